Context: an optimization exercise on an open-source flow, tuned for small area. The choices shown serve that exercise and are no tape-out recipe. At most, simulation tests tie the RTL to the original design; equivalence was not proved. Runs are listed by start time; runs that overlapped did not see each other's results, and the first one shown may already differ from the original design. Some runs may be left out. An edit can pass the tests and still lose a function that they never use. No functional check of the RTL was part of runs 1 and 12.

<file path="design/flow/design.v">
module poly_unit(clk, resetn, go, data_in, data_result, hex0, hex1);
    input clk;
    input resetn;
    input go;
    input [7:0] data_in;
    output [7:0] data_result;
    output [6:0] hex0, hex1;
    part2 u0(
        .clk(clk),
        .resetn(resetn),
        .go(go),
        .data_in(data_in),
        .data_result(data_result)
    );
    hex_decoder H0(
        .hex_digit(data_result[3:0]), 
        .segments(hex0)
        );
    hex_decoder H1(
        .hex_digit(data_result[7:4]), 
        .segments(hex1)
        );
endmodule
module part2(
    input clk,
    input resetn,
    input go,
    input [7:0] data_in,
    output [7:0] data_result
    );
    wire ld_a, ld_b, ld_c, ld_x, ld_r;
    wire ld_alu_out;
    wire [1:0]  alu_select_a, alu_select_b;
    wire alu_op;
    control C0(
        .clk(clk),
        .resetn(resetn),
        .go(go),
        .ld_alu_out(ld_alu_out), 
        .ld_x(ld_x),
        .ld_a(ld_a),
        .ld_b(ld_b),
        .ld_c(ld_c), 
        .ld_r(ld_r), 
        .alu_select_a(alu_select_a),
        .alu_select_b(alu_select_b),
        .alu_op(alu_op)
    );
    datapath D0(
        .clk(clk),
        .resetn(resetn),
        .ld_alu_out(ld_alu_out), 
        .ld_x(ld_x),
        .ld_a(ld_a),
        .ld_b(ld_b),
        .ld_c(ld_c), 
        .ld_r(ld_r), 
        .alu_select_a(alu_select_a),
        .alu_select_b(alu_select_b),
        .alu_op(alu_op),
        .data_in(data_in),
        .data_result(data_result)
    );
 endmodule        
module control(
    input clk,
    input resetn,
    input go,
    output reg  ld_a, ld_b, ld_c, ld_x, ld_r,
    output reg  ld_alu_out,
    output reg [1:0]  alu_select_a, alu_select_b,
    output reg alu_op
    );
    reg [3:0] current_state, next_state; 
    localparam  S_LOAD_A        = 4'd0,
                S_LOAD_A_WAIT   = 4'd1,
                S_LOAD_B        = 4'd2,
                S_LOAD_B_WAIT   = 4'd3,
                S_LOAD_C        = 4'd4,
                S_LOAD_C_WAIT   = 4'd5,
                S_LOAD_X        = 4'd6,
                S_LOAD_X_WAIT   = 4'd7,
                S_CYCLE_0       = 4'd8,
                S_CYCLE_1       = 4'd9,
                S_CYCLE_2       = 4'd10,
					 S_CYCLE_3       = 4'd11,
					 S_CYCLE_4       = 4'd12;
    always @(*)
    begin: state_table 
            case (current_state)
                S_LOAD_A: next_state = go ? S_LOAD_A_WAIT : S_LOAD_A;  
                S_LOAD_A_WAIT: next_state = go ? S_LOAD_A_WAIT : S_LOAD_B;  
                S_LOAD_B: next_state = go ? S_LOAD_B_WAIT : S_LOAD_B;  
                S_LOAD_B_WAIT: next_state = go ? S_LOAD_B_WAIT : S_LOAD_C;  
                S_LOAD_C: next_state = go ? S_LOAD_C_WAIT : S_LOAD_C;  
                S_LOAD_C_WAIT: next_state = go ? S_LOAD_C_WAIT : S_LOAD_X;  
                S_LOAD_X: next_state = go ? S_LOAD_X_WAIT : S_LOAD_X;  
                S_LOAD_X_WAIT: next_state = go ? S_LOAD_X_WAIT : S_CYCLE_0;  
                S_CYCLE_0: next_state = S_CYCLE_1;
					 S_CYCLE_1: next_state = S_CYCLE_2;
					 S_CYCLE_2: next_state = S_CYCLE_3;
					 S_CYCLE_3: next_state = S_CYCLE_4;
                S_CYCLE_4: next_state = S_LOAD_A;  
            default:     next_state = S_LOAD_A;
        endcase
    end  
    always @(*)
    begin: enable_signals
        ld_alu_out = 1'b0;
        ld_a = 1'b0;
        ld_b = 1'b0;
        ld_c = 1'b0;
        ld_x = 1'b0;
        ld_r = 1'b0;
        alu_select_a = 2'b00;
        alu_select_b = 2'b00;
        alu_op       = 1'b0;
        case (current_state)
            S_LOAD_A: begin
                ld_a = 1'b1;
                end
            S_LOAD_B: begin
                ld_b = 1'b1;
                end
            S_LOAD_C: begin
                ld_c = 1'b1;
                end
            S_LOAD_X: begin
                ld_x = 1'b1;
                end
            S_CYCLE_0: begin  
                ld_alu_out = 1'b1; ld_a = 1'b1;  
                alu_select_a = 2'b00;  
                alu_select_b = 2'b11;  
                alu_op = 1'b1;  
            end
				S_CYCLE_1: begin  
					 ld_alu_out = 1'b1; ld_b = 1'b1;
					 alu_select_a = 2'b01;
					 alu_select_b = 2'b11;
					 alu_op = 1'b1;
			   end
				S_CYCLE_2: begin  
					 ld_alu_out = 1'b1; ld_a =  1'b1;
					 alu_select_a = 2'b00;
					 alu_select_b = 2'b11;
					 alu_op = 1'b1;
				end
				S_CYCLE_3: begin  
					 ld_alu_out = 1'b1; ld_a = 1'b1;
					 alu_select_a = 2'b00;
					 alu_select_b = 2'b01;
					 alu_op = 1'b0;
				end
            S_CYCLE_4: begin
                ld_r = 1'b1;  
                alu_select_a = 2'b00;  
                alu_select_b = 2'b10;  
                alu_op = 1'b0;  
            end
        endcase
    end  
    always@(posedge clk)
    begin: state_FFs
        if(!resetn)
            current_state <= S_LOAD_A;
        else
            current_state <= next_state;
    end  
endmodule
module datapath(
    input clk,
    input resetn,
    input [7:0] data_in,
    input ld_alu_out, 
    input ld_x, ld_a, ld_b, ld_c,
    input ld_r,
    input alu_op, 
    input [1:0] alu_select_a, alu_select_b,
    output reg [7:0] data_result
    );
    reg [7:0] a, b, c, x;
    reg [7:0] alu_out;
    reg [7:0] alu_a, alu_b;
    always @ (posedge clk) begin
        if (!resetn) begin
            a <= 8'd0; 
            b <= 8'd0; 
            c <= 8'd0; 
            x <= 8'd0; 
        end
        else begin
            if (ld_a)
                a <= ld_alu_out ? alu_out : data_in;  
            if (ld_b)
                b <= ld_alu_out ? alu_out : data_in;  
            if (ld_x)
                x <= data_in;
            if (ld_c)
                c <= data_in;
        end
    end
    always @ (posedge clk) begin
        if (!resetn) begin
            data_result <= 8'd0; 
        end
        else 
            if(ld_r)
                data_result <= alu_out;
    end
    always @(*)
    begin
        case (alu_select_a)
            2'd0:
                alu_a = a;
            2'd1:
                alu_a = b;
            2'd2:
                alu_a = c;
            2'd3:
                alu_a = x;
            default: alu_a = 8'd0;
        endcase
        case (alu_select_b)
            2'd0:
                alu_b = a;
            2'd1:
                alu_b = b;
            2'd2:
                alu_b = c;
            2'd3:
                alu_b = x;
            default: alu_b = 8'd0;
        endcase
    end
    always @(*)
    begin : ALU
        case (alu_op)
            0: begin
                   alu_out = alu_a + alu_b;  
               end
            1: begin
                   alu_out = alu_a * alu_b;  
               end
            default: alu_out = 8'd0;
        endcase
    end
endmodule
module hex_decoder(hex_digit, segments);
    input [3:0] hex_digit;
    output reg [6:0] segments;
    always @(*)
        case (hex_digit)
            4'h0: segments = 7'b100_0000;
            4'h1: segments = 7'b111_1001;
            4'h2: segments = 7'b010_0100;
            4'h3: segments = 7'b011_0000;
            4'h4: segments = 7'b001_1001;
            4'h5: segments = 7'b001_0010;
            4'h6: segments = 7'b000_0010;
            4'h7: segments = 7'b111_1000;
            4'h8: segments = 7'b000_0000;
            4'h9: segments = 7'b001_1000;
            4'hA: segments = 7'b000_1000;
            4'hB: segments = 7'b000_0011;
            4'hC: segments = 7'b100_0110;
            4'hD: segments = 7'b010_0001;
            4'hE: segments = 7'b000_0110;
            4'hF: segments = 7'b000_1110;   
            default: segments = 7'h7f;
        endcase
endmodule
</file>
<file path="design/flow/run.sh">
#!/bin/bash
# synth_recipe.tcl (not shown) runs the flow's synth.tcl, then flattens the netlist and writes it again
# the make line also repeats each setting of config.mk as NAME=value (left out here)
make -C /OpenROAD-flow-scripts/flow DESIGN_CONFIG=/design/flow/config.mk WORK_HOME=/design/flow/orfs CLKGATE_MAP_FILE= SYNTH_SCRIPT=/design/flow/synth_recipe.tcl finish
</file>
<file path="design/flow/config.mk">
export PLATFORM = sky130hd
export DESIGN_NAME = poly_unit
export DESIGN_NICKNAME = poly_unit
export VERILOG_FILES = /design/flow/design.v
export SDC_FILE = /design/flow/constraint.sdc
export NUM_CORES = 4
export LEC_CHECK = 0
export CAP_MARGIN = 20
export CORE_MARGIN = 2
export CORE_UTILIZATION = 40
export SLEW_MARGIN = 20
</file>
<file path="design/flow/constraint.sdc">
create_clock -name core_clock -period 6.0 [get_ports {clk}]
set_input_delay 1.2000 -clock core_clock [delete_from_list [all_inputs] [get_ports {clk}]]
set_output_delay 1.2000 -clock core_clock [all_outputs]
set_load 0.01 [all_outputs]
</file>
==> results of run 1 <==
-- state kept, by name, summed over array words and instances, names as in the netlist --
signal,count
u0.D0.data_result,8
u0.C0.ld_b,1
u0.C0.ld_c,1
u0.D0.alu_select_a,1
u0.C0.ld_x,1
u0.D0.c,8
u0.D0.alu_op,1
u0.D0.b,8
u0.D0.a,8
u0.D0.x,8
u0.D0.alu_select_b,2
u0.C0.current_state,4
u0.C0.ld_a,1
hex1,7
hex0,7
u0.C0.ld_r,1
-- cell usage after synthesis, types with 5 or more instances --
master | number | area share [%]
dfxtp_1 | 67 | 31
nor2_1 | 64 | 5.5
inv_1 | 53 | 4.6
mux2i_1 | 41 | 9.4
ha_1 | 33 | 9.5
nand2_1 | 33 | 2.8
a21oi_1 | 30 | 3.4
clkbuf_1 | 16 | 1.4
fa_1 | 13 | 6.0
xnor2_1 | 12 | 2.4
and2_1 | 11 | 1.6
nor3_1 | 10 | 1.1
o21ai_0 | 8 | 0.92
o22ai_1 | 8 | 1.1
mux4_2 | 7 | 3.6
nand3_1 | 7 | 0.80
or3_1 | 7 | 1.0
mux2_1 | 5 | 1.3
nand2b_1 | 5 | 0.72
-- cell usage in the layout, fill, tap and decap left out, types with 3 or more instances in the layout --
cell type,Yosys,routed
a211o_1,3,3
a21o_1,4,4
a21oi_1,30,30
a31oi_1,4,4
and2_1,11,11
buf_4,0,7
clkbuf_8,0,9
clkdlybuf4s50_1,0,32
dfxtp_1,67,67
fa_1,13,13
ha_1,33,33
inv_1,53,53
inv_2,4,4
mux2_1,5,5
mux2i_1,41,41
mux4_2,7,7
nand2_1,33,33
nand2b_1,5,5
nand3_1,7,7
nor2_1,64,64
nor2b_1,4,4
nor3_1,10,10
o21ai_0,8,8
o21ai_1,4,4
o22ai_1,8,8
or3_1,7,7
xnor2_1,12,12
xor2_1,4,4
-- layer usage --
layer / GRT usage [%] / up-vias / share of wire [%]
met3: 3.32 / 15 / 3.7
met4: 6.32 / 0 / 2.1
met2: 29.0 / 68 / 46
met1: 23.9 / 1649 / 48
met5: 0 / - / 0
li1: - / 1711 / -
-- metrics by stage --
step	hold slack, ns	setup WS (ns)	util [%]
2_1_floorplan	0.446	0.837	-
6_report	0.481	0.444	46.7
5_1_grt	0.516	0.174	46.7
3_5_place_dp	0.472	0.428	44.6
3_3_place_gp	0.460	0.577	44.6
4_1_cts	0.483	0.431	46.7
-- cell type report --
cell class / instances / area, um2 / area share [%]
inverters: 59 / 221 / 4.42
repair buffers: 39 / 373 / 7.43
clock inverters: 7 / 100 / 2.00
flip-flops and latches: 67 / 1340 / 26.7
well taps: 140 / 175 / 3.49
clock buffers: 9 / 124 / 2.47
multi-input cells: 345 / 2680 / 53.5
-- how the worst max path moves through the flow --
stage | slack, ns | endpoint | from
after floorplan | 0.84 | hex1[0] | u0.D0.alu_select_b[0]
after global placement | 0.58 | hex1[6] | u0.D0.alu_select_b[0]
after detailed placement | 0.43 | hex1[6] | u0.D0.alu_select_b[0]
after CTS | 0.43 | hex1[5] | u0.D0.alu_select_b[0]
after global routing | 0.17 | hex1[5] | u0.D0.alu_select_b[0]
final | 0.44 | hex1[6] | u0.D0.alu_select_b[0]
-- cell families after synthesis --
family                   synth area share (%)
AND/OR/NAND/NOR                          15.3
buffers and inverters                    7.83
AO/OA/AOI/OAI                            11.6
flip-flops                               30.7
multiplexers                             14.9
adder cells (fa/ha/maj)                  15.4
XOR/XNOR                                 4.24
-- worst register-to-register path: cells and delay by family, from the launching register on --
family	cells	cell delay, ns
mux	2	0.76
simple gates	2	0.26
flops	1	0.54
buf+inv	4	0.64
fa+ha+maj	5	2.01
xor+xnor	2	0.66
compound gates	3	0.59
==> results by group, run 1 <==
Status
  – Outcome: finished clean

Global route
  – Largest net degree at the start of global routing: 43
  – Global-route wire length before repair: 16.4 mm
  – Vias in the first global route: 3,383
  – Initial antenna violation count: 0
  – Total GRT Usage: 17.9%
  – Grt ovf: 0

Drt
  – Via density: 5.17
  – Via count: 3,443
  – Drc violations: 0
  – Routed len/inst: 14.5 um
  – WL final: 9.64 mm
  – DRT iter0 DRCs: 228
  – DRT Pass-1 Iters: 4
  – Post-DRT Antenna Nets: 0

Critical path
  – CP top delay family: adder cells
  – Worst-path fanout max: 19
  – Worst Setup Path Type: flip-flop to flip-flop
  – Startpoint Class: flip-flop
  – Reg2reg path depth: 18
  – Critical R2R Capture: hex1[6]
  – Crit path cell chain: buf_4 -> mux4_2 -> and2_1 -> ha_1 -> ha_1 -> fa_1 -> inv_1 -> fa_1 -> inv_1 -> ha_1 -> a21oi_1 -> xnor3_1 -> xnor3_1 -> nand2_2 -> a31oi_4 -> buf_4 -> mux2i_1 -> o22ai_1
  – Slowest stage delay, CP: 0.56 ns
  – Register-to-register setup slack: 0.44 ns
  – Crit path DAT: 5.79 ns
  – FF-to-FF Start: u0.D0.alu_select_b[0]
  – Slowest CP cell: mux4_2
  – WP buf/inv: 4
  – CP required: 6.23 ns
  – Crit end category: flip-flop
  – Critical Path Most Common Cell: ha_1
  – Critical Path Stages: 18

Synthesis
  – Synth Register Bits: 67
  – Synth Cell Area: 0.00436 mm2
  – FFs w/ async S/R, synth: 0%
  – Cell count after synthesis: 494
  – EDFF count, synth: 0
  – Syn_nets: 551
  – Syn Area/Cell: 8.83 um2
  – Post-synth cell types: 50
  – Yosys warns: 3
  – Register area share after synthesis: 30.7%
  – Main synth FF type: dfxtp_1

Die
  – FP Rows: 38
  – Core box area: 0.0107 mm2
  – Initial Util: 40.6%
  – I/O pins: 33
  – Die width: 108 um
  – DIE AREA: 0.0118 mm2
  – Die Y: 108 um

Min path
  – Worst min-delay path endpoint: u0.D0.a[7]
  – Min-delay src: u0.D0.a[7]
  – HP Class: flip-flop to flip-flop
  – Hold depth: 2

STA
  – Slew at the pin with the worst max-slew slack: 0.625 ns
  – Final period utilization: 92.6%
  – Min cycle time layout: 5.56 ns
  – Slew Limit Fails: 0
  – Skew final: 0.0128 ns
  – Max frequency: 0.180 GHz
  – Setup-failing EPs final: 0
  – Fin Setup TNS: 0 ns
  – Slew HR: 58.3%
  – RSZ-0062 raised after global routing: false
  – Endpoints failing hold: 0

Cells and area
  – Final instance area: 0.00502 mm2
  – Post-layout nets: 578
  – # diodes: 0
  – P&R area growth vs syn: 14.9%
  – Final std cells w/o fill: 666
  – Filler instances: 1,089
  – Layout cells sized above 1: 7.79%

CTS
  – CTS H-tree depth: 3
  – Sink Count: 67
  – TritonCTS clock tree: done
  – Buffer count from post-CTS setup fixing: 0
  – CTS clk-pin slew, worst paths: 0.08 ns
  – Clock Path Buffers: 2
  – Root buf cell: clkbuf_8
  – Cts bufs inserted: 9
  – Latest clock arrival within the worst-skew pair: 0.35 ns
  – CTS resizes: 0
  – Hold_buf cts: 0

Placement
  – DP Area: 0.00479 mm2
  – Port Buffer Count: 32
  – Detailed Place HPWL: 7.62 mm
  – Number of instances in the placed design: 650
  – Final Wtd Congestion: 0.872

Flow run
  – Number of max-cap violations: 0
Power of run 1 is not shown: the default activity estimate is doubtful for this run.
==> run 2: changes to the inputs <==
==> design/flow/design.v (replaced) <==
module poly_unit(clk, resetn, go, data_in, data_result, hex0, hex1);
    input clk;
    input resetn;
    input go;
    input [7:0] data_in;
    output reg [7:0] data_result;
    output [6:0] hex0, hex1;
    reg [3:0] st;
    reg [7:0] a, r2, r3, x;
    wire [7:0] y;
    wire ld_a    = st == 4'd0;
    wire ld_b    = st == 4'd2;
    wire ld_c    = st == 4'd4;
    wire ld_x    = ~st[3] & ~st[0];        
    wire cyc     = st[3];
    wire cyc0    = st == 4'd8;
    wire cyc4    = st[3] & st[2];
    wire adv     = cyc | (st[0] ^ go);
    always @(posedge clk) begin
        if (!resetn)
            st <= 4'd0;
        else if (cyc4)
            st <= 4'd0;
        else if (adv)
            st <= st + 4'd1;
    end
    always @(posedge clk) begin
        if (ld_a)
            a <= data_in;
        else if (cyc0)
            a <= y;
        if (ld_b | (ld_c & go))
            r3 <= data_in;
        if ((ld_c & go) | cyc)
            r2 <= r3;
        if (ld_x)
            x <= data_in;
    end
    always @(posedge clk) begin
        if (!resetn)
            data_result <= 8'd0;
        else if (cyc4)
            data_result <= y;
    end
    mac8 u_mac(.m(a), .q(x), .k(r2), .y(y));
    hex7 h0(.h(data_result[3:0]), .s(hex0));
    hex7 h1(.h(data_result[7:4]), .s(hex1));
endmodule
module hex7(input [3:0] h, output [6:0] s);
    wire [15:0] t0 = 16'h2812, t1 = 16'hd860, t2 = 16'hd004, t3 = 16'h8692,
                t4 = 16'h02ba, t5 = 16'h208e, t6 = 16'h1083;
    assign s = {t6[h], t5[h], t4[h], t3[h], t2[h], t1[h], t0[h]};
endmodule
module mac8(input [7:0] m, input [7:0] q, input [7:0] k, output [7:0] y);
    wire p1, p2, p3, p4, p5, p6, p7, p8, p9, p10, p11, p12, p13, p14, p15, p16, p17, p18, p19, p20, p21, p22, p23, p24, p25, p26, p27, p28, p29, p30, p31, p32, p33, p34, p35, p36, s37, c38, s39, c40, s41, c42, s43, c44, s45, c46, s47, c48, s49, c50, s51, c52, s53, c54, s55, c56, s57, c58, s59, c60, s61, c62, s63, c64, s65, c66, s67, c68, s69, c70, s71, c72, s73, c74, s75, c76, s77, c78, s79, c80, s81, c82, s83, c84, s85, c86, s87, c88, s89, c90, s91, c92, x93, x94, x95, x96, x97, x98, x99, x100, x101, x102, x103, x104, x105, x106, x107;
    assign p1 = m[0] & q[0];
    assign p2 = m[1] & q[0];
    assign p3 = m[2] & q[0];
    assign p4 = m[3] & q[0];
    assign p5 = m[4] & q[0];
    assign p6 = m[5] & q[0];
    assign p7 = m[6] & q[0];
    assign p8 = m[7] & q[0];
    assign p9 = m[0] & q[1];
    assign p10 = m[1] & q[1];
    assign p11 = m[2] & q[1];
    assign p12 = m[3] & q[1];
    assign p13 = m[4] & q[1];
    assign p14 = m[5] & q[1];
    assign p15 = m[6] & q[1];
    assign p16 = m[0] & q[2];
    assign p17 = m[1] & q[2];
    assign p18 = m[2] & q[2];
    assign p19 = m[3] & q[2];
    assign p20 = m[4] & q[2];
    assign p21 = m[5] & q[2];
    assign p22 = m[0] & q[3];
    assign p23 = m[1] & q[3];
    assign p24 = m[2] & q[3];
    assign p25 = m[3] & q[3];
    assign p26 = m[4] & q[3];
    assign p27 = m[0] & q[4];
    assign p28 = m[1] & q[4];
    assign p29 = m[2] & q[4];
    assign p30 = m[3] & q[4];
    assign p31 = m[0] & q[5];
    assign p32 = m[1] & q[5];
    assign p33 = m[2] & q[5];
    assign p34 = m[0] & q[6];
    assign p35 = m[1] & q[6];
    assign p36 = m[0] & q[7];
    assign s37 = k[0] ^ p1;
    assign c38 = k[0] & p1;
    assign s39 = k[1] ^ p2 ^ p9;
    assign c40 = (k[1] & p2) | (p9 & (k[1] ^ p2));
    assign s41 = c38 ^ s39;
    assign c42 = c38 & s39;
    assign s43 = k[2] ^ p10 ^ p16;
    assign c44 = (k[2] & p10) | (p16 & (k[2] ^ p10));
    assign s45 = p3 ^ c40 ^ s43;
    assign c46 = (p3 & c40) | (s43 & (p3 ^ c40));
    assign s47 = c42 ^ s45;
    assign c48 = c42 & s45;
    assign s49 = k[3] ^ p11 ^ p17;
    assign c50 = (k[3] & p11) | (p17 & (k[3] ^ p11));
    assign s51 = p22 ^ p4 ^ c44;
    assign c52 = (p22 & p4) | (c44 & (p22 ^ p4));
    assign s53 = s49 ^ c46 ^ s51;
    assign c54 = (s49 & c46) | (s51 & (s49 ^ c46));
    assign s55 = c48 ^ s53;
    assign c56 = c48 & s53;
    assign s57 = k[4] ^ p12 ^ p18;
    assign c58 = (k[4] & p12) | (p18 & (k[4] ^ p12));
    assign s59 = p23 ^ p27 ^ p5;
    assign c60 = (p23 & p27) | (p5 & (p23 ^ p27));
    assign s61 = c50 ^ s57 ^ s59;
    assign c62 = (c50 & s57) | (s59 & (c50 ^ s57));
    assign s63 = c52 ^ s61 ^ c54;
    assign c64 = (c52 & s61) | (c54 & (c52 ^ s61));
    assign s65 = c56 ^ s63;
    assign c66 = c56 & s63;
    assign s67 = k[5] ^ p13 ^ p19;
    assign c68 = (k[5] & p13) | (p19 & (k[5] ^ p13));
    assign s69 = p24 ^ p28 ^ p31;
    assign c70 = (p24 & p28) | (p31 & (p24 ^ p28));
    assign s71 = p6 ^ c58 ^ c60;
    assign c72 = (p6 & c58) | (c60 & (p6 ^ c58));
    assign s73 = s67 ^ s69 ^ c62;
    assign c74 = (s67 & s69) | (c62 & (s67 ^ s69));
    assign s75 = s71 ^ s73 ^ c64;
    assign c76 = (s71 & s73) | (c64 & (s71 ^ s73));
    assign s77 = c66 ^ s75;
    assign c78 = c66 & s75;
    assign s79 = k[6] ^ p14 ^ p20;
    assign c80 = (k[6] & p14) | (p20 & (k[6] ^ p14));
    assign s81 = p25 ^ p29 ^ p32;
    assign c82 = (p25 & p29) | (p32 & (p25 ^ p29));
    assign s83 = p34 ^ p7 ^ c68;
    assign c84 = (p34 & p7) | (c68 & (p34 ^ p7));
    assign s85 = c70 ^ s79 ^ s81;
    assign c86 = (c70 & s79) | (s81 & (c70 ^ s79));
    assign s87 = c72 ^ s83 ^ s85;
    assign c88 = (c72 & s83) | (s85 & (c72 ^ s83));
    assign s89 = c74 ^ s87 ^ c76;
    assign c90 = (c74 & s87) | (c76 & (c74 ^ s87));
    assign s91 = c78 ^ s89;
    assign c92 = c78 & s89;
    assign x93 = k[7] ^ p15;
    assign x94 = p21 ^ p26;
    assign x95 = p30 ^ p33;
    assign x96 = p35 ^ p36;
    assign x97 = p8 ^ x93;
    assign x98 = x94 ^ x95;
    assign x99 = x96 ^ c80;
    assign x100 = c82 ^ x97;
    assign x101 = x98 ^ x100;
    assign x102 = x99 ^ c84;
    assign x103 = c86 ^ x101;
    assign x104 = x102 ^ x103;
    assign x105 = c88 ^ x104;
    assign x106 = x105 ^ c90;
    assign x107 = c92 ^ x106;
    assign y = {x107, s91, s77, s65, s55, s47, s41, s37};
endmodule
==> run 2 against run 1 <==
  * First-iteration DRC count fell by 55%
  * Core utilization up 1.8 points
  * Critical path type unchanged
  * Register-to-register slack gained 1.1 ns
  * Still clean on timing, DRC and antenna
  * Critical endpoint is now a[7]
==> results by group, run 2 <==
Critical path
  – Worst-path fanout max: 8 (-11)
  – Crit path DAT: 4.63 ns (-1.16 ns)
  – Worst Setup Path Type: flip-flop to flip-flop
  – Startpoint Class: flip-flop
  – Crit end category: flip-flop
  – CP required: 6.15 ns (-0.08 ns)

STA
  – Slew Limit Fails: 0 (unchanged)
  – Slew at the pin with the worst max-slew slack: 1.08 ns (+0.458 ns)
  – Setup-failing EPs final: 0 (unchanged)
  – Fin Setup TNS: 0 ns (unchanged)
  – Slew HR: 27.8% (-30 points)
  – Skew final: 0.0120 ns (-0.000869 ns)
  – RSZ-0062 raised after global routing: false
  – Final period utilization: 74.8% (-18 points)
  – Max frequency: 0.223 GHz (+24%)
  – Endpoints failing hold: 0 (unchanged)
  – Min cycle time layout: 4.49 ns (-1.07 ns)

Cells and area
  – Storage element area: 0.00120 mm2 (-10%)
  – Multi-input logic area: 0.00163 mm2 (-39%)
  – Layout cells sized above 1: 6.09% (-1.7 points)
  – Most frequent cells in the layout: nand2_1, edfxtp_1, clkdlybuf4s50_1
  – Filler instances: 702 (-36%)
  – Post-layout nets: 363 (-37%)
  – P&R area growth vs syn: 17.8%
  – Commonest non-fill, non-tap cell in the layout: nand2_1
  – # diodes: 0 (unchanged)

Drt
  – Drc violations: 0 (unchanged)
  – Routed len/inst: 14.4 um (-0.49%)
  – DRT iter0 DRCs: 102 (-55%)
  – WL final: 5.92 mm (-39%)
  – DRT Pass-1 Iters: 4 (unchanged)
  – Via count: 1,986 (-42%)
  – Post-DRT Antenna Nets: 0 (unchanged)
  – Via density: 4.83 (-6.5%)

Placement
  – Detailed Place HPWL: 4.52 mm (-41%)
  – Port Buffer Count: 32 (unchanged)
  – Final Wtd Congestion: 0.798 (-8.5%)

Synthesis
  – Top cells by count, synth: nand2_1, edfxtp_1, inv_1, fa_1, ha_1
  – Syn_nets: 334 (-39%)
  – Synth Cell Area: 0.00297 mm2 (-32%)
  – Synth area leaders: edfxtp_1, fa_1, ha_1, dfxtp_1, nand2_1
  – Syn Area/Cell: 10.5 um2 (+19%)
  – Synth Area in XOR/XNOR: 5.14% (+0.89 points)
  – Mux cell area share after synthesis: 4.67% (-10 points)
  – Yosys warns: 1 (-2)
  – Post-synth cell types: 32 (-36%)
  – Cell count after synthesis: 282 (-43%)
  – Synth Register Bits: 44 (-34%)
  – Post-synth top area cell: edfxtp_1
  – Compound-Gate Fraction of Synth Area: 7.83% (-3.8 points)
  – Register area share after synthesis: 40.4% (+9.7 points)
  – Adder-cell share of the synthesized area: 22.6% (+7.1 points)
  – EDFF count, synth: 32 (+32)
  – Post-synth top area share: 32.3% (+1.6 points)
  – Count leader, synth: nand2_1
  – FFs w/ async S/R, synth: 0% (unchanged)
  – Main synth FF type: edfxtp_1
  – Largest family of logic cells by synthesized area: adder cells
  – Simple-gate portion of the synthesized area: 14.7% (-0.63 points)

Global route
  – Vias in the first global route: 1,970 (-42%)
  – Total GRT Usage: 15.6% (-2.3 points)
  – Initial antenna violation count: 0 (unchanged)
  – Global-route wire length before repair: 10.0 mm (-39%)
  – Largest net degree at the start of global routing: 20 (-53%)
  – Grt ovf: 0 (unchanged)

Die
  – Initial Util: 41.2% (+0.57 points)
  – FP Rows: 31 (-18%)
  – Die width: 90.2 um (-17%)
  – Core box area: 0.00721 mm2 (-33%)
  – Die Y: 90.2 um (-17%)
  – I/O pins: 33 (unchanged)
  – DIE AREA: 0.00813 mm2 (-31%)

CTS
  – Latest clock arrival within the worst-skew pair: 0.30 ns (-0.05 ns)
  – CTS resizes: 0 (unchanged)
  – TritonCTS clock tree: done
  – Root buf cell: clkbuf_8
  – Cts bufs inserted: 5 (-4)
  – Clock Path Buffers: 2 (unchanged)
  – Hold_buf cts: 0 (unchanged)
  – CTS clk-pin slew, worst paths: 0.08 ns (about the same)
  – Buffer count from post-CTS setup fixing: 0 (unchanged)
  – Sink Count: 44 (-34%)
  – CTS H-tree depth: 2 (-1)

Status
  – Outcome: finished clean

Flow run
  – Number of max-cap violations: 0 (unchanged)

Min path
  – HP Class: flip-flop to flip-flop
==> run 2: worst paths after layout <==
path | endpoint | cells past startpoint | start | slack (ns)
setup / recovery | a[7] | 14 | x[0] | 1.51
setup reg to reg | a[7] | 14 | x[0] | 1.51
hold / removal | r2[7] | 0 | r3[7] | 0.42
hold reg to reg | r2[7] | 0 | r3[7] | 0.42
==> run 2: worst max-delay path, cell delays in order (launching register included) <==
cell,delay [ns]
edfxtp_1,0.52
nand2_1,0.12
fa_1,0.43
fa_1,0.43
fa_1,0.42
fa_1,0.39
fa_1,0.40
fa_1,0.51
inv_1,0.05
ha_1,0.18
xor2_1,0.17
xnor2_1,0.19
xnor2_1,0.14
xnor3_1,0.25
mux2i_1,0.14
==> run 2: kinds of logic (layout without fill, tap and decap cells) <==
logic type,Yosys count,count (layout)
AOI/OAI and AO/OA,39,39
DFF,44,44
buffers and inverters,37,67
and+or+nand+nor,93,93
adders and majority gates,41,41
xor gates and xnor gates,15,15
muxes,13,13
==> run 2: final cells by class <==
cell class	instances	area share (%)
multi-input combinational	201	46.6
timing repair buffer	32	9.15
tap	99	3.54
inverter	27	2.90
sequential	44	34.3
clock buffer	8	3.50
==> run 2: layer usage <==
metal / global-route usage, % / up-vias / part of all wire [%]
met5: 0 / - / 0
met4: 3.72 / 0 / 0.93
met3: 3.86 / 7 / 4.1
met2: 24.7 / 41 / 48
met1: 21.8 / 959 / 47
li1: - / 979 / -
==> run 2: through the flow <==
step	area [um2]	hold slack (ns)	util, %	std cells	worst slack [ns]
3_5_place_dp	3380	0.406	46.8	403	1.55
5_1_grt	3500	0.435	48.5	411	1.29
6_report	3500	0.424	48.5	411	1.51
2_1_floorplan	2970	0.400	-	282	1.79
4_1_cts	3500	0.425	48.5	411	1.51
3_3_place_gp	3380	0.401	46.8	403	1.65
Power of run 2 is not shown: the default activity estimate is doubtful for this run.
==> run 3: changes to the inputs <==
--- a/design/flow/design.v
+++ b/design/flow/design.v
@@ -8,12 +8,10 @@
     reg [3:0] st;
-    reg [7:0] a, r2, r3, x;
+    reg [7:0] a, r2, r3, q;
     wire [7:0] y;
-    wire ld_a    = st == 4'd0;
-    wire ld_b    = st == 4'd2;
-    wire ld_c    = st == 4'd4;
-    wire ld_x    = ~st[3] & ~st[0];        
-    wire cyc     = st[3];
-    wire cyc0    = st == 4'd8;
-    wire cyc4    = st[3] & st[2];
-    wire adv     = cyc | (st[0] ^ go);
+    wire cyc  = st[3];
+    wire cyc0 = st == 4'd8;
+    wire cyc4 = st[3] & st[2];
+    wire sh   = ~st[3] & ~st[0] & go;      
+    wire ldx  = st[2] & st[1];             
+    wire adv  = cyc | (st[0] ^ go);
     always @(posedge clk) begin
@@ -27,12 +25,10 @@
     always @(posedge clk) begin
-        if (ld_a)
-            a <= data_in;
-        else if (cyc0)
-            a <= y;
-        if (ld_b | (ld_c & go))
-            r3 <= data_in;
-        if ((ld_c & go) | cyc)
+        if (sh) begin
+            q  <= data_in;
+            r3 <= q;
+        end
+        if (sh | cyc)
             r2 <= r3;
-        if (ld_x)
-            x <= data_in;
+        if (sh | cyc0)
+            a <= (ldx | cyc) ? y : 8'd0;
     end
@@ -44,3 +40,3 @@
     end
-    mac8 u_mac(.m(a), .q(x), .k(r2), .y(y));
+    mac8 u_mac(.m(a), .q(q), .k(r2), .y(y));
     hex7 h0(.h(data_result[3:0]), .s(hex0));
==> design/flow/flow/run.sh (new file) <==
#!/bin/bash
# The standard layout (standard.sh) with these changes to how it is made:
#  - synthesis is the standard flow's own script (synth_recipe.tcl) with two changes:
#    Yosys's synth also skips its quick ABC pass (-noabc, besides -nofsm
#    -noshare), and the final ABC technology mapping runs
#    flow/abc_area.script, an area-oriented script. Registers are mapped
#    before ABC, so they are the standard synthesis's.
#  - the port buffers are sky130_fd_sc_hd__buf_1;
#  - the clock tree uses clkbuf_4 in clusters of at most 8 sinks, with no
#    dummy loads.
# Each tool's output goes to a log of its own in this folder.
set -euo pipefail
work=$(pwd)
{
  echo 'proc synth {args} { yosys synth -nofsm -noshare -noabc {*}$args }'
  cat <<TCL
proc abc {args} {
  set i [lsearch -exact \$args -script]
  if { \$i >= 0 } {
    set args [lreplace \$args \$i [expr {\$i + 1}] -script $work/flow/abc_area.script]
  }
  yosys abc {*}\$args
}
TCL
  # synth_recipe.tcl without its first line, the proc synth replaced above
  head -1 "$work/synth_recipe.tcl" | grep -q '^proc synth ' || { echo "unexpected synth_recipe.tcl" >&2; exit 1; }
  tail -n +2 "$work/synth_recipe.tcl"
} > "$work/area_synth.tcl"
args=("SYNTH_SCRIPT=$work/area_synth.tcl"
      "BUFFER_PORTS_ARGS=-buffer_cell sky130_fd_sc_hd__buf_1"
      "CTS_ARGS=-sink_clustering_enable -repair_clock_nets -dont_use_dummy_load -sink_clustering_size 8 -buf_list sky130_fd_sc_hd__clkbuf_4")
bash standard.sh "${args[@]}" synth > synth.log 2>&1
bash standard.sh "${args[@]}" finish > layout.log 2>&1
==> design/flow/flow/abc_area.script (new file) <==
strash
dch -f
map -a
mfs2
strash
dch -f
map -a
topo
==> design/flow/standard.sh (new file) <==
#!/bin/bash
# synth_recipe.tcl (not shown) runs the flow's synth.tcl, then flattens the netlist and writes it again
# the make line also repeats each setting of config.mk as NAME=value (left out here)
make -C /OpenROAD-flow-scripts/flow DESIGN_CONFIG=/design/flow/config.mk WORK_HOME=/design/flow/orfs CLKGATE_MAP_FILE= SYNTH_SCRIPT=/design/flow/synth_recipe.tcl "${@:-finish}"
--- a/design/flow/config.mk
+++ b/design/flow/config.mk
@@ -9,3 +9,3 @@
 export CORE_MARGIN = 2
-export CORE_UTILIZATION = 40
+export CORE_UTILIZATION = 60
 export SLEW_MARGIN = 20
removed: design/flow/run.sh
==> run 3 against run 2 <==
  * Non-clock buffer count increased by 2
  * Still clean
  * Clock skew increased by 0.0021 ns
  * Register-to-register slack got worse by 0.26 ns
  * Flip-flop and latch count unchanged
==> results by group, run 3 <==
CTS
  – Latest clock arrival within the worst-skew pair: 0.35 ns (+0.05 ns)
  – CTS clk-pin slew, worst paths: 0.12 ns (+0.04 ns)
  – CTS H-tree depth: 2 (unchanged)
  – TritonCTS clock tree: done
  – Hold_buf cts: 0 (unchanged)
  – Buffer count from post-CTS setup fixing: 0 (unchanged)
  – CTS resizes: 0 (unchanged)
  – Sink Count: 44 (unchanged)
  – Root buf cell: clkbuf_4
  – Cts bufs inserted: 5 (unchanged)
  – Clock Path Buffers: 2 (unchanged)

Critical path
  – Worst Setup Path Type: flip-flop to flip-flop
  – FF-to-FF Start: a[0]
  – Setup crit start: a[0]
  – CP required: 6.08 ns (-0.07 ns)
  – Worst-path fanout max: 7 (-1)
  – Crit path DAT: 4.83 ns (+0.20 ns)
  – Crit end category: flip-flop
  – Startpoint Class: flip-flop

Placement
  – Number of instances in the placed design: 327 (-19%)
  – Final Wtd Congestion: 0.932 (+17%)
  – Pre-CTS worst setup slack: 1.27 ns (-0.280 ns)
  – Detailed Place HPWL: 3.93 mm (-13%)
  – Port Buffer Count: 32 (unchanged)

Synthesis
  – Post-synth top area cell: edfxtp_1
  – Main synth FF type: edfxtp_1
  – Cell count after synthesis: 243 (-14%)
  – FFs w/ async S/R, synth: 0% (unchanged)
  – Count leader, synth: nor2_1
  – Syn_nets: 284 (-15%)
  – Register area share after synthesis: 47.3% (+6.8 points)
  – EDFF count, synth: 32 (unchanged)
  – Synth Cell Area: 0.00254 mm2 (-14%)
  – Synth Register Bits: 44 (unchanged)
  – Syn Area/Cell: 10.5 um2 (-0.76%)
  – Synth area leaders: edfxtp_1, fa_1, dfxtp_1, nor2_1, clkinv_1
  – Yosys warns: 1 (unchanged)
  – Top cells by count, synth: nor2_1, clkinv_1, edfxtp_1, nand2_1, fa_1
  – Post-synth top area share: 37.8% (+5.5 points)
  – Post-synth cell types: 23 (-28%)

Drt
  – Post-DRT Antenna Nets: 0 (unchanged)
  – Drc violations: 0 (unchanged)
  – WL final: 4.82 mm (-19%)
  – DRT Pass-1 Iters: 4 (unchanged)
  – Via density: 5.49 (+14%)
  – Routed len/inst: 14.5 um (+0.83%)
  – Via count: 1,824 (-8.2%)
  – DRT iter0 DRCs: 126 (+24%)

Min path
  – Min-delay src: r3[6]
  – HP Class: flip-flop to flip-flop

STA
  – Max frequency: 0.211 GHz (-5.5%)
  – Final worst slack: 1.25 ns (-0.260 ns)
  – Slew HR: 52.8% (+25 points)
  – Skew final: 0.0141 ns (+0.00213 ns)
  – Min cycle time layout: 4.75 ns (+0.261 ns)
  – Slew Limit Fails: 0 (unchanged)
  – Final period utilization: 79.1% (+4.3 points)
  – Setup-failing EPs final: 0 (unchanged)
  – Slew at the pin with the worst max-slew slack: 0.701 ns (-0.382 ns)
  – Endpoints failing hold: 0 (unchanged)
  – Fin Setup TNS: 0 ns (unchanged)
  – RSZ-0062 raised after global routing: false

Die
  – Die width: 69.1 um (-23%)
  – Initial Util: 63.1% (+22 points)
  – DIE AREA: 0.00477 mm2 (-41%)
  – I/O pins: 33 (unchanged)
  – FP Rows: 23 (-26%)
  – Die Y: 69.1 um (-23%)
  – Core box area: 0.00403 mm2 (-44%)

Cells and area
  – # diodes: 0 (unchanged)
  – Most frequent cells in the layout: nor2_1, clkinv_1, edfxtp_1, buf_1, nand2_1
  – Post-layout nets: 325 (-10%)
  – P&R area growth vs syn: 9.26%
  – Layout cells sized above 1: 3.19% (-2.9 points)
  – Final std cells w/o fill: 332 (-19%)
  – Commonest non-fill, non-tap cell in the layout: nor2_1

Global route
  – Initial antenna violation count: 0 (unchanged)
  – Largest net degree at the start of global routing: 17 (-15%)
  – Grt ovf: 0 (unchanged)
  – Vias in the first global route: 1,781 (-9.6%)
  – Total GRT Usage: 21.8% (+6.1 points)
  – Global-route wire length before repair: 8.11 mm (-19%)

Flow run
  – Number of max-cap violations: 0 (unchanged)

Status
  – Outcome: finished clean
==> run 3: cell types whose count changed in the layout (fill, tap and decap cells not counted), moves of 15 or more <==
cell,delta
and2_1,-15
inv_1,-27
clkinv_1,+36
nand2_1,-25
clkdlybuf4s50_1,-32
buf_1,+32
nor2_1,+37
==> run 3: critical path, stage by stage, from the launching register on <==
cell and delay [ns]:
edfxtp_1 0.38, clkinv_1 0.20, nor2_1 0.21, fa_1 0.46, fa_1 0.46, fa_1 0.42, fa_1 0.42, fa_1 0.39
fa_1 0.47, ha_1 0.22, xor2_1 0.18, xor2_1 0.19, xor2_1 0.18, xor2_1 0.22, nor2_1 0.06
==> run 3: cell type report <==
class | count | area, um2
Fill cell | 336 | 1250
Multi-Input combinational cell | 163 | 1200
Sequential cell | 44 | 1200
Timing Repair Buffer | 34 | 135
Inverter | 36 | 135
Tap cell | 50 | 62.6
Clock buffer | 5 | 37.5
==> run 3: path summary, 6_finish.rpt <==
kind              slack (ns)    end  cells after the start
setup / recovery        1.25   a[7]                     14
hold reg to reg         0.44  r2[6]                      0
hold / removal          0.44  r2[6]                      0
setup reg to reg        1.25   a[7]                     14
==> run 3: cells by family after synthesis <==
family | Yosys count | share of synthesized area, %
fa+ha+maj | 30 | 21.0
compound gates | 29 | 7.19
flops | 44 | 47.3
simple gates | 89 | 14.1
buf+inv | 36 | 5.32
xor+xnor | 15 | 5.17
==> run 3: metal layers <==
layer	vias up	share of wire [%]	track usage [%]
met5	-	0	0
li1	888	-	-
met4	0	1.0	6.10
met2	64	46	32.8
met3	7	6.2	6.29
met1	865	47	31.0
==> run 3: metrics by stage <==
stage | hold slack (ns) | instance area (um2) | utilization [%]
floorplan | 0.400 | 2540 | -
global placement | 0.401 | 2740 | 68.0
detailed placement | 0.405 | 2740 | 68.0
CTS | 0.438 | 2780 | 68.9
global route | 0.446 | 2780 | 68.9
finish | 0.436 | 2780 | 68.9
Power of run 3 is not shown: the default activity estimate is doubtful for this run.
==> run 4: changes to the inputs <==
--- a/design/flow/design.v
+++ b/design/flow/design.v
@@ -11,3 +11,3 @@
     wire cyc  = st[3];
-    wire cyc0 = st == 4'd8;
+    wire cyc3 = st[3] & st[1] & st[0];    
     wire cyc4 = st[3] & st[2];
@@ -29,5 +29,5 @@
         end
-        if (sh | cyc)
+        if (sh | cyc3)
             r2 <= r3;
-        if (sh | cyc0)
+        if (sh | cyc3)
             a <= (ldx | cyc) ? y : 8'd0;
--- a/design/flow/flow/run.sh
+++ b/design/flow/flow/run.sh
@@ -4,5 +4,6 @@
 #    Yosys's synth also skips its quick ABC pass (-noabc, besides -nofsm
-#    -noshare), and the final ABC technology mapping runs
-#    flow/abc_area.script, an area-oriented script. Registers are mapped
-#    before ABC, so they are the standard synthesis's.
+#    -noshare), extract_fa extracts only full adders (-fa), and the final
+#    ABC technology mapping runs flow/abc_area.script, an area-oriented
+#    script. Registers are mapped before ABC, so they are the standard
+#    synthesis's.
 #  - the port buffers are sky130_fd_sc_hd__buf_1;
@@ -16,2 +17,3 @@
   cat <<TCL
+proc extract_fa {args} { yosys extract_fa -fa {*}\$args }
 proc abc {args} {
@@ -30,3 +32,3 @@
       "BUFFER_PORTS_ARGS=-buffer_cell sky130_fd_sc_hd__buf_1"
-      "CTS_ARGS=-sink_clustering_enable -repair_clock_nets -dont_use_dummy_load -sink_clustering_size 8 -buf_list sky130_fd_sc_hd__clkbuf_4")
+      "CTS_ARGS=-sink_clustering_enable -repair_clock_nets -dont_use_dummy_load -sink_clustering_size 50 -buf_list sky130_fd_sc_hd__clkbuf_8")
 bash standard.sh "${args[@]}" synth > synth.log 2>&1
==> design/flow/flow/abc_area.script (replaced) <==
strash
dc2
dch -f
map -a
mfs2
strash
dc2
dch -f
amap
==> run 4 against run 3 <==
  * Synthesized cell count up 4.9%
  * Routed wire length down 4.6%
  * Fmax up 0.56%
  * Clock skew down 0.0069 ns
  * Largest cell class is now flip-flops and latches
  * Critical path type unchanged
  * Still clean on timing, DRC and antenna
==> results by group, run 4 <==
Drt
  – Routed len/inst: 13.4 um (-7.9%)
  – DRT Pass-1 Iters: 4 (unchanged)
  – Drc violations: 0 (unchanged)
  – Post-DRT Antenna Nets: 0 (unchanged)
  – Via density: 5.37 (-2.2%)
  – DRT iter0 DRCs: 97 (-23%)
  – WL final: 4.60 mm (-4.6%)
  – Via count: 1,848 (+1.3%)

CTS
  – Latest clock arrival within the worst-skew pair: 0.29 ns (-0.06 ns)
  – TritonCTS clock tree: done
  – Clock Path Buffers: 2 (unchanged)
  – Hold_buf cts: 0 (unchanged)
  – CTS clk-pin slew, worst paths: 0.07 ns (-0.05 ns)
  – CTS H-tree depth: 2 (unchanged)
  – Sink Count: 44 (unchanged)
  – Cts bufs inserted: 5 (unchanged)
  – Root buf cell: clkbuf_8
  – Buffer count from post-CTS setup fixing: 0 (unchanged)
  – CTS resizes: 0 (unchanged)

Synthesis
  – Largest family of logic cells by synthesized area: adder cells
  – Main synth FF type: edfxtp_1
  – Cell count after synthesis: 255 (+4.9%)
  – Post-synth top area share: 38.8% (+0.99 points)
  – Mux cell area share after synthesis: 0% (unchanged)
  – Syn_nets: 287 (+1.1%)
  – Syn Area/Cell: 9.71 um2 (-7.1%)
  – Yosys warns: 1 (unchanged)
  – Post-synth top area cell: edfxtp_1
  – Synth Cell Area: 0.00248 mm2 (-2.6%)
  – FFs w/ async S/R, synth: 0% (unchanged)
  – Simple-gate portion of the synthesized area: 16.3% (+2.2 points)
  – Synth Register Bits: 44 (unchanged)
  – Compound-Gate Fraction of Synth Area: 12.9% (+5.7 points)
  – Synth Area in XOR/XNOR: 0% (-5.2 points)
  – Adder-cell share of the synthesized area: 17.0% (-4.0 points)
  – Top cells by count, synth: nor2_1, clkinv_1, edfxtp_1, fa_1, a21oi_1
  – Post-synth cell types: 21 (-8.7%)
  – Synth area leaders: edfxtp_1, fa_1, nor2_1, dfxtp_1, clkinv_1
  – Register area share after synthesis: 48.5% (+1.2 points)
  – EDFF count, synth: 32 (unchanged)
  – Count leader, synth: nor2_1

STA
  – RSZ-0062 raised after global routing: false
  – Fin Setup TNS: 0 ns (unchanged)
  – Final period utilization: 78.7% (-0.44 points)
  – Slew HR: 47.4% (-5.4 points)
  – Max frequency: 0.212 GHz (+0.56%)
  – Endpoints failing hold: 0 (unchanged)
  – Min cycle time layout: 4.72 ns (-0.0266 ns)
  – Skew final: 0.00719 ns (-0.00691 ns)
  – Slew Limit Fails: 0 (unchanged)
  – Setup-failing EPs final: 0 (unchanged)
  – Slew at the pin with the worst max-slew slack: 0.789 ns (+0.0889 ns)

Die
  – FP Rows: 23 (unchanged)
  – Die Y: 68.2 um (-1.2%)
  – DIE AREA: 0.00466 mm2 (-2.4%)
  – I/O pins: 33 (unchanged)
  – Die width: 68.2 um (-1.2%)
  – Initial Util: 61.9% (-1.2 points)
  – Core box area: 0.00400 mm2 (-0.71%)

Critical path
  – Crit path DAT: 4.73 ns (-0.10 ns)
  – Crit path cell chain: clkinv_1 -> nor2_1 -> fa_1 -> fa_1 -> fa_1 -> fa_1 -> fa_1 -> fa_1 -> a21oi_1 -> nor2_1 -> a21oi_1 -> nor2_1 -> a21oi_1 -> nor2_1 -> a21oi_1 -> nor2_1 -> a21oi_1 -> nor2_1
  – WP buf/inv: 1 (unchanged)
  – Crit end category: flip-flop
  – Worst-path fanout max: 7 (unchanged)
  – CP top delay family: adder cells
  – Worst Setup Path Type: flip-flop to flip-flop
  – CP required: 6.01 ns (-0.07 ns)
  – Slowest CP cell: fa_1
  – Startpoint Class: flip-flop
  – Slowest stage delay, CP: 0.47 ns (about the same)

Cells and area
  – Post-layout nets: 328 (+0.92%)
  – P&R area growth vs syn: 10.8%
  – Layout cells sized above 1: 2.38% (-0.81 points)
  – Final instance area: 0.00274 mm2 (-1.2%)
  – Most frequent cells in the layout: nor2_1, clkinv_1, edfxtp_1, buf_1, fa_1
  – Fin util: 68.6% (-0.35 points)
  – Final std cells w/o fill: 344 (+3.6%)
  – # diodes: 0 (unchanged)
  – Commonest non-fill, non-tap cell in the layout: nor2_1

Global route
  – Initial antenna violation count: 0 (unchanged)
  – Vias in the first global route: 1,635 (-8.2%)
  – Global-route wire length before repair: 7.44 mm (-8.3%)
  – Grt ovf: 0 (unchanged)
  – Largest net degree at the start of global routing: 17 (unchanged)
  – Total GRT Usage: 22.1% (+0.30 points)

Status
  – Outcome: finished clean

Flow run
  – Number of max-cap violations: 0 (unchanged)

Placement
  – Number of instances in the placed design: 339 (+3.7%)
  – Port Buffer Count: 32 (unchanged)
  – DP Area: 0.00267 mm2 (-2.4%)
  – Detailed Place HPWL: 3.57 mm (-9.1%)
  – Final Wtd Congestion: 0.880 (-5.6%)

Min path
  – HP Class: flip-flop to flip-flop
## run 4: cell count changes in the layout (fill, tap and decap cells not counted), sizes merged, moves of 3 or more
cell and delta:
nor3 +3, a21oi +9, o21ai +8, xnor2 -5, nand2 -11, nand3 -11
xor2 -10, ha -9, nor2 +32, o32ai +4
## run 4: final cells by class
class | count | area [um2]
Clock buffer | 5 | 68.8
Multi-Input combinational cell | 176 | 1140
Sequential cell | 44 | 1200
Fill cell | 312 | 1260
Inverter | 35 | 131
Timing Repair Buffer | 34 | 135
Tap cell | 50 | 62.6
## run 4: cells by family (layout without fill, tap and decap cells)
logic type	after synthesis	in the layout
adder cells (fa/ha/maj)	21	21
AO/OA/AOI/OAI	52	52
AND/OR/NAND/NOR	103	103
buffers and inverters	35	74
flip-flops	44	44
## run 4: through the flow
step / setup slack (ns) / hold WS, ns
detailed placement: 1.32 / 0.406
global route: 0.879 / 0.431
finish: 1.28 / 0.421
CTS: 1.30 / 0.416
global placement: 1.46 / 0.401
floorplan: 1.61 / 0.400
## run 4: per-layer routing
metal  wire (um)  global-route usage [%]  up-vias
li1            -                       -      943
met4          29                    6.00        0
met5           0                       0        -
met1        2230                    31.6      864
met2        2160                    34.1       39
met3         184                    4.93        2
## run 4: worst paths after layout
check / start / end / slack (ns) / cells past startpoint
min reg2reg: r3[2] / r2[2] / 0.42 / 0
max reg2reg: q[2] / a[7] / 1.28 / 18
min: r3[2] / r2[2] / 0.42 / 0
max: q[2] / a[7] / 1.28 / 18
## run 4: worst register-to-register path: cells and delay by family (launching register included)
family                     cells  cell delay, ns
adders and majority gates      6            2.57
and+or+nand+nor                6            0.52
DFF                            1            0.36
AOI/OAI and AO/OA              5            0.79
buffers and inverters          1            0.20
Power of run 4 is not shown: the default activity estimate is doubtful for this run.
==> run 5: changes to the inputs <==
--- a/design/flow/flow/run.sh
+++ b/design/flow/flow/run.sh
@@ -32,3 +32,3 @@
       "BUFFER_PORTS_ARGS=-buffer_cell sky130_fd_sc_hd__buf_1"
-      "CTS_ARGS=-sink_clustering_enable -repair_clock_nets -dont_use_dummy_load -sink_clustering_size 50 -buf_list sky130_fd_sc_hd__clkbuf_8")
+      "CTS_ARGS=-sink_clustering_enable -repair_clock_nets -dont_use_dummy_load -sink_clustering_size 8 -buf_list sky130_fd_sc_hd__clkbuf_4")
 bash standard.sh "${args[@]}" synth > synth.log 2>&1
==> run 5 against run 4 <==
  * Routed wire length down 0.11%
  * Final cell count did not move
  * Clock skew increased by 0.0076 ns
  * Non-clock buffer count stayed put
  * Cell area is 1.1% lower
  * Via count rose by 0.54%
  * Sequential share of layout area up 0.51 points
  * Critical path depth is the same
  * Worst hold slack better by 0.0037 ns
  * Critical path type unchanged
  * Largest cell class unchanged
  * Highest routed layer unchanged
==> results by group, run 5 <==
Status
  – Outcome: finished clean

STA
  – Slew Limit Fails: 0 (unchanged)
  – Max frequency: 0.212 GHz (+0.21%)
  – RSZ-0062 raised after global routing: false
  – Slew HR: 47.6% (+0.24 points)
  – Final period utilization: 78.5% (-0.16 points)
  – Setup-failing EPs final: 0 (unchanged)
  – Fin Setup TNS: 0 ns (unchanged)
  – Slew at the pin with the worst max-slew slack: 0.786 ns (-0.00362 ns)
  – Min cycle time layout: 4.71 ns (-0.00980 ns)
  – Skew final: 0.0148 ns (+0.00763 ns)
  – Endpoints failing hold: 0 (unchanged)

Die
  – Die Y: 68.2 um (unchanged)
  – Core box area: 0.00400 mm2 (unchanged)
  – Die width: 68.2 um (unchanged)
  – Initial Util: 61.9% (unchanged)
  – I/O pins: 33 (unchanged)
  – FP Rows: 23 (unchanged)
  – DIE AREA: 0.00466 mm2 (unchanged)

CTS
  – Sink Count: 44 (unchanged)
  – Latest clock arrival within the worst-skew pair: 0.35 ns (+0.06 ns)
  – Hold_buf cts: 0 (unchanged)
  – Clock Path Buffers: 2 (unchanged)
  – TritonCTS clock tree: done
  – CTS H-tree depth: 2 (unchanged)
  – Root buf cell: clkbuf_4
  – CTS resizes: 0 (unchanged)
  – Cts bufs inserted: 5 (unchanged)
  – Buffer count from post-CTS setup fixing: 0 (unchanged)
  – CTS clk-pin slew, worst paths: 0.12 ns (+0.05 ns)

Synthesis
  – Post-synth top area cell: edfxtp_1
  – Synth Area in XOR/XNOR: 0% (unchanged)
  – Top cells by count, synth: nor2_1, clkinv_1, edfxtp_1, fa_1, a21oi_1
  – Compound-Gate Fraction of Synth Area: 12.9% (unchanged)
  – Cell count after synthesis: 255 (unchanged)
  – Mux cell area share after synthesis: 0% (unchanged)
  – Synth Register Bits: 44 (unchanged)
  – Syn_nets: 287 (unchanged)
  – EDFF count, synth: 32 (unchanged)
  – Largest family of logic cells by synthesized area: adder cells
  – Synth area leaders: edfxtp_1, fa_1, nor2_1, dfxtp_1, clkinv_1
  – FFs w/ async S/R, synth: 0% (unchanged)
  – Main synth FF type: edfxtp_1
  – Count leader, synth: nor2_1
  – Simple-gate portion of the synthesized area: 16.3% (unchanged)
  – Post-synth top area share: 38.8% (unchanged)
  – Register area share after synthesis: 48.5% (unchanged)
  – Adder-cell share of the synthesized area: 17.0% (unchanged)
  – Yosys warns: 1 (unchanged)
  – Syn Area/Cell: 9.71 um2 (unchanged)
  – Post-synth cell types: 21 (unchanged)
  – Synth Cell Area: 0.00248 mm2 (unchanged)

Critical path
  – WP buf/inv: 1 (unchanged)
  – CP top delay family: adder cells
  – Slowest stage delay, CP: 0.47 ns (about the same)
  – Crit path cell chain: clkinv_1 -> nor2_1 -> fa_1 -> fa_1 -> fa_1 -> fa_1 -> fa_1 -> fa_1 -> a21oi_1 -> nor2_1 -> a21oi_1 -> nor2_1 -> a21oi_1 -> nor2_1 -> a21oi_1 -> nor2_1 -> a21oi_1 -> nor2_1
  – Worst-path fanout max: 7 (unchanged)
  – Setup crit start: a[0]
  – Worst Setup Path Type: flip-flop to flip-flop
  – Slowest CP cell: fa_1
  – Crit end category: flip-flop
  – Startpoint Class: flip-flop
  – Crit path DAT: 4.79 ns (+0.06 ns)
  – FF-to-FF Start: a[0]
  – CP required: 6.08 ns (+0.07 ns)

Cells and area
  – Commonest non-fill, non-tap cell in the layout: nor2_1
  – Most frequent cells in the layout: nor2_1, clkinv_1, edfxtp_1, buf_1, fa_1
  – P&R area growth vs syn: 9.50%
  – Post-layout nets: 328 (unchanged)
  – Layout cells sized above 1: 2.38% (unchanged)
  – # diodes: 0 (unchanged)

Min path
  – Min-delay src: r3[0]
  – HP Class: flip-flop to flip-flop

Global route
  – Vias in the first global route: 1,652 (+1.0%)
  – Initial antenna violation count: 0 (unchanged)
  – Total GRT Usage: 22.0% (-0.11 points)
  – Grt ovf: 0 (unchanged)
  – Global-route wire length before repair: 7.45 mm (about the same)
  – Largest net degree at the start of global routing: 17 (unchanged)

Drt
  – WL final: 4.60 mm (-0.11%)
  – Drc violations: 0 (unchanged)
  – DRT iter0 DRCs: 82 (-15%)
  – Post-DRT Antenna Nets: 0 (unchanged)
  – Routed len/inst: 13.4 um (-0.11%)
  – DRT Pass-1 Iters: 4 (unchanged)
  – Via density: 5.40 (+0.54%)
  – Via count: 1,858 (+0.54%)

Placement
  – Final Wtd Congestion: 0.880 (unchanged)
  – Port Buffer Count: 32 (unchanged)
  – Detailed Place HPWL: 3.57 mm (unchanged)

Flow run
  – Number of max-cap violations: 0 (unchanged)
## run 5: cell counts after synthesis
No cell type changed its count.
## run 5: logic make-up (layout without fill, tap and decap cells)
family | Yosys count | in the layout
DFF | 44 | 44
AOI/OAI and AO/OA | 52 | 52
adders and majority gates | 21 | 21
buffers and inverters | 35 | 74
and+or+nand+nor | 103 | 103
## run 5: worst paths after layout
path | end | slack (ns) | depth (start not counted)
setup / recovery | a[7] | 1.29 | 18
hold / removal | r2[0] | 0.43 | 0
setup reg to reg | a[7] | 1.29 | 18
hold reg to reg | r2[0] | 0.43 | 0
## run 5: metrics by stage
stage,instance area [um2],std cells,worst slack [ns],utilization (%),hold slack [ns]
after detailed placement,2670,339,1.32,66.8,0.406
after global placement,2670,339,1.46,66.8,0.401
after CTS,2710,344,1.28,67.8,0.416
final,2710,344,1.29,67.8,0.425
after floorplan,2480,255,1.61,-,0.400
after global routing,2710,344,0.866,67.8,0.434
## run 5: per-layer routing
layer	up-vias	share of wire [%]	global-route usage (%)
met4	0	1.6	8.00
met3	8	2.7	3.62
li1	947	-	-
met2	33	46	33.9
met1	870	50	31.5
met5	-	0	0
## run 5: area by class of cell
type	count	area (um2)
inverter	35	131
multi-input combinational	176	1140
tap	50	62.6
fill	318	1290
timing repair buffer	34	135
clock buffer	5	37.5
sequential	44	1200
Power of run 5 is not shown: the default activity estimate is doubtful for this run.
==> run 6: changes to the inputs <==
--- a/design/flow/design.v
+++ b/design/flow/design.v
@@ -8,9 +8,7 @@
     reg [3:0] st;
-    reg [7:0] a, r2, r3, q;
+    reg [7:0] a, r2, r3;
     wire [7:0] y;
     wire cyc  = st[3];
-    wire cyc3 = st[3] & st[1] & st[0];    
     wire cyc4 = st[3] & st[2];
     wire sh   = ~st[3] & ~st[0] & go;      
-    wire ldx  = st[2] & st[1];             
     wire adv  = cyc | (st[0] ^ go);
@@ -26,9 +24,6 @@
         if (sh) begin
-            q  <= data_in;
-            r3 <= q;
+            r3 <= data_in;
+            r2 <= r3;
+            a  <= st[2] ? y : 8'd0;        
         end
-        if (sh | cyc3)
-            r2 <= r3;
-        if (sh | cyc3)
-            a <= (ldx | cyc) ? y : 8'd0;
     end
@@ -40,3 +35,3 @@
     end
-    mac8 u_mac(.m(a), .q(q), .k(r2), .y(y));
+    mac8 u_mac(.m(a), .q(cyc ? r3 : data_in), .k(r2), .y(y));
     hex7 h0(.h(data_result[3:0]), .s(hex0));
==> run 6 against run 5 <==
  * Largest cell class is now multi-input combinational cells
  * Global-route usage grew 1.8 points
  * Synthesized cell count shrank 5.1%
  * Cell area shrank 7.6%
  * Still clean
  * Critical endpoint unchanged
  * Via count grew 1.3%
  * Critical path depth grew 1
==> results by group, run 6 <==
Global route
  – Global-route wire length before repair: 7.58 mm (+1.9%)
  – Grt ovf: 0 (unchanged)
  – Initial antenna violation count: 0 (unchanged)
  – Vias in the first global route: 1,674 (+1.3%)
  – Largest net degree at the start of global routing: 25 (+8)
  – Total GRT Usage: 23.8% (+1.8 points)

Cells and area
  – Multi-input logic area: 0.00121 mm2 (+5.6%)
  – # diodes: 0 (unchanged)
  – P&R area growth vs syn: 11.3%
  – Fin util: 69.0% (+1.2 points)
  – Layout cells sized above 1: 3.53% (+1.2 points)
  – Post-layout nets: 317 (-3.4%)
  – Filler instances: 324 (+1.9%)
  – Storage element area: 961 um2 (-20%)
  – Most frequent cells in the layout: nor2_1, buf_1, clkinv_1, edfxtp_1, fa_1
  – Final instance area: 0.00251 mm2 (-7.6%)
  – Commonest non-fill, non-tap cell in the layout: nor2_1

CTS
  – Sink Count: 36 (-18%)
  – CTS H-tree depth: 2 (unchanged)
  – CTS clk-pin slew, worst paths: 0.10 ns (-0.02 ns)
  – CTS resizes: 0 (unchanged)
  – Cts bufs inserted: 5 (unchanged)
  – TritonCTS clock tree: done
  – Root buf cell: clkbuf_4
  – Clock Path Buffers: 2 (unchanged)
  – Hold_buf cts: 0 (unchanged)
  – Latest clock arrival within the worst-skew pair: 0.33 ns (-0.02 ns)
  – Buffer count from post-CTS setup fixing: 0 (unchanged)

Min path
  – Hold depth: 0 (unchanged)
  – HP Class: flip-flop to flip-flop

STA
  – Slew Limit Fails: 0 (unchanged)
  – Fin Setup TNS: 0 ns (unchanged)
  – Final period utilization: 88.6% (+10 points)
  – Slew HR: 56.0% (+8.4 points)
  – RSZ-0062 raised after global routing: false
  – Min cycle time layout: 5.32 ns (+0.609 ns)
  – Endpoints failing hold: 0 (unchanged)
  – Slew at the pin with the worst max-slew slack: 0.658 ns (-0.128 ns)
  – Max frequency: 0.188 GHz (-11%)
  – Skew final: 0.00888 ns (-0.00595 ns)
  – Setup-failing EPs final: 0 (unchanged)

Critical path
  – Critical Path Stages: 19 (+1)
  – CP required: 6.09 ns (about the same)
  – Slowest CP cell: dfxtp_1
  – Crit path DAT: 5.41 ns (+0.62 ns)
  – Critical Path Most Common Cell: fa_1
  – Crit path cell chain: clkinv_1 -> o22ai_1 -> nor2_1 -> fa_1 -> fa_1 -> fa_1 -> fa_1 -> fa_1 -> fa_1 -> a21oi_1 -> nor2_1 -> a21oi_1 -> nor2_1 -> a21oi_1 -> nor2_1 -> a21oi_1 -> nand2_1 -> o21ai_0 -> nor2_1
  – Reg2reg path depth: 19 (+1)
  – WP buf/inv: 1 (unchanged)
  – Crit end category: flip-flop
  – CP top delay family: adder cells
  – Slowest stage delay, CP: 0.57 ns (+0.10 ns)
  – Startpoint Class: flip-flop
  – Worst-path fanout max: 11 (+4)
  – Worst Setup Path Type: flip-flop to flip-flop

Drt
  – Via density: 5.69 (+5.3%)
  – Post-DRT Antenna Nets: 0 (unchanged)
  – Routed len/inst: 13.8 um (+3.2%)
  – WL final: 4.56 mm (-0.70%)
  – DRT iter0 DRCs: 115 (+40%)
  – Via count: 1,882 (+1.3%)
  – DRT Pass-1 Iters: 4 (unchanged)
  – Drc violations: 0 (unchanged)

Synthesis
  – Register area share after synthesis: 42.7% (-5.8 points)
  – Synth Cell Area: 0.00225 mm2 (-9.1%)
  – Post-synth cell types: 24 (+14%)
  – Synth area leaders: edfxtp_1, fa_1, nor2_1, dfxtp_1, o22ai_1
  – Yosys warns: 1 (unchanged)
  – Syn Area/Cell: 9.30 um2 (-4.2%)
  – FFs w/ async S/R, synth: 0% (unchanged)
  – Main synth FF type: edfxtp_1
  – Cell count after synthesis: 242 (-5.1%)
  – Post-synth top area share: 32.0% (-6.8 points)
  – Synth Register Bits: 36 (-18%)
  – Count leader, synth: nor2_1
  – Top cells by count, synth: nor2_1, clkinv_1, edfxtp_1, fa_1
  – Post-synth top area cell: edfxtp_1
  – Syn_nets: 274 (-4.5%)
  – EDFF count, synth: 24 (-25%)

Die
  – Initial Util: 61.9% (about the same)
  – Die Y: 65.3 um (-4.4%)
  – Core box area: 0.00363 mm2 (-9.2%)
  – Die width: 65.3 um (-4.4%)
  – FP Rows: 22 (-4.3%)
  – I/O pins: 33 (unchanged)
  – DIE AREA: 0.00426 mm2 (-8.6%)

Placement
  – Final Wtd Congestion: 0.910 (+3.4%)
  – DP Area: 0.00246 mm2 (-7.9%)
  – Detailed Place HPWL: 3.56 mm (-0.46%)
  – Port Buffer Count: 32 (unchanged)

Flow run
  – Number of max-cap violations: 0 (unchanged)

Status
  – Outcome: finished clean
==> run 6: cell types whose count changed after synthesis, moves of 2 or more <==
cell / change
nor3_1: -2
a21oi_1: -3
clkinv_1: -11
o211a_1: +2
nor2_1: -5
edfxtp_1: -8
a211oi_1: +3
o22ai_1: +7
o21ai_0: +3
o32ai_1: -3
==> run 6: layout make-up <==
cell class	count	area share [%]
Clock buffer	5	1.50
Inverter	24	3.59
Multi-Input combinational cell	182	48.2
Sequential cell	36	38.3
Tap cell	48	2.40
Timing Repair Buffer	36	5.99
==> run 6: per-layer routing <==
metal / wire, um / vias to the layer above / global-route usage [%]
met5: 0 / - / 0
met4: 40 / 0 / 7.03
met3: 278 / 4 / 4.62
met2: 2110 / 76 / 37.1
met1: 2140 / 870 / 34.0
li1: - / 932 / -
==> run 6: path summary, 6_finish.rpt <==
path	startpoint	endpoint	slack, ns
max	st[3]	a[7]	0.68
min	r3[0]	r2[0]	0.46
max reg2reg	st[3]	a[7]	0.68
min reg2reg	r3[0]	r2[0]	0.46
==> run 6: worst reg2reg max path: cells and delay by family (launching register included) <==
| family | cells | cell delay (ns) |
|---|---|---|
| DFF | 1 | 0.57 |
| adders and majority gates | 6 | 2.65 |
| buffers and inverters | 1 | 0.38 |
| AOI/OAI and AO/OA | 6 | 1.09 |
| and+or+nand+nor | 6 | 0.41 |
==> run 6: logic make-up after synthesis <==
| group | synth area share, % |
|---|---|
| AND/OR/NAND/NOR | 17.8 |
| AO/OA/AOI/OAI | 16.4 |
| flip-flops | 42.7 |
| buffers and inverters | 4.00 |
| adder cells (fa/ha/maj) | 18.7 |
| XOR/XNOR | 0.389 |
==> run 6: per-stage QoR <==
step | hold WS [ns] | worst slack, ns | cells
2_1_floorplan | 0.427 | 0.599 | 242
3_3_place_gp | 0.431 | 0.479 | 326
3_5_place_dp | 0.438 | 0.416 | 326
4_1_cts | 0.463 | 0.681 | 331
5_1_grt | 0.475 | 0.229 | 331
6_report | 0.462 | 0.682 | 331
Power of run 6 is not shown: the default activity estimate is doubtful for this run.
==> run 7: changes to the inputs <==
--- a/design/flow/flow/run.sh
+++ b/design/flow/flow/run.sh
@@ -32,3 +32,3 @@
       "BUFFER_PORTS_ARGS=-buffer_cell sky130_fd_sc_hd__buf_1"
-      "CTS_ARGS=-sink_clustering_enable -repair_clock_nets -dont_use_dummy_load -sink_clustering_size 8 -buf_list sky130_fd_sc_hd__clkbuf_4")
+      "CTS_ARGS=-sink_clustering_enable -repair_clock_nets -dont_use_dummy_load -sink_clustering_size 12 -buf_list sky130_fd_sc_hd__clkbuf_4")
 bash standard.sh "${args[@]}" synth > synth.log 2>&1
--- a/design/flow/config.mk
+++ b/design/flow/config.mk
@@ -7,5 +7,6 @@
 export LEC_CHECK = 0
-export CAP_MARGIN = 20
+export CAP_MARGIN = 0
 export CORE_MARGIN = 2
 export CORE_UTILIZATION = 60
-export SLEW_MARGIN = 20
+export GPL_TIMING_DRIVEN = 0
+export SLEW_MARGIN = 0
==> run 7 against run 6 <==
  * Sequential share of layout area about the same
  * Via count down 0.96%
  * Clock skew up 0.0046 ns
  * Worst hold slack worse by 0.015 ns
  * Routed wire length up 2.1%
  * Die area unchanged
  * Register-to-register slack worse by 0.06 ns
  * Fmax down 3.9%
  * Core utilization up 0.10 points
  * Synthesized cell count unchanged
  * Setup slack worse by 0.22 ns
==> results by group, run 7 <==
Status
  – Outcome: finished clean

Cells and area
  – Multi-input logic area: 0.00122 mm2 (+1.1%)
  – Layout cells sized above 1: 4.29% (+0.75 points)
  – Post-layout nets: 314 (-0.95%)
  – Fin util: 69.1% (+0.10 points)
  – Most frequent cells in the layout: nor2_1, buf_1, edfxtp_1
  – Filler instances: 311 (-4.0%)
  – Final instance area: 0.00251 mm2 (+0.15%)
  – P&R area growth vs syn: 11.5%
  – Commonest non-fill, non-tap cell in the layout: nor2_1
  – Storage element area: 962 um2 (+0.13%)
  – # diodes: 0 (unchanged)

STA
  – Max frequency: 0.181 GHz (-3.9%)
  – Slew HR: 44.9% (-11 points)
  – Skew final: 0.0135 ns (+0.00457 ns)
  – Slew Limit Fails: 0 (unchanged)
  – RSZ-0062 raised after global routing: false
  – Setup-failing EPs final: 0 (unchanged)
  – Slew at the pin with the worst max-slew slack: 0.821 ns (+0.163 ns)
  – Endpoints failing hold: 0 (unchanged)
  – Min cycle time layout: 5.53 ns (+0.215 ns)
  – Final period utilization: 92.2% (+3.6 points)
  – Final worst slack: 0.466 ns (-0.215 ns)

Synthesis
  – Syn_nets: 274 (unchanged)
  – Simple-gate portion of the synthesized area: 17.8% (unchanged)
  – Post-synth top area cell: edfxtp_1
  – EDFF count, synth: 24 (unchanged)
  – Yosys warns: 1 (unchanged)
  – Synth area leaders: edfxtp_1, fa_1, nor2_1, dfxtp_1, o22ai_1
  – Compound-Gate Fraction of Synth Area: 16.4% (unchanged)
  – Synth Cell Area: 0.00225 mm2 (unchanged)
  – Count leader, synth: nor2_1
  – Synth Area in XOR/XNOR: 0.389% (unchanged)
  – Largest family of logic cells by synthesized area: adder cells
  – Register area share after synthesis: 42.7% (unchanged)
  – Cell count after synthesis: 242 (unchanged)
  – Post-synth cell types: 24 (unchanged)
  – FFs w/ async S/R, synth: 0% (unchanged)
  – Adder-cell share of the synthesized area: 18.7% (unchanged)
  – Post-synth top area share: 32.0% (unchanged)
  – Synth Register Bits: 36 (unchanged)
  – Top cells by count, synth: nor2_1, clkinv_1, edfxtp_1, fa_1
  – Mux cell area share after synthesis: 0% (unchanged)
  – Syn Area/Cell: 9.30 um2 (unchanged)
  – Main synth FF type: edfxtp_1

CTS
  – Root buf cell: clkbuf_4
  – Latest clock arrival within the worst-skew pair: 0.33 ns (about the same)
  – CTS H-tree depth: 2 (unchanged)
  – Sink Count: 36 (unchanged)
  – Clock Path Buffers: 2 (unchanged)
  – TritonCTS clock tree: done
  – CTS clk-pin slew, worst paths: 0.10 ns (about the same)
  – Hold_buf cts: 0 (unchanged)
  – Cts bufs inserted: 5 (unchanged)
  – Buffer count from post-CTS setup fixing: 0 (unchanged)

Drt
  – Post-DRT Antenna Nets: 0 (unchanged)
  – Routed len/inst: 14.2 um (+3.0%)
  – DRT Pass-1 Iters: 5 (+1)
  – WL final: 4.66 mm (+2.1%)
  – DRT iter0 DRCs: 119 (+3.5%)
  – Via density: 5.68 (about the same)
  – Via count: 1,864 (-0.96%)
  – Drc violations: 0 (unchanged)

Critical path
  – Worst Setup Path Type: input pin to flip-flop
  – Worst-path fanout max: 7 (-4)
  – Crit end category: flip-flop
  – Crit path DAT: 5.62 ns (+0.21 ns)
  – CP required: 6.08 ns (about the same)
  – Startpoint Class: input pin

Min path
  – HP Class: flip-flop to flip-flop

Placement
  – Pre-CTS worst setup slack: -0.0886 ns (-0.504 ns)
  – Port Buffer Count: 32 (unchanged)
  – Detailed Place HPWL: 3.64 mm (+2.4%)
  – Final Wtd Congestion: 0.907 (-0.32%)
  – DP Area: 0.00245 mm2 (-0.61%)

Global route
  – Vias in the first global route: 1,790 (+6.9%)
  – Global-route wire length before repair: 8.22 mm (+8.4%)
  – Initial antenna violation count: 0 (unchanged)
  – Total GRT Usage: 25.6% (+1.8 points)
  – Grt ovf: 0 (unchanged)
  – Largest net degree at the start of global routing: 16 (-36%)

Die
  – Initial Util: 61.9% (unchanged)
  – I/O pins: 33 (unchanged)
  – FP Rows: 22 (unchanged)
  – Die Y: 65.3 um (unchanged)
  – Die width: 65.3 um (unchanged)
  – DIE AREA: 0.00426 mm2 (unchanged)
  – Core box area: 0.00363 mm2 (unchanged)

Flow run
  – Number of max-cap violations: 0 (unchanged)
## run 7: final cells by class
cell class	count	area share, %
tap	48	2.39
timing repair buffer	33	5.38
sequential	36	38.3
multi-input combinational	182	48.7
inverter	24	3.74
clock buffer	5	1.50
## run 7: cells by family after synthesis
family / count (synthesis)
simple gates: 100
compound gates: 60
flops: 36
buf+inv: 24
fa+ha+maj: 21
xor+xnor: 1
## run 7: per-layer routing
layer  part of all wire [%]  track usage (%)
met1                     46             35.6
met2                     46             40.3
met3                    6.6             5.65
met4                    1.9             8.07
met5                      0                0
## run 7: stage by stage
stage	hold WS [ns]	cells	setup TNS, ns
after floorplan	0.427	242	0
after global placement	0.431	322	0
after detailed placement	0.435	323	-0.134
after CTS	0.454	328	0
after global routing	0.475	328	0
final	0.447	328	0
## run 7: critical path, stage by stage
cell and delay (ns):
buf_1 0.10, o22ai_2 0.36, nor2_1 0.11, fa_1 0.42, fa_1 0.52, fa_1 0.48, fa_1 0.43, fa_1 0.40
fa_1 0.43, a21oi_1 0.20, nor2_1 0.05, a21oi_1 0.16, nor2_1 0.07, a21oi_1 0.17, a21oi_1 0.11, o21ai_0 0.34
nor2_1 0.07
## run 7: worst paths after layout
check	start	end	slack [ns]	cells after the start
setup / recovery	data_in[1]	a[7]	0.47	17
hold / removal	r3[5]	r2[5]	0.45	0
setup reg to reg	st[3]	a[7]	0.62	17
hold reg to reg	r3[5]	r2[5]	0.45	0
## run 7: timing repair
item                                   in CTS  in global routing
setup endpoints to repair                   0                  2
resized for setup                           0                  5
endpoints found under the hold margin       0                  0
Power of run 7 is not shown: the default activity estimate is doubtful for this run.
==> run 8: changes to the inputs <==
--- a/design/flow/design.v
+++ b/design/flow/design.v
@@ -40,5 +40,26 @@
 module hex7(input [3:0] h, output [6:0] s);
-    wire [15:0] t0 = 16'h2812, t1 = 16'hd860, t2 = 16'hd004, t3 = 16'h8692,
-                t4 = 16'h02ba, t5 = 16'h208e, t6 = 16'h1083;
-    assign s = {t6[h], t5[h], t4[h], t3[h], t2[h], t1[h], t0[h]};
+    wire _00_, _01_, _02_, _03_, _04_, _05_, _06_, _07_, _08_, _09_, _10_, _11_, _12_, _13_, _14_, _15_, _16_, _17_, _18_, _19_, _20_, _21_, _22_, _23_, _24_, _25_, _26_, _27_, _28_, _29_, _30_, _31_, _32_, _33_, _34_, _35_, _36_, _37_, _38_;
+    assign _00_ = (~h[2]);
+    assign _01_ = (~h[3]);
+    assign _02_ = (~h[1]&~h[0]);
+    assign _03_ = (~h[1]) | (~h[0]);
+    assign _04_ = (~_00_) | (~_03_);
+    assign _05_ = (~_02_&~_04_);
+    assign _06_ = (~_00_&~h[1]);
+    assign _07_ = (~_01_&~_06_);
+    assign _08_ = (~_01_&~_07_) | (~_06_&~_07_);
+    assign s[5] = (h[0]&_08_) | (_05_&_08_);
+    assign _09_ = (~_01_&~_05_);
+    assign _10_ = (~h[0]&~_06_);
+    assign _11_ = (~h[0]&~_10_) | (~_04_&~_10_);
+    assign _12_ = (~h[3]&~_11_);
+    assign s[3] = (~_09_&~_12_) | (~_00_&~_03_);
+    assign _13_ = (~_02_&~s[3]);
+    assign _14_ = (~_01_&~s[5]);
+    assign s[2] = (_05_&_12_) | (h[2]&_14_);
+    assign _15_ = (~_13_&~s[2]);
+    assign s[1] = (~s[5]&~_15_);
+    assign s[4] = (~_09_&~_10_);
+    assign s[6] = (~_13_&_08_);
+    assign s[0] = (~_03_&~h[2]&~_12_) | (~_03_&~_14_&~_12_) | (~_14_&~h[2]&~_12_) | (~_14_&~_14_&~_12_);
 endmodule
--- a/design/flow/flow/run.sh
+++ b/design/flow/flow/run.sh
@@ -32,3 +32,3 @@
       "BUFFER_PORTS_ARGS=-buffer_cell sky130_fd_sc_hd__buf_1"
-      "CTS_ARGS=-sink_clustering_enable -repair_clock_nets -dont_use_dummy_load -sink_clustering_size 12 -buf_list sky130_fd_sc_hd__clkbuf_4")
+      "CTS_ARGS=-sink_clustering_enable -repair_clock_nets -dont_use_dummy_load -sink_clustering_size 8 -buf_list sky130_fd_sc_hd__clkbuf_4")
 bash standard.sh "${args[@]}" synth > synth.log 2>&1
==> design/flow/flow/abc_area.script (replaced) <==
strash
dch -f
map -a
mfs2
strash
dch -f
map -a
mfs2
strash
dch -f
amap
--- a/design/flow/config.mk
+++ b/design/flow/config.mk
@@ -7,6 +7,6 @@
 export LEC_CHECK = 0
-export CAP_MARGIN = 0
+export CAP_MARGIN = 20
 export CORE_MARGIN = 2
-export CORE_UTILIZATION = 60
-export GPL_TIMING_DRIVEN = 0
-export SLEW_MARGIN = 0
+export CORE_UTILIZATION = 75
+export PLACE_DENSITY = 0.8
+export SLEW_MARGIN = 20
==> run 8 against run 7 <==
  * First-iteration DRC count is 42% higher
  * Via count is 3.9% higher
  * Synthesized cell count is 0.83% lower
  * Still clean
  * Flip-flop and latch count is the same
  * Synthesized area down 1.9%
  * Final cell count fell by 4.6%
  * Highest routed layer unchanged
  * Routed wire length rose by 10%
==> results by group, run 8 <==
Status
  – Outcome: finished clean

STA
  – RSZ-0062 raised after global routing: false
  – Fin Setup TNS: 0 ns (unchanged)
  – Final period utilization: 87.0% (-5.2 points)
  – Min cycle time layout: 5.22 ns (-0.312 ns)
  – Max frequency: 0.191 GHz (+6.0%)
  – Skew final: 0.0118 ns (-0.00167 ns)
  – Slew HR: 48.8% (+3.9 points)
  – Setup-failing EPs final: 0 (unchanged)
  – Slew at the pin with the worst max-slew slack: 0.759 ns (-0.0617 ns)
  – Slew Limit Fails: 0 (unchanged)
  – Endpoints failing hold: 0 (unchanged)

CTS
  – Buffer count from post-CTS setup fixing: 0 (unchanged)
  – Root buf cell: clkbuf_4
  – CTS clk-pin slew, worst paths: 0.10 ns (about the same)
  – TritonCTS clock tree: done
  – Cts bufs inserted: 5 (unchanged)
  – Sink Count: 36 (unchanged)
  – Clock Path Buffers: 2 (unchanged)
  – CTS H-tree depth: 2 (unchanged)
  – Hold_buf cts: 0 (unchanged)
  – CTS resizes: 0 (unchanged)
  – Latest clock arrival within the worst-skew pair: 0.35 ns (+0.02 ns)

Synthesis
  – Yosys warns: 1 (unchanged)
  – Cell count after synthesis: 240 (-0.83%)
  – Post-synth cell types: 19 (-21%)
  – Main synth FF type: edfxtp_1
  – Count leader, synth: nor2_1
  – Synth Area in XOR/XNOR: 0.397% (+0.0075 points)
  – FFs w/ async S/R, synth: 0% (unchanged)
  – Adder-cell share of the synthesized area: 19.0% (+0.36 points)
  – EDFF count, synth: 24 (unchanged)
  – Top cells by count, synth: nor2_1, clkinv_1, edfxtp_1, a21oi_1, fa_1
  – Simple-gate portion of the synthesized area: 16.7% (-1.2 points)
  – Post-synth top area cell: edfxtp_1
  – Compound-Gate Fraction of Synth Area: 15.6% (-0.76 points)
  – Largest family of logic cells by synthesized area: adder cells
  – Register area share after synthesis: 43.5% (+0.82 points)
  – Syn Area/Cell: 9.20 um2 (-1.1%)
  – Mux cell area share after synthesis: 0% (unchanged)
  – Synth area leaders: edfxtp_1, fa_1, nor2_1, dfxtp_1, a21oi_1
  – Post-synth top area share: 32.6% (+0.62 points)
  – Synth Cell Area: 0.00221 mm2 (-1.9%)
  – Syn_nets: 272 (-0.73%)
  – Synth Register Bits: 36 (unchanged)

Critical path
  – Crit path DAT: 5.33 ns (-0.29 ns)
  – Worst-path fanout max: 7 (unchanged)
  – Startpoint Class: input pin
  – CP required: 6.10 ns (+0.02 ns)
  – Reg2reg path depth: 14 (-3)
  – Crit path cell chain: buf_1 -> o22ai_1 -> nor2_1 -> fa_1 -> fa_1 -> fa_1 -> fa_1 -> fa_1 -> fa_1 -> nand2_1 -> nor2_1 -> a21oi_1 -> o21ai_0 -> nor2_1
  – Critical Path Most Common Cell: fa_1
  – Slowest CP cell: fa_1
  – Slowest stage delay, CP: 0.58 ns (+0.06 ns)
  – Crit end category: flip-flop
  – Worst Setup Path Type: input pin to flip-flop

Placement
  – Final Wtd Congestion: 0.927 (+2.2%)
  – Detailed Place HPWL: 3.74 mm (+2.7%)
  – Number of instances in the placed design: 308 (-4.6%)
  – Port Buffer Count: 32 (unchanged)

Drt
  – Post-DRT Antenna Nets: 0 (unchanged)
  – WL final: 5.12 mm (+10%)
  – Drc violations: 0 (unchanged)
  – DRT iter0 DRCs: 169 (+42%)
  – DRT Pass-1 Iters: 6 (+1)
  – Via density: 6.19 (+8.8%)
  – Routed len/inst: 16.4 um (+15%)
  – Via count: 1,936 (+3.9%)

Global route
  – Largest net degree at the start of global routing: 25 (+9)
  – Global-route wire length before repair: 8.14 mm (-1.0%)
  – Initial antenna violation count: 0 (unchanged)
  – Total GRT Usage: 33.1% (+7.6 points)
  – Grt ovf: 0 (unchanged)
  – Vias in the first global route: 1,807 (+0.95%)

Cells and area
  – Post-layout nets: 316 (+0.64%)
  – # diodes: 0 (unchanged)
  – Most frequent cells in the layout: nor2_1, buf_1, clkinv_1
  – Multi-input logic area: 0.00115 mm2 (-6.0%)
  – Storage element area: 961 um2 (-0.13%)
  – Commonest non-fill, non-tap cell in the layout: nor2_1
  – Filler instances: 155 (-50%)
  – Final std cells w/o fill: 313 (-4.6%)
  – Layout cells sized above 1: 3.90% (-0.39 points)
  – P&R area growth vs syn: 10.8%

Die
  – FP Rows: 19 (-14%)
  – I/O pins: 33 (unchanged)
  – Initial Util: 79.4% (+17 points)
  – Die width: 58.3 um (-11%)
  – DIE AREA: 0.00339 mm2 (-20%)
  – Die Y: 58.3 um (-11%)
  – Core box area: 0.00278 mm2 (-23%)

Min path
  – Hold depth: 0 (unchanged)
  – HP Class: flip-flop to flip-flop

Flow run
  – Number of max-cap violations: 0 (unchanged)
## run 8: changes by cell type after synthesis, moves of 2 or more
cell      change
a21oi_1       +9
a31o_1        -3
clkinv_1      +4
nor2_1        -2
nor4_1        -2
o211a_1       -2
o211ai_1      +3
o21a_1        -2
o21ai_0       -3
o31ai_1       -3
## run 8: logic make-up after synthesis
| family | count (synthesis) |
|---|---|
| flip-flops | 36 |
| adder cells (fa/ha/maj) | 21 |
| AO/OA/AOI/OAI | 60 |
| buffers and inverters | 28 |
| XOR/XNOR | 1 |
| AND/OR/NAND/NOR | 94 |
## run 8: path summary, 6_finish.rpt
path / startpoint / slack [ns] / to
worst min register to register: r3[5] / 0.46 / r2[5]
worst max-delay path: data_in[1] / 0.78 / a[7]
worst max register to register: st[3] / 1.16 / a[7]
worst min-delay path: r3[5] / 0.46 / r2[5]
## run 8: final cells by class
| cell class | instances | area share (%) |
|---|---|---|
| tap | 31 | 1.58 |
| sequential | 36 | 39.3 |
| clock buffer | 5 | 1.53 |
| multi-input combinational | 176 | 46.9 |
| timing repair buffer | 37 | 6.44 |
| inverter | 28 | 4.29 |
## run 8: stage by stage
step	utilization, %	hold WS (ns)	setup WS (ns)	area [um2]
final	88.0	0.461	0.778	2450
after global placement	86.6	0.432	0.785	2410
after global routing	88.0	0.465	0.639	2450
after floorplan	-	0.427	1.01	2210
after detailed placement	86.6	0.436	0.506	2410
after CTS	88.0	0.457	0.882	2450
## run 8: per-layer routing
layer  part of all wire, %  wire (um)  vias to the layer above  global-route usage (%)
li1                      -          -                      903                       -
met3                    11        576                       21                    10.7
met1                    37       1910                      874                    42.9
met2                    49       2500                      138                    53.3
met4                   2.6        132                        0                    11.0
met5                     0          0                        -                       0
## run 8: critical path, delay by kind of cell
kind	cells	cell delay, ns
fa+ha+maj	6	2.84
compound gates	3	0.79
simple gates	4	0.40
buf+inv	1	0.08
Power of run 8 is not shown: the default activity estimate is doubtful for this run.
==> run 9: changes to the inputs <==
--- a/design/flow/config.mk
+++ b/design/flow/config.mk
@@ -9,4 +9,3 @@
 export CORE_MARGIN = 2
-export CORE_UTILIZATION = 75
-export PLACE_DENSITY = 0.8
+export CORE_UTILIZATION = 60
 export SLEW_MARGIN = 20
==> run 9 against run 8 <==
  * Register-to-register slack better by 0.14 ns
  * Non-clock buffer count stayed put
  * Routed wire length fell by 7.2%
  * Cell area up 0.87%
  * Die area up 23%
  * Setup slack better by 0.22 ns
  * Core utilization fell by 20 points
  * Via count fell by 4.3%
  * First-iteration DRC count decreased by 36%
  * Sequential share of layout area shrank 0.34 points
  * Critical path type unchanged
  * Largest cell class unchanged
  * Highest routed layer unchanged
==> results by group, run 9 <==
Die
  – Die Y: 64.7 um (+11%)
  – Initial Util: 61.2% (-18 points)
  – DIE AREA: 0.00418 mm2 (+23%)
  – FP Rows: 22 (+3)
  – Core box area: 0.00361 mm2 (+30%)
  – Die width: 64.7 um (+11%)
  – I/O pins: 33 (unchanged)

Cells and area
  – P&R area growth vs syn: 11.8%
  – Post-layout nets: 316 (unchanged)
  – Filler instances: 312 (+100%)
  – Layout cells sized above 1: 3.90% (unchanged)
  – # diodes: 0 (unchanged)
  – Most frequent cells in the layout: nor2_1, buf_1, clkinv_1
  – Storage element area: 961 um2 (unchanged)
  – Commonest non-fill, non-tap cell in the layout: nor2_1
  – Multi-input logic area: 0.00115 mm2 (unchanged)

Drt
  – Via count: 1,853 (-4.3%)
  – DRT iter0 DRCs: 108 (-36%)
  – Via density: 5.62 (-9.2%)
  – DRT Pass-1 Iters: 5 (-1)
  – WL final: 4.75 mm (-7.2%)
  – Drc violations: 0 (unchanged)
  – Post-DRT Antenna Nets: 0 (unchanged)
  – Routed len/inst: 14.4 um (-12%)

CTS
  – Root buf cell: clkbuf_4
  – Cts bufs inserted: 5 (unchanged)
  – TritonCTS clock tree: done
  – CTS clk-pin slew, worst paths: 0.11 ns (about the same)
  – Sink Count: 36 (unchanged)
  – Clock Path Buffers: 2 (unchanged)
  – Buffer count from post-CTS setup fixing: 0 (unchanged)
  – Latest clock arrival within the worst-skew pair: 0.34 ns (about the same)
  – Hold_buf cts: 0 (unchanged)
  – CTS resizes: 0 (unchanged)
  – CTS H-tree depth: 2 (unchanged)

Status
  – Outcome: finished clean

Synthesis
  – Main synth FF type: edfxtp_1
  – Post-synth top area share: 32.6% (unchanged)
  – Cell count after synthesis: 240 (unchanged)
  – Syn_nets: 272 (unchanged)
  – Synth Cell Area: 0.00221 mm2 (unchanged)
  – Syn Area/Cell: 9.20 um2 (unchanged)
  – Post-synth top area cell: edfxtp_1
  – Count leader, synth: nor2_1
  – Top cells by count, synth: nor2_1, clkinv_1, edfxtp_1, a21oi_1, fa_1
  – Yosys warns: 1 (unchanged)
  – Register area share after synthesis: 43.5% (unchanged)
  – Synth Register Bits: 36 (unchanged)
  – Synth area leaders: edfxtp_1, fa_1, nor2_1, dfxtp_1, a21oi_1
  – Post-synth cell types: 19 (unchanged)
  – FFs w/ async S/R, synth: 0% (unchanged)
  – EDFF count, synth: 24 (unchanged)

Critical path
  – Worst Setup Path Type: input pin to flip-flop
  – CP required: 6.08 ns (-0.02 ns)
  – Startpoint Class: input pin
  – Worst-path fanout max: 7 (unchanged)
  – Crit end category: flip-flop
  – Crit path DAT: 5.09 ns (-0.24 ns)

Global route
  – Grt ovf: 0 (unchanged)
  – Vias in the first global route: 1,636 (-9.5%)
  – Largest net degree at the start of global routing: 25 (unchanged)
  – Total GRT Usage: 24.3% (-8.8 points)
  – Initial antenna violation count: 0 (unchanged)
  – Global-route wire length before repair: 7.56 mm (-7.1%)

Placement
  – Port Buffer Count: 32 (unchanged)
  – Detailed Place HPWL: 3.71 mm (-0.86%)
  – Final Wtd Congestion: 0.874 (-5.7%)

STA
  – Skew final: 0.0242 ns (+0.0124 ns)
  – Setup-failing EPs final: 0 (unchanged)
  – Final period utilization: 83.4% (-3.6 points)
  – Endpoints failing hold: 0 (unchanged)
  – Fin Setup TNS: 0 ns (unchanged)
  – Max frequency: 0.200 GHz (+4.4%)
  – Min cycle time layout: 5.00 ns (-0.219 ns)
  – RSZ-0062 raised after global routing: false
  – Slew HR: 61.6% (+13 points)
  – Slew Limit Fails: 0 (unchanged)
  – Slew at the pin with the worst max-slew slack: 0.576 ns (-0.184 ns)

Min path
  – HP Class: flip-flop to flip-flop

Flow run
  – Number of max-cap violations: 0 (unchanged)
==> run 9: cell counts after synthesis <==
No cell type changed its count.
==> run 9: cell families after synthesis <==
family	Yosys count	share of synthesized area (%)
adder cells (fa/ha/maj)	21	19.0
flip-flops	36	43.5
buffers and inverters	28	4.76
AO/OA/AOI/OAI	60	15.6
AND/OR/NAND/NOR	94	16.7
XOR/XNOR	1	0.397
==> run 9: path summary, 6_finish.rpt <==
kind              startpoint  endpoint  slack [ns]  cells past startpoint
hold / removal         r3[0]     r2[0]        0.44                      0
setup reg to reg       st[3]      a[7]        1.30                     15
setup / recovery  data_in[1]      a[7]         1.0                     14
hold reg to reg        r3[0]     r2[0]        0.44                      0
==> run 9: critical path: stages <==
cell and delay, ns:
buf_1 0.08, o22ai_1 0.45, nor2_1 0.11, fa_1 0.42, fa_1 0.52, fa_1 0.45
fa_1 0.41, fa_1 0.39, fa_1 0.53, nand2_1 0.08, nor2_1 0.09, a21oi_1 0.05
o21ai_0 0.22, nor2_1 0.08
==> run 9: per-stage QoR <==
step	setup WS [ns]	cells	instance area, um2	hold slack (ns)	utilization [%]
finish	0.997	330	2470	0.439	68.5
global route	0.840	330	2470	0.461	68.5
CTS	1.01	330	2470	0.439	68.5
detailed placement	0.656	325	2430	0.441	67.4
global placement	0.771	325	2430	0.432	67.4
floorplan	1.01	240	2210	0.427	-
==> run 9: metal layers <==
metal	vias to the layer above	wire length (um)	track usage, %
met5	-	0	0
met4	0	43	5.59
met3	6	280	5.73
met2	64	2270	37.5
met1	869	2160	35.5
li1	914	-	-
==> run 9: cell type report <==
class	instances	share of cell area [%]
inverter	28	4.26
clock buffer	5	1.52
sequential	36	38.9
tap	48	2.43
multi-input combinational	176	46.5
timing repair buffer	37	6.39
Power of run 9 is not shown: the default activity estimate is doubtful for this run.
==> run 10: changes to the inputs <==
--- a/design/flow/flow/run.sh
+++ b/design/flow/flow/run.sh
@@ -6,3 +6,4 @@
 #    ABC technology mapping runs flow/abc_area.script, an area-oriented
-#    script. Registers are mapped before ABC, so they are the standard
+#    script, without the weak _0 cells and clkinv_1, which have same-area
+#    twins. Registers are mapped before ABC, so they are the standard
 #    synthesis's.
@@ -23,2 +24,7 @@
   }
+  # weak cells with a same-area _1 (or inv_1) twin: leave them out so that the
+  # placer need not buffer their nets
+  foreach c {o21ai_0 a21boi_0 and2_0 o311ai_0 or2_0 clkinv_1} {
+    lappend args -dont_use sky130_fd_sc_hd__\$c
+  }
   yosys abc {*}\$args
==> run 10 against run 9 <==
  * Largest cell class unchanged
  * Critical path depth did not move
  * Critical path type unchanged
  * Non-clock buffer count fell by 2
  * Cell area fell by 0.61%
  * Synthesized area did not move
  * Setup slack improved by 0.0073 ns
  * Synthesized cell count fell by 0.83%
==> results by group, run 10 <==
Synthesis
  – Simple-gate portion of the synthesized area: 16.0% (-0.68 points)
  – Post-synth cell types: 20 (+1)
  – Top cells by count, synth: nor2_1, inv_1, edfxtp_1, fa_1, a21oi_1
  – Compound-Gate Fraction of Synth Area: 16.3% (+0.68 points)
  – Syn_nets: 270 (-0.74%)
  – Synth Register Bits: 36 (unchanged)
  – FFs w/ async S/R, synth: 0% (unchanged)
  – Synth Area in XOR/XNOR: 0.397% (unchanged)
  – Synth area leaders: edfxtp_1, fa_1, nor2_1, dfxtp_1, inv_1
  – Post-synth top area share: 32.6% (unchanged)
  – Cell count after synthesis: 238 (-0.83%)
  – Adder-cell share of the synthesized area: 19.0% (unchanged)
  – EDFF count, synth: 24 (unchanged)
  – Yosys warns: 1 (unchanged)
  – Syn Area/Cell: 9.28 um2 (+0.84%)
  – Main synth FF type: edfxtp_1
  – Count leader, synth: nor2_1
  – Register area share after synthesis: 43.5% (unchanged)
  – Largest family of logic cells by synthesized area: adder cells
  – Mux cell area share after synthesis: 0% (unchanged)
  – Post-synth top area cell: edfxtp_1
  – Synth Cell Area: 0.00221 mm2 (unchanged)

Critical path
  – Crit path DAT: 5.11 ns (+0.02 ns)
  – Crit end category: flip-flop
  – Worst Setup Path Type: input pin to flip-flop
  – Startpoint Class: input pin
  – Worst-path fanout max: 7 (unchanged)
  – CP required: 6.11 ns (+0.03 ns)
  – Register-to-register setup slack: 1.38 ns (+0.08 ns)

Drt
  – Post-DRT Antenna Nets: 0 (unchanged)
  – Routed len/inst: 13.7 um (-5.0%)
  – DRT iter0 DRCs: 119 (+10%)
  – DRT Pass-1 Iters: 4 (-1)
  – Via count: 1,825 (-1.5%)
  – Drc violations: 0 (unchanged)
  – WL final: 4.46 mm (-6.1%)
  – Via density: 5.60 (-0.30%)

CTS
  – Buffer count from post-CTS setup fixing: 0 (unchanged)
  – CTS H-tree depth: 2 (unchanged)
  – CTS clk-pin slew, worst paths: 0.12 ns (about the same)
  – Latest clock arrival within the worst-skew pair: 0.35 ns (about the same)
  – TritonCTS clock tree: done
  – Root buf cell: clkbuf_4
  – Sink Count: 36 (unchanged)
  – Hold_buf cts: 0 (unchanged)
  – Clock Path Buffers: 2 (unchanged)
  – CTS resizes: 0 (unchanged)
  – Cts bufs inserted: 5 (unchanged)

Global route
  – Largest net degree at the start of global routing: 25 (unchanged)
  – Initial antenna violation count: 0 (unchanged)
  – Vias in the first global route: 1,651 (+0.92%)
  – Grt ovf: 0 (unchanged)
  – Total GRT Usage: 24.3% (about the same)
  – Global-route wire length before repair: 7.58 mm (+0.37%)

STA
  – Slew Limit Fails: 0 (unchanged)
  – Slew HR: 40.0% (-22 points)
  – Final period utilization: 83.3% (-0.12 points)
  – Setup-failing EPs final: 0 (unchanged)
  – Fin Setup TNS: 0 ns (unchanged)
  – Skew final: 0.0368 ns (+0.0126 ns)
  – RSZ-0062 raised after global routing: false
  – Min cycle time layout: 5.00 ns (-0.00728 ns)
  – Max frequency: 0.200 GHz (+0.15%)
  – Slew at the pin with the worst max-slew slack: 0.894 ns (+0.318 ns)
  – Endpoints failing hold: 0 (unchanged)

Cells and area
  – Commonest non-fill, non-tap cell in the layout: nor2_1
  – Filler instances: 335 (+7.4%)
  – Storage element area: 961 um2 (unchanged)
  – Most frequent cells in the layout: nor2_1, buf_1, inv_1
  – Post-layout nets: 312 (-1.3%)
  – # diodes: 0 (unchanged)
  – P&R area growth vs syn: 11.1%
  – Multi-input logic area: 0.00115 mm2 (unchanged)
  – Layout cells sized above 1: 3.24% (-0.66 points)

Min path
  – HP Class: flip-flop to flip-flop

Die
  – Die width: 64.7 um (unchanged)
  – DIE AREA: 0.00418 mm2 (unchanged)
  – Initial Util: 61.2% (unchanged)
  – I/O pins: 33 (unchanged)
  – Core box area: 0.00361 mm2 (unchanged)
  – FP Rows: 22 (unchanged)
  – Die Y: 64.7 um (unchanged)

Flow run
  – Number of max-cap violations: 0 (unchanged)

Placement
  – Final Wtd Congestion: 0.929 (+6.3%)
  – Port Buffer Count: 32 (unchanged)
  – Detailed Place HPWL: 3.47 mm (-6.4%)

Status
  – Outcome: finished clean
-- run 10: critical path: stages --
cell     delay, ns
buf_1         0.09
o22ai_1       0.44
nor2_1        0.12
fa_1          0.44
fa_1          0.52
fa_1          0.45
fa_1          0.42
fa_1          0.39
fa_1          0.54
nand2_1       0.08
xor2_1        0.18
nand2_1       0.07
o21ai_1       0.11
nor2_1        0.05
-- run 10: final cells by class --
type	count	area share [%]
inverters	28	4.28
multi-input cells	174	46.8
well taps	48	2.45
repair buffers	35	5.81
clock buffers	5	1.53
flip-flops and latches	36	39.2
-- run 10: stage by stage --
stage	cells	hold WS [ns]	util (%)	area [um2]	setup slack [ns]
2_1_floorplan	238	0.427	-	2210	0.963
3_3_place_gp	321	0.437	67.0	2420	0.748
3_5_place_dp	321	0.434	67.0	2420	0.614
4_1_cts	326	0.452	68.0	2450	1.00
5_1_grt	326	0.456	68.0	2450	0.735
6_report	326	0.452	68.0	2450	1.00
-- run 10: per-layer routing --
metal | global-route usage (%) | part of all wire (%) | vias to the layer above
met5 | 0 | 0 | -
met1 | 35.4 | 48 | 871
li1 | - | - | 903
met4 | 6.38 | 0.81 | 0
met3 | 6.08 | 4.8 | 4
met2 | 37.0 | 47 | 47
-- run 10: final timing paths --
path	startpoint	endpoint	cells after the start
max	data_in[2]	a[7]	14
max reg2reg	st[3]	a[7]	14
min	r3[0]	r2[0]	0
min reg2reg	r3[0]	r2[0]	0
-- run 10: logic make-up after synthesis --
group,count (synthesis)
and+or+nand+nor,90
adders and majority gates,21
xor gates and xnor gates,1
DFF,36
buffers and inverters,28
AOI/OAI and AO/OA,62
Power of run 10 is not shown: the default activity estimate is doubtful for this run.
==> run 11: changes to the inputs <==
--- a/design/flow/config.mk
+++ b/design/flow/config.mk
@@ -10,2 +10,3 @@
 export CORE_UTILIZATION = 60
+export GPL_TIMING_DRIVEN = 0
 export SLEW_MARGIN = 20
==> run 11 against run 10 <==
  * Critical path depth did not move
  * Clock skew is 0.0076 ns lower
  * Synthesized cell count did not move
  * Routed wire length down 0.22%
  * Highest routed layer unchanged
  * Setup slack worse by 0.33 ns
  * Die area is the same
==> results by group, run 11 <==
Drt
  – WL final: 4.45 mm (-0.22%)
  – DRT iter0 DRCs: 140 (+18%)
  – Routed len/inst: 13.7 um (about the same)
  – Post-DRT Antenna Nets: 0 (unchanged)
  – Via density: 5.50 (-1.7%)
  – Via count: 1,788 (-2.0%)
  – DRT Pass-1 Iters: 4 (unchanged)
  – Drc violations: 0 (unchanged)

Cells and area
  – Storage element area: 961 um2 (unchanged)
  – Commonest non-fill, non-tap cell in the layout: nor2_1
  – # diodes: 0 (unchanged)
  – Filler instances: 312 (-6.9%)
  – Final std cells w/o fill: 325 (-0.31%)
  – Fin util: 67.8% (-0.21 points)
  – Multi-input logic area: 0.00115 mm2 (unchanged)
  – Most frequent cells in the layout: nor2_1, buf_1, inv_1
  – P&R area growth vs syn: 10.8%
  – Layout cells sized above 1: 2.89% (-0.35 points)
  – Post-layout nets: 311 (-0.32%)

Synthesis
  – Post-synth top area cell: edfxtp_1
  – FFs w/ async S/R, synth: 0% (unchanged)
  – Syn Area/Cell: 9.28 um2 (unchanged)
  – Post-synth top area share: 32.6% (unchanged)
  – Count leader, synth: nor2_1
  – Register area share after synthesis: 43.5% (unchanged)
  – Cell count after synthesis: 238 (unchanged)
  – Main synth FF type: edfxtp_1
  – Top cells by count, synth: nor2_1, inv_1, edfxtp_1, fa_1, a21oi_1
  – Syn_nets: 270 (unchanged)
  – EDFF count, synth: 24 (unchanged)
  – Synth Register Bits: 36 (unchanged)
  – Synth Cell Area: 0.00221 mm2 (unchanged)
  – Synth area leaders: edfxtp_1, fa_1, nor2_1, dfxtp_1, inv_1
  – Yosys warns: 1 (unchanged)
  – Post-synth cell types: 20 (unchanged)

CTS
  – Buffer count from post-CTS setup fixing: 0 (unchanged)
  – Latest clock arrival within the worst-skew pair: 0.34 ns (about the same)
  – Hold_buf cts: 0 (unchanged)
  – Cts bufs inserted: 5 (unchanged)
  – CTS clk-pin slew, worst paths: 0.10 ns (-0.02 ns)
  – Sink Count: 36 (unchanged)
  – CTS resizes: 0 (unchanged)
  – Clock Path Buffers: 2 (unchanged)
  – TritonCTS clock tree: done
  – Root buf cell: clkbuf_4
  – CTS H-tree depth: 2 (unchanged)

STA
  – Fin Setup TNS: 0 ns (unchanged)
  – Max frequency: 0.188 GHz (-6.2%)
  – Slew HR: 44.5% (+4.5 points)
  – Final period utilization: 88.8% (+5.5 points)
  – Endpoints failing hold: 0 (unchanged)
  – Final worst slack: 0.673 ns (-0.331 ns)
  – Slew at the pin with the worst max-slew slack: 0.826 ns (-0.0673 ns)
  – Skew final: 0.0292 ns (-0.00760 ns)
  – Slew Limit Fails: 0 (unchanged)
  – Min cycle time layout: 5.33 ns (+0.331 ns)
  – Setup-failing EPs final: 0 (unchanged)
  – RSZ-0062 raised after global routing: false

Placement
  – Final Wtd Congestion: 0.841 (-9.4%)
  – Port Buffer Count: 32 (unchanged)
  – Number of instances in the placed design: 320 (-0.31%)
  – Detailed Place HPWL: 3.51 mm (+1.2%)
  – Pre-CTS worst setup slack: 0.502 ns (-0.112 ns)

Status
  – Outcome: finished clean

Critical path
  – Worst-path fanout max: 13 (+6)
  – CP required: 6.10 ns (about the same)
  – Crit end category: flip-flop
  – Crit path cell chain: inv_1 -> o22ai_1 -> nor2_1 -> fa_1 -> fa_1 -> fa_1 -> fa_1 -> fa_1 -> fa_1 -> nand2_1 -> xor2_1 -> nand2_1 -> o21ai_1 -> nor2_1
  – Slowest stage delay, CP: 0.68 ns (+0.14 ns)
  – Crit path DAT: 5.43 ns (+0.32 ns)
  – Slowest CP cell: dfxtp_1
  – Worst Setup Path Type: flip-flop to flip-flop
  – Startpoint Class: flip-flop
  – Critical Path Most Common Cell: fa_1

Flow run
  – Number of max-cap violations: 0 (unchanged)

Die
  – Die Y: 64.7 um (unchanged)
  – DIE AREA: 0.00418 mm2 (unchanged)
  – FP Rows: 22 (unchanged)
  – Initial Util: 61.2% (unchanged)
  – Core box area: 0.00361 mm2 (unchanged)
  – Die width: 64.7 um (unchanged)
  – I/O pins: 33 (unchanged)

Global route
  – Vias in the first global route: 1,559 (-5.6%)
  – Total GRT Usage: 23.0% (-1.4 points)
  – Global-route wire length before repair: 7.14 mm (-5.8%)
  – Initial antenna violation count: 0 (unchanged)
  – Grt ovf: 0 (unchanged)
  – Largest net degree at the start of global routing: 14 (-44%)

Min path
  – HP Class: flip-flop to flip-flop
run 11: cell counts after synthesis:
Identical to the previous run, type by type.
run 11: area by class of cell:
class	instances	area share, %
Sequential cell	36	39.3
Timing Repair Buffer	34	5.52
Inverter	28	4.30
Clock buffer	5	1.53
Tap cell	48	2.46
Multi-Input combinational cell	174	46.9
run 11: per-layer routing:
layer | wire, um | vias up | global-route usage (%)
met5 | 0 | - | 0
met4 | 42 | 0 | 6.12
met3 | 262 | 6 | 5.90
met2 | 2050 | 47 | 34.6
met1 | 2090 | 834 | 33.4
li1 | - | 901 | -
run 11: stage by stage:
step                      hold WS [ns]  cell area, um2
after floorplan                  0.427            2210
after global placement           0.429            2390
after detailed placement         0.436            2410
after CTS                        0.463            2450
after global routing             0.469            2450
final                            0.458            2450
run 11: path summary, 6_finish.rpt:
path	startpoint	to	slack [ns]	cells past startpoint
max reg2reg	st[3]	a[7]	0.67	14
min	r3[6]	r2[6]	0.46	0
min reg2reg	r3[6]	r2[6]	0.46	0
max	st[3]	a[7]	0.67	14
run 11: worst max-delay path: cells and delay by family (launching register included):
family / cells / cell delay, ns
DFF: 1 / 0.68
AOI/OAI and AO/OA: 2 / 0.70
xor gates and xnor gates: 1 / 0.20
buffers and inverters: 1 / 0.35
and+or+nand+nor: 4 / 0.36
adders and majority gates: 6 / 2.79
run 11: cells by family (layout without fill, tap and decap cells):
| logic type | Yosys count | count (layout) | share of synthesized area [%] |
|---|---|---|---|
| AOI/OAI and AO/OA | 62 | 62 | 16.3 |
| xor gates and xnor gates | 1 | 1 | 0.397 |
| adders and majority gates | 21 | 21 | 19.0 |
| buffers and inverters | 28 | 67 | 4.76 |
| DFF | 36 | 36 | 43.5 |
| and+or+nand+nor | 90 | 90 | 16.0 |
Power of run 11 is not shown: the default activity estimate is doubtful for this run.
==> run 12: changes to the inputs <==
--- a/design/flow/design.v
+++ b/design/flow/design.v
@@ -14,2 +14,5 @@
     wire adv  = cyc | (st[0] ^ go);
+    wire ldc  = sh & st[2] & ~st[1];       
+    wire ldx  = sh & st[2] & st[1];        
+    wire upd  = ldc | ldx | cyc4;          
     always @(posedge clk) begin
@@ -26,5 +29,7 @@
             r2 <= r3;
-            a  <= st[2] ? y : 8'd0;        
         end
+        a <= y;
     end
+    wire [7:0] m = ({8{ldx}} & data_in) | ({8{cyc4}} & r3) | {7'd0, ~upd};
+    wire [7:0] k = {8{upd}} & r2;
     always @(posedge clk) begin
@@ -35,3 +40,3 @@
     end
-    mac8 u_mac(.m(a), .q(cyc ? r3 : data_in), .k(r2), .y(y));
+    mac8 u_mac(.m(a), .q(m), .k(k), .y(y));
     hex7 h0(.h(data_result[3:0]), .s(hex0));
--- a/design/flow/config.mk
+++ b/design/flow/config.mk
@@ -10,3 +10,2 @@
 export CORE_UTILIZATION = 60
-export GPL_TIMING_DRIVEN = 0
 export SLEW_MARGIN = 20
==> run 12 against run 11 <==
  * Still clean
  * Final cell count is 6.5% higher
  * Critical path depth grew 8
  * Cell area is 2.8% higher
  * Non-clock buffer count up 5
  * Worst hold slack is essentially flat
  * Clock skew is 0.012 ns lower
  * Routed wire length up 9.4%
  * Setup slack worse by 0.30 ns
  * Core utilization increased by 1.9 points
  * Fmax is 5.3% lower
  * Critical path type is now input pin to flip-flop
  * Critical endpoint is now data_result[7]
==> results by group, run 12 <==
Critical path
  – Slowest stage delay, CP: 0.46 ns (-0.22 ns)
  – CP required: 6.20 ns (+0.10 ns)
  – Slowest CP cell: fa_1
  – Critical Path Most Common Cell: fa_1
  – Worst-path fanout max: 8 (-5)
  – FF-to-FF Start: st[3]
  – WP buf/inv: 2 (+1)
  – Startpoint Class: input pin
  – Crit path cell chain: buf_1 -> inv_1 -> or2_1 -> nor2_4 -> and3_4 -> a22oi_2 -> nor2_1 -> fa_1 -> fa_1 -> fa_1 -> fa_1 -> fa_1 -> fa_2 -> a21oi_2 -> nor2_1 -> a21oi_1 -> nor2_1 -> a21oi_1 -> xor2_1 -> nor2_1 -> a21oi_1 -> o22ai_1
  – CP top delay family: adder cells
  – Worst Setup Path Type: input pin to flip-flop
  – Crit end category: flip-flop
  – Crit path DAT: 5.83 ns (+0.40 ns)
  – Setup crit start: go

Drt
  – DRT iter0 DRCs: 99 (-29%)
  – Drc violations: 0 (unchanged)
  – DRT Pass-1 Iters: 4 (unchanged)
  – Routed len/inst: 14.1 um (+2.7%)
  – Post-DRT Antenna Nets: 0 (unchanged)
  – Via count: 1,844 (+3.1%)
  – Via density: 5.33 (-3.1%)
  – WL final: 4.87 mm (+9.4%)

STA
  – Endpoints failing hold: 0 (unchanged)
  – Min cycle time layout: 5.63 ns (+0.301 ns)
  – Skew final: 0.0170 ns (-0.0122 ns)
  – Setup-failing EPs final: 0 (unchanged)
  – Final period utilization: 93.8% (+5.0 points)
  – Max frequency: 0.178 GHz (-5.3%)
  – Slew at the pin with the worst max-slew slack: 0.524 ns (-0.302 ns)
  – RSZ-0062 raised after global routing: false
  – Fin Setup TNS: 0 ns (unchanged)
  – Slew Limit Fails: 0 (unchanged)
  – Slew HR: 65.0% (+21 points)
  – Worst hold slack: 0.458 ns (-0.000106 ns)

Synthesis
  – Main synth FF type: dfxtp_1
  – Synth Register Bits: 36 (unchanged)
  – Yosys warns: 1 (unchanged)
  – Syn Area/Cell: 8.70 um2 (-6.2%)
  – Top cells by count, synth: nor2_1, inv_1, fa_1, dfxtp_1
  – Post-synth cell types: 22 (+10%)
  – Count leader, synth: nor2_1
  – FFs w/ async S/R, synth: 0% (unchanged)
  – Register area share after synthesis: 39.9% (-3.6 points)
  – Synth area leaders: edfxtp_1, fa_1, dfxtp_1, nor2_1, inv_1
  – Post-synth top area cell: edfxtp_1
  – Synth Cell Area: 0.00221 mm2 (about the same)
  – EDFF count, synth: 16 (-33%)
  – Post-synth top area share: 21.7% (-11 points)
  – Cell count after synthesis: 254 (+6.7%)
  – Syn_nets: 286 (+5.9%)

Die
  – DIE AREA: 0.00418 mm2 (about the same)
  – Core box area: 0.00361 mm2 (unchanged)
  – Die width: 64.7 um (about the same)
  – Die Y: 64.7 um (about the same)
  – FP Rows: 22 (unchanged)
  – Initial Util: 61.3% (about the same)
  – I/O pins: 33 (unchanged)

Cells and area
  – Filler instances: 302 (-3.2%)
  – Layout cells sized above 1: 6.38% (+3.5 points)
  – Final instance area: 0.00251 mm2 (+2.8%)
  – # diodes: 0 (unchanged)
  – P&R area growth vs syn: 13.8%
  – Most frequent cells in the layout: nor2_1, inv_1, buf_1
  – Final std cells w/o fill: 346 (+6.5%)
  – Post-layout nets: 332 (+6.8%)
  – Commonest non-fill, non-tap cell in the layout: nor2_1

Min path
  – Min-delay src: r3[5]
  – HP Class: flip-flop to flip-flop

CTS
  – Sink Count: 36 (unchanged)
  – Latest clock arrival within the worst-skew pair: 0.35 ns (about the same)
  – CTS H-tree depth: 2 (unchanged)
  – Clock Path Buffers: 2 (unchanged)
  – Cts bufs inserted: 5 (unchanged)
  – Buffer count from post-CTS setup fixing: 0 (unchanged)
  – CTS clk-pin slew, worst paths: 0.10 ns (about the same)
  – Hold_buf cts: 0 (unchanged)
  – Root buf cell: clkbuf_4
  – CTS resizes: 0 (unchanged)
  – TritonCTS clock tree: done

Placement
  – Final Wtd Congestion: 0.857 (+1.9%)
  – DP Area: 0.00248 mm2 (+2.9%)
  – Detailed Place HPWL: 3.91 mm (+11%)
  – Port Buffer Count: 32 (unchanged)
  – Number of instances in the placed design: 341 (+6.6%)

Global route
  – Vias in the first global route: 1,806 (+16%)
  – Total GRT Usage: 26.7% (+3.7 points)
  – Grt ovf: 0 (unchanged)
  – Initial antenna violation count: 0 (unchanged)
  – Largest net degree at the start of global routing: 17 (+3)
  – Global-route wire length before repair: 8.20 mm (+15%)

Flow run
  – Number of max-cap violations: 0 (unchanged)

Status
  – Outcome: finished clean
run 12: cell count changes after synthesis, moves of 6 or more:
cell,before,now
a22oi_1,0,7
nand2_1,13,19
dfxtp_1,12,20
nor2b_1,2,9
inv_1,28,35
edfxtp_1,24,16
o22ai_1,16,9
run 12: logic make-up (layout without fill, tap and decap cells):
| group | after synthesis | in the layout | synth area share (%) |
|---|---|---|---|
| xor gates and xnor gates | 2 | 2 | 0.793 |
| AOI/OAI and AO/OA | 57 | 57 | 15.2 |
| DFF | 36 | 36 | 39.9 |
| and+or+nand+nor | 103 | 103 | 19.1 |
| buffers and inverters | 35 | 79 | 5.95 |
| adders and majority gates | 21 | 21 | 19.0 |
run 12: final timing paths:
check	cells past startpoint	slack (ns)	endpoint
worst max register to register	23	0.73	data_result[7]
worst min register to register	0	0.46	r2[5]
worst min-delay path	0	0.46	r2[5]
worst max-delay path	22	0.37	data_result[7]
run 12: through the flow:
stage                     util, %  setup WS, ns
after floorplan                 -        0.0150
after global placement       68.7         0.129
after detailed placement     68.7        0.0479
after CTS                    69.7         0.408
after global routing         69.7         0.120
final                        69.7         0.372
run 12: per-layer routing:
layer / track usage, % / up-vias / wire, um
met5: 0 / - / 0
met4: 8.51 / 0 / 94
met3: 6.08 / 11 / 265
met2: 44.7 / 49 / 2410
met1: 34.5 / 856 / 2100
li1: - / 928 / -
run 12: final cells by class:
class | instances | area, um2 | share of cell area (%)
Clock buffer | 5 | 37.5 | 1.49
Multi-Input combinational cell | 183 | 1230 | 49.0
Sequential cell | 36 | 881 | 35.0
Tap cell | 48 | 60.1 | 2.39
Timing Repair Buffer | 39 | 173 | 6.87
Inverter | 35 | 131 | 5.22
Power of run 12 is not shown: the default activity estimate is doubtful for this run.
==> run 13: changes to the inputs <==
--- a/design/flow/design.v
+++ b/design/flow/design.v
@@ -14,5 +14,2 @@
     wire adv  = cyc | (st[0] ^ go);
-    wire ldc  = sh & st[2] & ~st[1];       
-    wire ldx  = sh & st[2] & st[1];        
-    wire upd  = ldc | ldx | cyc4;          
     always @(posedge clk) begin
@@ -29,7 +26,5 @@
             r2 <= r3;
+            a  <= st[2] ? y : 8'd0;        
         end
-        a <= y;
     end
-    wire [7:0] m = ({8{ldx}} & data_in) | ({8{cyc4}} & r3) | {7'd0, ~upd};
-    wire [7:0] k = {8{upd}} & r2;
     always @(posedge clk) begin
@@ -40,3 +35,3 @@
     end
-    mac8 u_mac(.m(a), .q(m), .k(k), .y(y));
+    mac8 u_mac(.m(a), .q(cyc ? r3 : data_in), .k(r2), .y(y));
     hex7 h0(.h(data_result[3:0]), .s(hex0));
==> design/flow/flow/abc_area.script (replaced) <==
strash
dch -f
amap
mfs2
strash
dch -f
amap
mfs2
strash
dch -f
amap
==> run 13 against run 12 <==
  * Cell area is 3.2% lower
  * Clock skew is 0.00061 ns lower
  * Die area is 0.85% lower
  * Synthesized cell count is 8.7% lower
  * Core utilization is 1.5 points higher
  * Final cell count is 8.1% lower
  * Critical path depth is 5 lower
  * Via count is 3.1% lower
  * First-iteration DRC count is 67% higher
  * Flip-flop and latch count stayed put
  * Sequential share of layout area is 4.4 points higher
==> results by group, run 13 <==
Global route
  – Global-route wire length before repair: 7.55 mm (-7.9%)
  – Total GRT Usage: 24.4% (-2.3 points)
  – Grt ovf: 0 (unchanged)
  – Initial antenna violation count: 0 (unchanged)
  – Vias in the first global route: 1,613 (-11%)
  – Largest net degree at the start of global routing: 25 (+8)

Critical path
  – Worst-path fanout max: 3 (-5)
  – Worst Setup Path Type: input pin to flip-flop
  – Setup crit start: data_in[1]
  – Startpoint Class: input pin
  – Critical R2R Capture: a[7]
  – CP required: 6.09 ns (-0.11 ns)
  – Reg2reg path depth: 17 (-26%)
  – Register-to-register setup slack: 1.00 ns (+0.27 ns)
  – Crit end category: flip-flop
  – FF-to-FF Start: st[3]
  – Crit path DAT: 5.17 ns (-0.66 ns)
  – Critical Path Sink: a[7]

Die
  – Die width: 64.4 um (-0.43%)
  – FP Rows: 21 (-4.5%)
  – DIE AREA: 0.00415 mm2 (-0.85%)
  – Core box area: 0.00342 mm2 (-5.3%)
  – Initial Util: 64.1% (+2.8 points)
  – I/O pins: 33 (unchanged)
  – Die Y: 64.4 um (-0.43%)

CTS
  – Clock Path Buffers: 2 (unchanged)
  – Latest clock arrival within the worst-skew pair: 0.34 ns (about the same)
  – Hold_buf cts: 0 (unchanged)
  – Cts bufs inserted: 5 (unchanged)
  – CTS H-tree depth: 2 (unchanged)
  – Root buf cell: clkbuf_4
  – TritonCTS clock tree: done
  – Buffer count from post-CTS setup fixing: 0 (unchanged)
  – CTS clk-pin slew, worst paths: 0.10 ns (about the same)
  – Sink Count: 36 (unchanged)
  – CTS resizes: 0 (unchanged)

STA
  – Min cycle time layout: 5.07 ns (-0.554 ns)
  – Endpoints failing hold: 0 (unchanged)
  – Slew at the pin with the worst max-slew slack: 0.865 ns (+0.341 ns)
  – Slew Limit Fails: 0 (unchanged)
  – RSZ-0062 raised after global routing: false
  – Final period utilization: 84.6% (-9.2 points)
  – Max frequency: 0.197 GHz (+11%)
  – Skew final: 0.0164 ns (-0.000614 ns)
  – Setup-failing EPs final: 0 (unchanged)
  – Fin Setup TNS: 0 ns (unchanged)
  – Slew HR: 41.9% (-23 points)

Status
  – Outcome: finished clean

Cells and area
  – Layout cells sized above 1: 3.31% (-3.1 points)
  – # diodes: 0 (unchanged)
  – P&R area growth vs syn: 11.2%
  – Post-layout nets: 306 (-7.8%)
  – Filler instances: 276 (-8.6%)
  – Commonest non-fill, non-tap cell in the layout: nor2_1
  – Most frequent cells in the layout: nor2_1, buf_1, inv_1

Min path
  – HP Class: flip-flop to flip-flop

Drt
  – Routed len/inst: 14.0 um (-0.63%)
  – WL final: 4.45 mm (-8.7%)
  – DRT iter0 DRCs: 165 (+67%)
  – DRT Pass-1 Iters: 4 (unchanged)
  – Via count: 1,786 (-3.1%)
  – Via density: 5.62 (+5.4%)
  – Drc violations: 0 (unchanged)
  – Post-DRT Antenna Nets: 0 (unchanged)

Synthesis
  – Register area share after synthesis: 43.9% (+4.0 points)
  – Syn Area/Cell: 9.44 um2 (+8.5%)
  – Post-synth top area share: 32.9% (+11 points)
  – Synth area leaders: edfxtp_1, fa_1, nor2_1, dfxtp_1, o22ai_1
  – FFs w/ async S/R, synth: 0% (unchanged)
  – Synth Register Bits: 36 (unchanged)
  – Yosys warns: 1 (unchanged)
  – EDFF count, synth: 24 (+8)
  – Synth Cell Area: 0.00219 mm2 (-0.91%)
  – Cell count after synthesis: 232 (-8.7%)
  – Post-synth cell types: 23 (+4.5%)
  – Top cells by count, synth: nor2_1, inv_1, edfxtp_1, fa_1
  – Syn_nets: 264 (-7.7%)
  – Count leader, synth: nor2_1
  – Post-synth top area cell: edfxtp_1
  – Main synth FF type: edfxtp_1

Placement
  – Final Wtd Congestion: 0.843 (-1.6%)
  – Port Buffer Count: 32 (unchanged)
  – Detailed Place HPWL: 3.47 mm (-11%)

Flow run
  – Number of max-cap violations: 0 (unchanged)
[run 13: cell types whose count changed in the layout (fill, tap and decap cells not counted), sizes merged, moves of 8 or more]
cell    before  now
inv         35   25
edfxtp      16   24
dfxtp       20   12
o22ai        9   18
nor2b        9    1
[run 13: area by class of cell]
class                           count  area (um2)  area share [%]
Timing Repair Buffer               35         143            5.86
Tap cell                           46        57.6            2.36
Sequential cell                    36         961            39.5
Inverter                           25        93.8            3.85
Multi-Input combinational cell    171        1140            46.9
Clock buffer                        5        37.5            1.54
[run 13: worst min path at each step]
stage                      from  endpoint  slack (ns)  cells past startpoint
after floorplan           r3[7]     r2[7]        0.43                      0
after CTS                 r3[3]     r2[3]        0.45                      0
after global routing      r3[5]     r2[5]        0.48                      0
after detailed placement  r3[3]     r2[3]        0.44                      0
final                     r3[3]     r2[3]        0.46                      0
after global placement    r3[0]     r2[0]        0.43                      0
[run 13: cells by family after synthesis]
kind of cell	Yosys count	synth area share, %
compound gates	58	15.8
xor+xnor	2	0.800
fa+ha+maj	21	19.2
buf+inv	25	4.29
flops	36	43.9
simple gates	90	16.0
[run 13: critical path: stages]
cell and delay [ns]:
buf_1 0.08, o22ai_1 0.22, nor2_1 0.09, fa_1 0.42, fa_1 0.54, fa_1 0.46
fa_1 0.43, fa_1 0.40, fa_1 0.42, xor2_1 0.23, nor2_1 0.06, a21oi_1 0.16
nor2_1 0.07, a21oi_1 0.16, nand2_1 0.07, o21ai_1 0.10, nor2_1 0.05
[run 13: metrics by stage]
stage	instance area (um2)	utilization, %	cells	setup slack, ns	hold slack (ns)
floorplan	2190	-	232	0.777	0.427
global placement	2390	70.0	313	0.675	0.435
detailed placement	2390	70.0	313	0.533	0.436
CTS	2430	71.1	318	0.901	0.455
global route	2430	71.3	318	0.651	0.475
finish	2430	71.3	318	0.926	0.457
[run 13: layer usage]
metal / global-route usage [%] / share of wire, % / vias up
met5: 0 / 0 / -
met4: 7.71 / 0.47 / 0
met3: 5.38 / 5.4 / 4
met2: 36.1 / 47 / 53
met1: 36.3 / 47 / 846
li1: - / - / 883
Power of run 13 is not shown: the default activity estimate is doubtful for this run.
==> run 14: changes to the inputs <==
--- a/design/flow/config.mk
+++ b/design/flow/config.mk
@@ -10,2 +10,3 @@
 export CORE_UTILIZATION = 60
+export GPL_TIMING_DRIVEN = 0
 export SLEW_MARGIN = 20
==> run 14 against run 13 <==
  * Still clean
  * Clock skew down 0.0081 ns
  * Worst hold slack worse by 0.0055 ns
  * Routed wire length decreased by 6.9%
  * Core utilization decreased by 0.48 points
  * Sequential share of layout area is 0.27 points higher
  * Non-clock buffer count decreased by 2
  * Register-to-register slack worse by 0.40 ns
  * Clock-buffer cell count unchanged
  * Die area stayed put
  * Critical path depth stayed put
  * Setup slack worse by 0.39 ns
==> results by group, run 14 <==
Die
  – Die Y: 64.4 um (unchanged)
  – Initial Util: 64.1% (unchanged)
  – DIE AREA: 0.00415 mm2 (unchanged)
  – I/O pins: 33 (unchanged)
  – Core box area: 0.00342 mm2 (unchanged)
  – Die width: 64.4 um (unchanged)
  – FP Rows: 21 (unchanged)

STA
  – Endpoints failing hold: 0 (unchanged)
  – Max frequency: 0.183 GHz (-7.2%)
  – Fin Setup TNS: 0 ns (unchanged)
  – Final period utilization: 91.1% (+6.5 points)
  – Slew at the pin with the worst max-slew slack: 0.809 ns (-0.0561 ns)
  – Slew Limit Fails: 0 (unchanged)
  – Min cycle time layout: 5.46 ns (+0.391 ns)
  – Skew final: 0.00825 ns (-0.00814 ns)
  – RSZ-0062 raised after global routing: false
  – Setup-failing EPs final: 0 (unchanged)
  – Slew HR: 45.7% (+3.8 points)

Placement
  – Final Wtd Congestion: 0.846 (+0.33%)
  – Port Buffer Count: 32 (unchanged)
  – Detailed Place HPWL: 3.23 mm (-7.0%)
  – DP Area: 0.00238 mm2 (-0.47%)

Drt
  – Drc violations: 0 (unchanged)
  – DRT iter0 DRCs: 129 (-22%)
  – DRT Pass-1 Iters: 4 (unchanged)
  – WL final: 4.14 mm (-6.9%)
  – Post-DRT Antenna Nets: 0 (unchanged)
  – Via count: 1,745 (-2.3%)
  – Via density: 5.52 (-1.7%)
  – Routed len/inst: 13.1 um (-6.3%)

Cells and area
  – Fin util: 70.8% (-0.48 points)
  – Most frequent cells in the layout: nor2_1, buf_1, inv_1
  – # diodes: 0 (unchanged)
  – Layout cells sized above 1: 2.59% (-0.72 points)
  – P&R area growth vs syn: 10.5%
  – Final instance area: 0.00242 mm2 (-0.67%)
  – Commonest non-fill, non-tap cell in the layout: nor2_1
  – Post-layout nets: 304 (-0.65%)

Synthesis
  – Synth Cell Area: 0.00219 mm2 (unchanged)
  – Syn_nets: 264 (unchanged)
  – Post-synth top area share: 32.9% (unchanged)
  – FFs w/ async S/R, synth: 0% (unchanged)
  – EDFF count, synth: 24 (unchanged)
  – Cell count after synthesis: 232 (unchanged)
  – Count leader, synth: nor2_1
  – Register area share after synthesis: 43.9% (unchanged)
  – Main synth FF type: edfxtp_1
  – Yosys warns: 1 (unchanged)
  – Synth Register Bits: 36 (unchanged)
  – Synth area leaders: edfxtp_1, fa_1, nor2_1, dfxtp_1, o22ai_1
  – Post-synth top area cell: edfxtp_1
  – Post-synth cell types: 23 (unchanged)
  – Syn Area/Cell: 9.44 um2 (unchanged)
  – Top cells by count, synth: nor2_1, inv_1, edfxtp_1, fa_1

Critical path
  – Slowest CP cell: fa_1
  – Reg2reg path depth: 17 (unchanged)
  – CP top delay family: adder cells
  – WP buf/inv: 1 (unchanged)
  – FF-to-FF Start: st[3]
  – Critical Path Stages: 17 (unchanged)
  – Register-to-register setup slack: 0.60 ns (-0.40 ns)
  – Worst Setup Path Type: input pin to flip-flop
  – Slowest stage delay, CP: 0.52 ns (-0.02 ns)
  – Crit path DAT: 5.55 ns (+0.38 ns)
  – CP required: 6.09 ns (about the same)
  – Critical R2R Capture: a[7]
  – Startpoint Class: input pin
  – Worst-path fanout max: 6 (+3)
  – Critical Path Most Common Cell: fa_1
  – Crit path cell chain: buf_1 -> o22ai_1 -> nor2_1 -> fa_1 -> fa_1 -> fa_1 -> fa_1 -> fa_1 -> fa_1 -> xor2_1 -> nor2_1 -> a21oi_1 -> nor2_1 -> a21oi_1 -> nand2_1 -> o21ai_1 -> nor2_1
  – Crit end category: flip-flop

Global route
  – Grt ovf: 0 (unchanged)
  – Total GRT Usage: 22.4% (-1.9 points)
  – Largest net degree at the start of global routing: 17 (-32%)
  – Vias in the first global route: 1,574 (-2.4%)
  – Initial antenna violation count: 0 (unchanged)
  – Global-route wire length before repair: 6.96 mm (-7.9%)

CTS
  – Latest clock arrival within the worst-skew pair: 0.33 ns (about the same)
  – CTS resizes: 0 (unchanged)
  – Hold_buf cts: 0 (unchanged)
  – Sink Count: 36 (unchanged)
  – CTS H-tree depth: 2 (unchanged)
  – Cts bufs inserted: 5 (unchanged)
  – Root buf cell: clkbuf_4
  – CTS clk-pin slew, worst paths: 0.10 ns (about the same)
  – Clock Path Buffers: 2 (unchanged)
  – Buffer count from post-CTS setup fixing: 0 (unchanged)
  – TritonCTS clock tree: done

Status
  – Outcome: finished clean

Min path
  – Min-delay src: r3[2]
  – Worst min-delay path endpoint: r2[2]
  – HP Class: flip-flop to flip-flop
  – Hold depth: 0 (unchanged)

Flow run
  – Number of max-cap violations: 0 (unchanged)
[run 14: area by class of cell]
cell class                      instances  area [um2]
Multi-Input combinational cell        171        1140
Fill cell                             275         997
Sequential cell                        36         961
Timing Repair Buffer                   33         131
Inverter                               25        93.8
Tap cell                               46        57.6
Clock buffer                            5        37.5
[run 14: kinds of logic after synthesis]
group | count (synthesis) | share of synthesized area [%]
buffers and inverters | 25 | 4.29
and+or+nand+nor | 90 | 16.0
xor gates and xnor gates | 2 | 0.800
adders and majority gates | 21 | 19.2
DFF | 36 | 43.9
AOI/OAI and AO/OA | 58 | 15.8
[run 14: worst max path at each step]
stage,slack [ns],to,startpoint
global placement,0.23,a[7],data_in[2]
floorplan,0.78,a[7],data_in[2]
finish,0.54,a[7],data_in[2]
CTS,0.55,a[7],data_in[2]
global route,0.21,a[7],st[3]
detailed placement,0.20,a[7],data_in[2]
[run 14: metrics by stage]
step / hold WS (ns) / instances / setup slack [ns]
2_1_floorplan: 0.427 / 232 / 0.777
3_3_place_gp: 0.430 / 310 / 0.233
3_5_place_dp: 0.435 / 311 / 0.197
4_1_cts: 0.451 / 316 / 0.551
5_1_grt: 0.462 / 316 / 0.211
6_report: 0.451 / 316 / 0.535
[run 14: per-layer routing]
layer	wire length, um	up-vias	part of all wire (%)	GRT usage [%]
met5	0	-	0	0
met4	65	0	1.6	7.18
met3	181	6	4.4	5.21
met2	1830	48	44	32.8
met1	2070	803	50	33.6
li1	-	888	-	-
Power of run 14 is not shown: the default activity estimate is doubtful for this run.
==> run 15: changes to the inputs <==
--- a/design/flow/config.mk
+++ b/design/flow/config.mk
@@ -9,4 +9,5 @@
 export CORE_MARGIN = 2
-export CORE_UTILIZATION = 60
+export CORE_UTILIZATION = 70
 export GPL_TIMING_DRIVEN = 0
+export PLACE_DENSITY = 0.75
 export SLEW_MARGIN = 20
==> run 15 against run 14 <==
  * Sequential share of layout area up 0.21 points
  * Core utilization grew 9.3 points
  * Final cell count is 4.1% lower
  * Highest routed layer unchanged
  * Register-to-register slack improved by 0.07 ns
  * Setup slack improved by 0.11 ns
  * Global-route usage rose by 4.5 points
  * Flip-flop and latch count is the same
  * Non-clock buffer count unchanged
  * Die area decreased by 13%
  * Routed wire length up 3.4%
==> results by group, run 15 <==
Status
  – Outcome: finished clean

Global route
  – Top Usage Layer GRT: met2
  – Initial antenna violation count: 0 (unchanged)
  – Total GRT Usage: 26.9% (+4.5 points)
  – Vias in the first global route: 1,634 (+3.8%)
  – Largest net degree at the start of global routing: 14 (-3)
  – Grt met1 use: 33.0% (-0.58 points)
  – Met2 Use GR: 44.9% (+12 points)
  – Grt ovf: 0 (unchanged)
  – Global-route wire length before repair: 6.93 mm (-0.40%)
  – M3 GR Usage: 7.36% (+2.2 points)

Critical path
  – Crit end category: flip-flop
  – Worst Setup Path Type: input pin to flip-flop
  – Startpoint Class: input pin
  – CP required: 6.08 ns (about the same)
  – Crit path DAT: 5.43 ns (-0.12 ns)
  – Setup crit start: data_in[2]
  – FF-to-FF Start: st[3]
  – Worst-path fanout max: 6 (unchanged)

Synthesis
  – Post-synth top area cell: edfxtp_1
  – Syn_nets: 264 (unchanged)
  – Synth Register Bits: 36 (unchanged)
  – Yosys warns: 1 (unchanged)
  – Syn Area/Cell: 9.44 um2 (unchanged)
  – FFs w/ async S/R, synth: 0% (unchanged)
  – Synth Cell Area: 0.00219 mm2 (unchanged)
  – Top cells by count, synth: nor2_1, inv_1, edfxtp_1, fa_1
  – Post-synth top area share: 32.9% (unchanged)
  – Synth area leaders: edfxtp_1, fa_1, nor2_1, dfxtp_1, o22ai_1
  – EDFF count, synth: 24 (unchanged)
  – Main synth FF type: edfxtp_1
  – Count leader, synth: nor2_1
  – Post-synth cell types: 23 (unchanged)
  – Register area share after synthesis: 43.9% (unchanged)
  – Cell count after synthesis: 232 (unchanged)

STA
  – Setup-failing EPs final: 0 (unchanged)
  – Final period utilization: 89.2% (-1.9 points)
  – Max frequency: 0.187 GHz (+2.1%)
  – Min cycle time layout: 5.35 ns (-0.115 ns)
  – RSZ-0062 raised after global routing: false
  – Slew HR: 40.6% (-5.1 points)
  – Slew Limit Fails: 0 (unchanged)
  – Skew final: 0.0445 ns (+0.0362 ns)
  – Slew at the pin with the worst max-slew slack: 0.885 ns (+0.0759 ns)
  – Endpoints failing hold: 0 (unchanged)
  – Fin Setup TNS: 0 ns (unchanged)

Drt
  – Drc violations: 0 (unchanged)
  – Via density: 5.89 (+6.6%)
  – DRT iter0 DRCs: 89 (-31%)
  – Via count: 1,784 (+2.2%)
  – WL final: 4.28 mm (+3.4%)
  – DRT Pass-1 Iters: 4 (unchanged)
  – Post-DRT Antenna Nets: 0 (unchanged)
  – Routed len/inst: 14.1 um (+7.8%)

Cells and area
  – Multi-input logic area: 0.00114 mm2 (unchanged)
  – Layout cells sized above 1: 2.59% (unchanged)
  – Most frequent cells in the layout: nor2_1, buf_1, inv_1
  – P&R area growth vs syn: 9.89%
  – Filler instances: 226 (-18%)
  – Post-layout nets: 304 (unchanged)
  – Commonest non-fill, non-tap cell in the layout: nor2_1
  – Final std cells w/o fill: 303 (-4.1%)
  – Fin util: 80.1% (+9.3 points)
  – Storage element area: 961 um2 (unchanged)
  – # diodes: 0 (unchanged)

CTS
  – Root buf cell: clkbuf_4
  – CTS clk-pin slew, worst paths: 0.08 ns (-0.02 ns)
  – Buffer count from post-CTS setup fixing: 0 (unchanged)
  – Latest clock arrival within the worst-skew pair: 0.36 ns (+0.03 ns)
  – Clock Path Buffers: 2 (unchanged)
  – CTS resizes: 0 (unchanged)
  – Hold_buf cts: 0 (unchanged)
  – Cts bufs inserted: 5 (unchanged)
  – Sink Count: 36 (unchanged)
  – CTS H-tree depth: 2 (unchanged)
  – TritonCTS clock tree: done

Min path
  – Min-delay src: r3[7]
  – HP Class: flip-flop to flip-flop

Placement
  – Number of instances in the placed design: 298 (-4.2%)
  – Final Wtd Congestion: 0.855 (+1.1%)
  – Port Buffer Count: 32 (unchanged)
  – Detailed Place HPWL: 3.38 mm (+4.7%)

Die
  – Core box area: 0.00300 mm2 (-12%)
  – I/O pins: 33 (unchanged)
  – Initial Util: 72.9% (+8.8 points)
  – Die Y: 59.9 um (-7.0%)
  – FP Rows: 20 (-4.8%)
  – Die width: 59.9 um (-7.0%)
  – DIE AREA: 0.00359 mm2 (-13%)

Flow run
  – Number of max-cap violations: 0 (unchanged)
run 15: cell counts after synthesis:
Identical to the previous run, type by type.
run 15: worst paths after layout:
kind | endpoint | slack [ns] | cells past startpoint
setup / recovery | a[7] | 0.65 | 17
hold / removal | r2[7] | 0.46 | 0
setup reg to reg | a[7] | 0.67 | 17
hold reg to reg | r2[7] | 0.46 | 0
run 15: worst max-delay path: stages:
cell and delay (ns):
buf_1 0.09, o22ai_1 0.42, nor2_1 0.13, fa_1 0.45
fa_1 0.52, fa_1 0.47, fa_1 0.42, fa_1 0.40
fa_1 0.42, xor2_1 0.21, nor2_1 0.06, a21oi_1 0.15
nor2_1 0.07, a21oi_1 0.18, nand2_1 0.07, o21ai_1 0.11
nor2_1 0.06
run 15: metal layers:
| layer | vias up | wire length, um |
|---|---|---|
| li1 | 877 | - |
| met3 | 14 | 229 |
| met2 | 61 | 2030 |
| met1 | 832 | 1920 |
| met5 | - | 0 |
| met4 | 0 | 95 |
run 15: layout make-up:
type / count / area share (%)
Multi-Input combinational cell: 171 / 47.3
Sequential cell: 36 / 39.9
Timing Repair Buffer: 33 / 5.62
Inverter: 25 / 3.90
Tap cell: 33 / 1.72
Clock buffer: 5 / 1.56
run 15: kinds of logic (layout without fill, tap and decap cells):
kind of cell | after synthesis | in the layout | share of synthesized area [%]
AND/OR/NAND/NOR | 90 | 90 | 16.0
AO/OA/AOI/OAI | 58 | 58 | 15.8
flip-flops | 36 | 36 | 43.9
buffers and inverters | 25 | 63 | 4.29
adder cells (fa/ha/maj) | 21 | 21 | 19.2
XOR/XNOR | 2 | 2 | 0.800
run 15: per-stage QoR:
stage	instance area, um2	setup WS, ns	hold slack (ns)
floorplan	2190	0.777	0.427
global placement	2350	0.364	0.431
detailed placement	2370	0.312	0.436
CTS	2410	0.650	0.465
global route	2410	0.276	0.475
finish	2410	0.650	0.460
Power of run 15 is not shown: the default activity estimate is doubtful for this run.

[afterwards: timing with drivers on the ports]
Ports are ideal in the flow. The routed layouts listed here were re-timed in OpenROAD.
Step 1, drivers: a clkbuf_16 drives clk and a buf_2 each remaining input, both assumed.
Step 2 adds t to the input delays and takes it off the output delays; t is the mean of the earliest and latest rising clock arrival at the registers after step 1. Input paths then give back, and output paths get back, about the clock's delay inside the block.
a / b / c = ideal / step 1 / step 2; a / b = the first two.
| run | shift t [ns] | setup WS [ns] | worst setup path after step 2 |
|---|---|---|---|
| run 1 | 0.379 | 0.444 / 0.444 / 0.444 | register to register |
| run 2 | 0.321 | 1.514 / 1.514 / 1.514 | register to register |
| run 3 | 0.366 | 1.254 / 1.254 / 1.254 | register to register |
| run 4 | 0.309 | 1.280 / 1.280 / 1.280 | register to register |
| run 5 | 0.367 | 1.290 / 1.290 / 1.290 | register to register |
| run 6 | 0.348 | 0.682 / 0.682 / 0.406 | input to register |
| run 7 | 0.344 | 0.466 / 0.471 / 0.127 | input to register |
| run 8 | 0.362 | 0.778 / 0.780 / 0.418 | input to register |
| run 9 | 0.354 | 0.997 / 0.996 / 0.642 | input to register |
| run 10 | 0.351 | 1.004 / 1.007 / 0.656 | input to register |
| run 11 | 0.347 | 0.673 / 0.673 / 0.492 | input to register |
| run 12 | 0.362 | 0.372 / 0.375 / 0.013 | input to register |
| run 13 | 0.350 | 0.926 / 0.929 / 0.579 | input to register |
| run 14 | 0.356 | 0.535 / 0.541 / 0.185 | input to register |
| run 15 | 0.362 | 0.650 / 0.648 / 0.286 | input to register |
After both steps every run listed still meets setup and hold. For run 15, which loses most, drivers alone change the setup slack by -0.002 ns; drivers and shift together by -0.364 ns.
